This design comes from an exercise in tuning for small area on the open sky130 flow, not from production work. At most, simulation tests tie the RTL to the original design; equivalence was not proved. Runs are listed by start time; runs that overlapped did not see each other's results, and the first one shown may already differ from the original design. The series may have gaps, and a smaller design here may also do less where the tests do not look. The RTL of run 1 was laid out without a check of its function. Power is estimated from default activity; no workload was simulated.

<file path="flow/design.v">
module fetch
#(
    parameter int unsigned NUM_HART = 4,
    parameter int unsigned REG_WIDTH = 32,
    parameter int unsigned MEM_ADDR_WIDTH = REG_WIDTH
)(
    input  logic [NUM_HART-1:0]         in_hart_sel,
    input  logic                        in_hart_valid,
    output logic [NUM_HART-1:0]         pc_rd_hart_sel,
    input  logic [REG_WIDTH-1:0]        pc,
    output logic                        imem_rd_en,
    output logic [MEM_ADDR_WIDTH-1:0]   imem_rd_addr,
    input  logic                        imem_rd_ack,
    input  logic [REG_WIDTH-1:0]        imem_rd_data,
    output logic [NUM_HART-1:0]         out_hart_sel,
    output logic                        out_instr_valid,
    output logic [31:0]                 out_instr,
    output logic [REG_WIDTH-1:0]        out_pc
);
    always_comb pc_rd_hart_sel = in_hart_sel;
    always_comb imem_rd_en = in_hart_valid;
    always_comb imem_rd_addr = pc[MEM_ADDR_WIDTH-1:0];
    always_comb out_hart_sel = in_hart_sel;
    always_comb out_instr_valid = imem_rd_ack;
    always_comb out_instr = imem_rd_data[31:0];
    always_comb out_pc = pc;
endmodule
module decode
#(
    parameter int unsigned NUM_HART = 4,
    parameter int unsigned REG_WIDTH = 32,
    localparam int unsigned BYTES_PER_REG = REG_WIDTH / 8
)(
    input  logic [NUM_HART-1:0]         in_hart_sel,
    input  logic                        in_instr_valid,
    input  logic [31:0]                 in_instr,
    input  logic [REG_WIDTH-1:0]        in_pc,
    output logic [NUM_HART-1:0]         reg_rd_hart_sel,
    output logic [4:0]                  reg1_rd_addr,
    output logic [4:0]                  reg2_rd_addr,
    input  logic [REG_WIDTH-1:0]        reg1,
    input  logic [REG_WIDTH-1:0]        reg2,
    output logic [NUM_HART-1:0]         out_hart_sel,
    output logic                        out_lane_j_add_pc,
    output logic                        out_tube_0c_sel,
    output logic                        out_op_sign,
    output logic                        out_op_inv2,
    output logic                        out_op_cin,
    output logic [1:0]                  out_op_rsel,
    output logic [1:0]                  out_op_fsel,
    output logic                        out_pc_wr_en,
    output logic                        out_branch,
    output logic                        out_pc_sel_j,
    output logic                        out_pc_sel_k,
    output logic                        out_lane_y_sel_j,
    output logic                        out_lane_y_sel_k,
    output logic                        out_mem_rd_en,
    output logic                        out_mem_wr_en,
    output logic [BYTES_PER_REG-1:0]    out_mem_wr_ben,
    output logic                        out_reg_wr_en,
    output logic [1:0]                  out_reg_wr_size,
    output logic                        out_reg_wr_sign_ext,
    output logic [4:0]                  out_reg_wr_addr,
    output logic [REG_WIDTH-1:0]        out_lane_a,
    output logic [REG_WIDTH-1:0]        out_lane_b,
    output logic [REG_WIDTH-1:0]        out_lane_c,
    output logic [REG_WIDTH-1:0]        out_lane_d
);
    logic [31:0] instr;
    logic [1:0] op0;
    logic [4:2] op1;
    logic [6:5] op2;
    logic [14:12] op3;
    logic [31:25] op7;
    logic rv_grp_load;
    logic rv_grp_loadfp;
    logic rv_grp_miscmem;
    logic rv_grp_opimm;
    logic rv_grp_auipc;
    logic rv_grp_store;
    logic rv_grp_storefp;
    logic rv_grp_amo;
    logic rv_grp_op;
    logic rv_grp_lui;
    logic rv_grp_branch;
    logic rv_grp_jalr;
    logic rv_grp_jal;
    logic rv_grp_system;
    logic rv_op_muldiv;
    logic [REG_WIDTH-1:0] imm_i;
    logic [REG_WIDTH-1:0] imm_s;
    logic [REG_WIDTH-1:0] imm_b;
    logic [REG_WIDTH-1:0] imm_u;
    logic [REG_WIDTH-1:0] imm_j;
    logic [REG_WIDTH-1:0] imm;
    logic [REG_WIDTH-1:0] lane_a;
    logic [REG_WIDTH-1:0] lane_b;
    logic [REG_WIDTH-1:0] lane_c;
    logic [REG_WIDTH-1:0] lane_d;
    logic lane_j_add_pc;
    logic tube_0c_sel;
    logic [6:0] tube_op;
    logic issue;     
    logic pc_wr_en;
    logic mem_rd_en;
    logic mem_wr_en;
    logic [BYTES_PER_REG-1:0] mem_wr_ben;
    logic mem_lane_y_sel_j;
    logic mem_lane_y_sel_k;
    logic       reg_wr_en;
    logic [4:0] reg_wr_addr;
    always_comb instr = in_instr;
    always_comb op0 = instr[1:0];
    always_comb op1 = instr[4:2];
    always_comb op2 = instr[6:5];
    always_comb op3 = instr[14:12];
    always_comb op7 = instr[31:25];
    always_comb reg_rd_hart_sel = in_hart_sel;
    always_comb reg1_rd_addr = instr[19:15];
    always_comb reg2_rd_addr = instr[24:20];
    always_comb rv_grp_load    = in_instr_valid & (op2 == 2'b00) & (op1 == 3'b000) & (op0 == 2'b11);
    always_comb rv_grp_loadfp  = in_instr_valid & (op2 == 2'b00) & (op1 == 3'b001) & (op0 == 2'b11);
    always_comb rv_grp_miscmem = in_instr_valid & (op2 == 2'b00) & (op1 == 3'b011) & (op0 == 2'b11);
    always_comb rv_grp_opimm   = in_instr_valid & (op2 == 2'b00) & (op1 == 3'b100) & (op0 == 2'b11);
    always_comb rv_grp_auipc   = in_instr_valid & (op2 == 2'b00) & (op1 == 3'b101) & (op0 == 2'b11);
    always_comb rv_grp_store   = in_instr_valid & (op2 == 2'b01) & (op1 == 3'b000) & (op0 == 2'b11);
    always_comb rv_grp_storefp = in_instr_valid & (op2 == 2'b01) & (op1 == 3'b001) & (op0 == 2'b11);
    always_comb rv_grp_amo     = in_instr_valid & (op2 == 2'b01) & (op1 == 3'b011) & (op0 == 2'b11);
    always_comb rv_grp_op      = in_instr_valid & (op2 == 2'b01) & (op1 == 3'b100) & (op0 == 2'b11);
    always_comb rv_grp_lui     = in_instr_valid & (op2 == 2'b01) & (op1 == 3'b101) & (op0 == 2'b11);
    always_comb rv_grp_branch  = in_instr_valid & (op2 == 2'b11) & (op1 == 3'b000) & (op0 == 2'b11);
    always_comb rv_grp_jalr    = in_instr_valid & (op2 == 2'b11) & (op1 == 3'b001) & (op0 == 2'b11);
    always_comb rv_grp_jal     = in_instr_valid & (op2 == 2'b11) & (op1 == 3'b011) & (op0 == 2'b11);
    always_comb rv_grp_system  = in_instr_valid & (op2 == 2'b11) & (op1 == 3'b100) & (op0 == 2'b11);
    always_comb rv_op_muldiv = (op7 == 7'b0000001);
    always_comb imm_i = { { REG_WIDTH-11 {instr[31]} }, instr[30:20] };
    always_comb imm_s = { { REG_WIDTH-11 {instr[31]} }, instr[30:25], instr[11:8], instr[7] };
    always_comb imm_b = { { REG_WIDTH-12 {instr[31]} }, instr[7], instr[30:25], instr[11:8], 1'b0 };
    always_comb imm_u = { { REG_WIDTH-31 {instr[31]} }, instr[30:12], 12'b0 };
    always_comb imm_j = { { REG_WIDTH-20 {instr[31]} }, instr[19:12], instr[20], instr[30:25], instr[24:21], 1'b0 };
    always_comb begin
        case (1'b1)
            rv_grp_load:        imm = imm_i;
            rv_grp_miscmem:     imm = imm_i;
            rv_grp_opimm:       imm = imm_i;
            rv_grp_auipc:       imm = imm_u;
            rv_grp_store:       imm = imm_s;
            rv_grp_lui:         imm = imm_u;
            rv_grp_branch:      imm = imm_b;
            rv_grp_jalr:        imm = imm_i;
            rv_grp_jal:         imm = imm_j;
            default:            imm = 'x;
        endcase
    end
    always_comb lane_a = in_pc;
    always_comb begin
        case (1'b1)
            rv_grp_load:        lane_b = imm;
            rv_grp_auipc:       lane_b = imm;
            rv_grp_store:       lane_b = reg2;
            rv_grp_lui:         lane_b = imm;
            rv_grp_branch:      lane_b = imm;
            rv_grp_jalr:        lane_b = imm;
            rv_grp_jal:         lane_b = imm;
            default:            lane_b = 'x;
        endcase
    end
    always_comb lane_c = reg1;
    always_comb begin
        case (1'b1)
            rv_grp_load:        lane_d = imm;
            rv_grp_opimm:       lane_d = imm;
            rv_grp_auipc:       lane_d = '0;
            rv_grp_store:       lane_d = imm;
            rv_grp_op:          lane_d = reg2;
            rv_grp_lui:         lane_d = '0;
            rv_grp_branch:      lane_d = reg2;
            rv_grp_jalr:        lane_d = imm;
            rv_grp_jal:         lane_d = '0;
            default:            lane_d = 'x;
        endcase
    end
    always_comb begin
        case (1'b1)
            rv_grp_load:        tube_0c_sel = 1'b1;
            rv_grp_opimm:       tube_0c_sel = 1'b1;
            rv_grp_store:       tube_0c_sel = 1'b1;
            rv_grp_storefp:     tube_0c_sel = 1'b1;
            rv_grp_op:          tube_0c_sel = ~rv_op_muldiv;
            rv_grp_branch:      tube_0c_sel = 1'b1;
            rv_grp_jalr:        tube_0c_sel = 1'b1;
            rv_grp_system:      tube_0c_sel = 1'b1;
            default:            tube_0c_sel = 1'b0;
        endcase
    end
    always_comb begin
        case (1'b1)
            rv_grp_load:        tube_op = { 1'b0,    1'b0, 1'b0, 2'b00, 2'b00 };
            rv_grp_opimm: begin
                case (op3)
                    3'b000:     tube_op = { 1'b1,    1'b0, 1'b0, 2'bxx, 2'b00 };  
                    3'b001:     tube_op = { 1'b0,    1'b0, 1'bx, 2'b00, 2'b11 };  
                    3'b010:     tube_op = { 1'b1,    1'b1, 1'b1, 2'b10, 2'b01 };  
                    3'b011:     tube_op = { 1'b0,    1'b1, 1'b1, 2'b10, 2'b01 };  
                    3'b100:     tube_op = { 1'b0,    1'b0, 1'bx, 2'b00, 2'b10 };  
                    3'b101:     tube_op = { op7[30], 1'b0, 1'bx, 2'b10, 2'b11 };  
                    3'b110:     tube_op = { 1'b0,    1'b0, 1'bx, 2'b10, 2'b10 };  
                    default:    tube_op = { 1'b0,    1'b0, 1'bx, 2'b11, 2'b10 };  
                endcase
            end
            rv_grp_store:       tube_op = { 1'b0,    1'b0, 1'b0, 2'bxx, 2'b00 };
            rv_grp_op: begin
                case (op3)
                    3'b000:     tube_op = { 1'b1,    op7[30], op7[30], 2'bxx, 2'b00 };  
                    3'b001:     tube_op = { 1'b0,    1'b0,    1'bx,    2'b00, 2'b11 };  
                    3'b010:     tube_op = { 1'b1,    1'b1,    1'b1,    2'b10, 2'b01 };  
                    3'b011:     tube_op = { 1'b0,    1'b1,    1'b1,    2'b10, 2'b01 };  
                    3'b100:     tube_op = { 1'b0,    1'b0,    1'bx,    2'b00, 2'b10 };  
                    3'b101:     tube_op = { op7[30], 1'b0,    1'bx,    2'b10, 2'b11 };  
                    3'b110:     tube_op = { 1'b0,    1'b0,    1'bx,    2'b10, 2'b10 };  
                    default:    tube_op = { 1'b0,    1'b0,    1'bx,    2'b11, 2'b10 };  
                endcase
            end
            rv_grp_branch: begin
                case (op3)
                    3'b000:     tube_op = { 1'bx, 1'b0, 1'bx, 2'b00, 2'b01 };  
                    3'b001:     tube_op = { 1'bx, 1'b0, 1'bx, 2'b01, 2'b01 };  
                    3'b100:     tube_op = { 1'b1, 1'b1, 1'b1, 2'b10, 2'b01 };  
                    3'b101:     tube_op = { 1'b1, 1'b1, 1'b1, 2'b11, 2'b01 };  
                    3'b110:     tube_op = { 1'b0, 1'b1, 1'b1, 2'b10, 2'b01 };  
                    3'b111:     tube_op = { 1'b0, 1'b1, 1'b1, 2'b11, 2'b01 };  
                    default:    tube_op = 'x;
                endcase
            end
            rv_grp_jalr:        tube_op = { 1'b0, 1'b0, 1'b0, 2'bxx, 2'b00 };
            default:            tube_op = 'x;
        endcase
    end
    always_comb issue = in_instr_valid & (op1 != 3'b111) & (op0 == 2'b11);
    always_comb pc_wr_en = issue;
    always_comb mem_rd_en = issue & rv_grp_load;
    always_comb mem_wr_en = issue & rv_grp_store;
    always_comb begin
        mem_wr_ben = 'x;
        if (rv_grp_store) begin
            mem_wr_ben = '0;
            case (op3)
                3'b000:     mem_wr_ben[0]   = 1'b1;
                3'b001:     mem_wr_ben[1:0] = 2'b11;
                3'b010:     mem_wr_ben[3:0] = 4'b1111;
                3'b011:     mem_wr_ben      = '1;
                default:    mem_wr_ben      = 'x;
            endcase
        end
    end
    always_comb lane_j_add_pc = rv_grp_auipc | rv_grp_branch | rv_grp_jal;
    always_comb mem_lane_y_sel_j = rv_grp_auipc | rv_grp_lui;
    always_comb mem_lane_y_sel_k = rv_grp_opimm | rv_grp_op;
    always_comb begin
        case (1'b1)
            rv_grp_load:        reg_wr_en = issue;
            rv_grp_opimm:       reg_wr_en = issue;
            rv_grp_auipc:       reg_wr_en = issue;
            rv_grp_op:          reg_wr_en = issue & ~rv_op_muldiv;
            rv_grp_lui:         reg_wr_en = issue;
            rv_grp_jalr:        reg_wr_en = issue;
            rv_grp_jal:         reg_wr_en = issue;
            rv_grp_system:      reg_wr_en = issue;
            default:            reg_wr_en = 1'b0;
        endcase
    end
    always_comb reg_wr_addr = instr[11:7];
    always_comb out_hart_sel        = in_hart_sel;
    always_comb out_tube_0c_sel     = issue ? tube_0c_sel : 1'b0;
    always_comb { out_op_sign, out_op_inv2, out_op_cin, out_op_rsel, out_op_fsel } = tube_op;
    always_comb out_pc_wr_en        = pc_wr_en;
    always_comb out_branch          = rv_grp_branch;
    always_comb out_pc_sel_j        = rv_grp_jal;
    always_comb out_pc_sel_k        = rv_grp_jalr;
    always_comb out_lane_y_sel_j    = mem_lane_y_sel_j;
    always_comb out_lane_y_sel_k    = mem_lane_y_sel_k;
    always_comb out_lane_j_add_pc   = lane_j_add_pc;
    always_comb out_mem_rd_en       = mem_rd_en;
    always_comb out_mem_wr_en       = mem_wr_en;
    always_comb out_mem_wr_ben      = mem_wr_ben;
    always_comb out_reg_wr_en       = reg_wr_en;
    always_comb out_reg_wr_size     = instr[13:12];
    always_comb out_reg_wr_sign_ext = ~instr[14];
    always_comb out_reg_wr_addr     = reg_wr_addr;
    always_comb out_lane_a          = lane_a;
    always_comb out_lane_b          = lane_b;
    always_comb out_lane_c          = lane_c;
    always_comb out_lane_d          = lane_d;
endmodule
module tube_0c
#(
    parameter int unsigned REG_WIDTH = 32
)(
    input  logic                    in_valid,
    input  logic [REG_WIDTH-1:0]    in_data1,
    input  logic [REG_WIDTH-1:0]    in_data2,
    input  logic                    op_sign,
    input  logic                    op_inv2,
    input  logic                    op_cin,
    input  logic [1:0]              op_rsel,
    input  logic [1:0]              op_fsel,
    output logic                    out_valid,
    output logic [REG_WIDTH-1:0]    out_data
);
    localparam int unsigned SHAMT_WIDTH = $clog2(REG_WIDTH);
    logic sign1;
    logic sign2;
    logic [REG_WIDTH-1:0] data1;
    logic [REG_WIDTH-1:0] data2;
    logic [SHAMT_WIDTH-1:0] shamt;
    logic [REG_WIDTH-1:0] res_sum;
    logic res_carry;
    logic res_eq;
    logic res_ne;
    logic res_lt;
    logic res_ge;
    logic [REG_WIDTH-1:0] res_xor;
    logic [REG_WIDTH-1:0] res_or;
    logic [REG_WIDTH-1:0] res_and;
    logic [REG_WIDTH-1:0] res_sll;
    logic [REG_WIDTH-1:0] res_srl;
    logic [REG_WIDTH-1:0] res_sra;
    logic [REG_WIDTH-1:0] res_sr;
    logic [REG_WIDTH-1:0] final_sum;
    logic [REG_WIDTH-1:0] final_bool;
    logic [REG_WIDTH-1:0] final_bitvec;
    logic [REG_WIDTH-1:0] final_shift;
    always_comb sign1 = in_data1[REG_WIDTH-1];
    always_comb sign2 = in_data2[REG_WIDTH-1];
    always_comb data1 = in_data1;
    always_comb data2 = op_inv2 ? ~in_data2 : in_data2;
    always_comb shamt = data2[SHAMT_WIDTH-1:0];
    always_comb { res_carry, res_sum } = {1'b0, data1} + {1'b0, data2} + {{REG_WIDTH{1'b0}}, op_cin};
    always_comb res_eq = (res_xor == '0);
    always_comb res_ne = ~res_eq;
    always_comb res_lt = (op_sign & (sign1 ^ sign2)) ? res_carry : ~res_carry;
    always_comb res_ge = ~res_lt;
    always_comb res_xor = data1 ^ data2;
    always_comb res_or = data1 | data2;
    always_comb res_and = data1 & data2;
    always_comb res_sll = data1 << shamt;
    always_comb res_srl = data1 >> shamt;
    always_comb res_sra = $signed(data1) >>> shamt;
    always_comb res_sr = op_sign ? res_sra : res_srl;
    always_comb final_sum = res_sum;
    always_comb begin
        case (op_rsel)
            2'b00:   final_bool = { { REG_WIDTH-1 {1'b0} }, res_eq };
            2'b01:   final_bool = { { REG_WIDTH-1 {1'b0} }, res_ne };
            2'b10:   final_bool = { { REG_WIDTH-1 {1'b0} }, res_lt };
            default: final_bool = { { REG_WIDTH-1 {1'b0} }, res_ge };
        endcase
    end
    always_comb begin
        case (op_rsel)
            2'b00:   final_bitvec = res_xor;
            2'b10:   final_bitvec = res_or;
            2'b11:   final_bitvec = res_and;
            default: final_bitvec = 'x;
        endcase
    end
    always_comb begin
        case (op_rsel)
            2'b00:   final_shift = res_sll;
            2'b10:   final_shift = res_sr;
            default: final_shift = 'x;
        endcase
    end
    always_comb out_valid = in_valid;
    always_comb begin
        case (op_fsel)
            2'b00:   out_data = final_sum;
            2'b01:   out_data = final_bool;
            2'b10:   out_data = final_bitvec;
            default: out_data = final_shift;
        endcase
    end
endmodule
module exec
#(
    parameter int unsigned REG_WIDTH = 32
)(
    input  logic                    in_tube_0c_sel,
    input  logic                    in_op_sign,
    input  logic                    in_op_inv2,
    input  logic                    in_op_cin,
    input  logic [1:0]              in_op_rsel,
    input  logic [1:0]              in_op_fsel,
    input  logic                    in_lane_j_add_pc,
    input  logic                    in_reg_wr_en,
    input  logic [REG_WIDTH-1:0]    in_lane_a,
    input  logic [REG_WIDTH-1:0]    in_lane_b,
    input  logic [REG_WIDTH-1:0]    in_lane_c,
    input  logic [REG_WIDTH-1:0]    in_lane_d,
    output logic                    out_reg_wr_en,
    output logic [REG_WIDTH-1:0]    out_lane_i,
    output logic [REG_WIDTH-1:0]    out_lane_j,
    output logic [REG_WIDTH-1:0]    out_lane_k
);
    logic [REG_WIDTH-1:0]   pc;
    logic [REG_WIDTH-1:0]   lane_i;
    logic [REG_WIDTH-1:0]   lane_j;
    logic                   tube_out_valid_0c;
    logic [REG_WIDTH-1:0]   tube_out_data_0c;
    logic                   tube_muxed_valid;
    logic [REG_WIDTH-1:0]   tube_muxed_data;
    always_comb pc = in_lane_a;
    always_comb lane_i = pc + 4;
    always_comb lane_j = in_lane_b + (in_lane_j_add_pc ? pc : '0);
    tube_0c #(
        .REG_WIDTH  (REG_WIDTH)
    ) i_tube_0c (
        .in_valid   (in_tube_0c_sel),
        .in_data1   (in_lane_c),
        .in_data2   (in_lane_d),
        .op_sign    (in_op_sign),
        .op_inv2    (in_op_inv2),
        .op_cin     (in_op_cin),
        .op_rsel    (in_op_rsel),
        .op_fsel    (in_op_fsel),
        .out_valid  (tube_out_valid_0c),
        .out_data   (tube_out_data_0c)
    );
    always_comb tube_muxed_valid = tube_out_valid_0c;
    always_comb tube_muxed_data = tube_out_valid_0c ? tube_out_data_0c : '0;
    always_comb out_reg_wr_en = in_reg_wr_en;
    always_comb out_lane_i = lane_i;
    always_comb out_lane_j = lane_j;
    always_comb out_lane_k = tube_muxed_data;
endmodule
module memrw
#(
    parameter int unsigned NUM_HART = 4,
    parameter int unsigned REG_WIDTH = 32,
    parameter int unsigned MEM_ADDR_WIDTH = 32,
    localparam int unsigned BYTES_PER_REG = REG_WIDTH / 8,
    localparam int unsigned MEM_LOW_WIDTH = $clog2(REG_WIDTH / 8)
)(
    input  logic [NUM_HART-1:0]         in_hart_sel,
    input  logic                        in_pc_wr_en,
    input  logic                        in_branch,
    input  logic                        in_pc_sel_j,
    input  logic                        in_pc_sel_k,
    input  logic                        in_lane_y_sel_j,
    input  logic                        in_lane_y_sel_k,
    input  logic                        in_mem_rd_en,
    input  logic                        in_mem_wr_en,
    input  logic [BYTES_PER_REG-1:0]    in_mem_wr_ben,
    input  logic                        in_reg_wr_en,
    input  logic [REG_WIDTH-1:0]        in_lane_i,
    input  logic [REG_WIDTH-1:0]        in_lane_j,
    input  logic [REG_WIDTH-1:0]        in_lane_k,
    output logic [MEM_ADDR_WIDTH-1:0]   dmem_addr,
    output logic                        dmem_rd_en,
    output logic                        dmem_wr_en,
    output logic [REG_WIDTH-1:0]        dmem_wr_data,
    output logic [BYTES_PER_REG-1:0]    dmem_wr_ben,
    input  logic                        dmem_rd_ack,
    input  logic [REG_WIDTH-1:0]        dmem_rd_data,
    input  logic                        dmem_wr_ack,
    output logic [NUM_HART-1:0]         pc_wr_hart_sel,
    output logic                        pc_wr_en,
    output logic [REG_WIDTH-1:0]        pc_wr_data,
    output logic                        out_reg_wr_en,
    output logic [MEM_LOW_WIDTH-1:0]    out_reg_wr_shift,
    output logic [REG_WIDTH-1:0]        out_lane_y,
    output logic [REG_WIDTH-1:0]        out_lane_z
);
    logic [MEM_LOW_WIDTH-1:0] mem_reg_byte_addr;
    logic pc_sel_j;
    logic [REG_WIDTH-1:0] lane_y;
    logic reg_wr_en;
    always_comb mem_reg_byte_addr = in_lane_k[MEM_LOW_WIDTH-1:0];
    always_comb dmem_addr = { in_lane_k[MEM_ADDR_WIDTH-1:MEM_LOW_WIDTH], { MEM_LOW_WIDTH { 1'b0 } } };
    always_comb dmem_rd_en = in_mem_rd_en;
    always_comb dmem_wr_en = in_mem_wr_en;
    always_comb dmem_wr_data = in_lane_j << { mem_reg_byte_addr, 3'b000 };
    always_comb dmem_wr_ben = in_mem_wr_ben << mem_reg_byte_addr;
    always_comb pc_sel_j = in_branch ? in_lane_k[0] : in_pc_sel_j;
    always_comb pc_wr_hart_sel = in_hart_sel;
    always_comb pc_wr_en = in_pc_wr_en &
        (in_mem_rd_en ? dmem_rd_ack : 1'b1) &
        (in_mem_wr_en ? dmem_wr_ack : 1'b1);
    always_comb pc_wr_data =
        in_pc_sel_k ? in_lane_k :
        pc_sel_j ? in_lane_j :
        in_lane_i;
    always_comb lane_y =
        in_lane_y_sel_k ? in_lane_k :
        in_lane_y_sel_j ? in_lane_j :
        in_lane_i;
    always_comb begin
        if (in_mem_rd_en) begin
            reg_wr_en = in_reg_wr_en & dmem_rd_ack;
        end else begin
            reg_wr_en = in_reg_wr_en;
        end
    end
    always_comb out_reg_wr_en = reg_wr_en;
    always_comb out_reg_wr_shift = in_lane_k[MEM_LOW_WIDTH-1:0];
    always_comb out_lane_y = lane_y;
    always_comb out_lane_z = dmem_rd_data;
endmodule
module regwr
#(
    parameter int unsigned NUM_HART = 4,
    parameter int unsigned REG_WIDTH = 32,
    localparam int unsigned MEM_LOW_WIDTH = $clog2(REG_WIDTH / 8)
)(
    input  logic [NUM_HART-1:0]         in_hart_sel,
    input  logic                        in_reg_wr_en,
    input  logic                        in_reg_wr_sel_z,
    input  logic [1:0]                  in_reg_wr_size,
    input  logic                        in_reg_wr_sign_ext,
    input  logic [MEM_LOW_WIDTH-1:0]    in_reg_wr_shift,
    input  logic [4:0]                  in_reg_wr_addr,
    input  logic [REG_WIDTH-1:0]        in_lane_y,
    input  logic [REG_WIDTH-1:0]        in_lane_z,
    output logic [NUM_HART-1:0]         reg_wr_hart_sel,
    output logic                        reg_wr_en,
    output logic [4:0]                  reg_wr_addr,
    output logic [REG_WIDTH-1:0]        reg_wr_data
);
    localparam int unsigned SHIFT_AMOUNT_WIDTH = $clog2(REG_WIDTH);
    logic [SHIFT_AMOUNT_WIDTH-1:0] shift_amount;
    logic [REG_WIDTH-1:0] data_shifted;
    logic [REG_WIDTH-1:0] data_sign_ext;
    always_comb shift_amount = { in_reg_wr_shift, 3'b000 };
    always_comb data_shifted = in_lane_z >> shift_amount;
    for (genvar gi = 0 ; gi < REG_WIDTH ; gi++) begin: gen_data_sign_ext
        if (gi < 8) begin: gen_7_0
            always_comb data_sign_ext[gi] = data_shifted[gi];
        end else if (gi < 16) begin: gen_15_8
            always_comb begin
                case (in_reg_wr_size)
                    2'b00:   data_sign_ext[gi] = in_reg_wr_sign_ext & data_shifted[7];
                    default: data_sign_ext[gi] = data_shifted[gi];
                endcase
            end
        end else begin: gen_31_16
            always_comb begin
                case (in_reg_wr_size)
                    2'b00:   data_sign_ext[gi] = in_reg_wr_sign_ext & data_shifted[7];
                    2'b01:   data_sign_ext[gi] = in_reg_wr_sign_ext & data_shifted[15];
                    default: data_sign_ext[gi] = data_shifted[gi];
                endcase
            end
        end
    end
    always_comb reg_wr_hart_sel = in_hart_sel;
    always_comb reg_wr_en = in_reg_wr_en;
    always_comb reg_wr_addr = in_reg_wr_addr;
    always_comb reg_wr_data = in_reg_wr_sel_z ? data_sign_ext : in_lane_y;
endmodule
module reg_file
#(
    parameter int unsigned REG_WIDTH = 32
)(
    input  logic                    clk,
    input  logic                    rst,
    input  logic                    pc_wr_en,
    input  logic [REG_WIDTH-1:0]    pc_wr_data,
    output logic [REG_WIDTH-1:0]    pc,
    input  logic                    reg_wr_en,
    input  logic [4:0]              reg_wr_addr,
    input  logic [REG_WIDTH-1:0]    reg_wr_data,
    input  logic [4:0]              reg1_rd_addr,
    input  logic [4:0]              reg2_rd_addr,
    output logic [REG_WIDTH-1:0]    reg1,
    output logic [REG_WIDTH-1:0]    reg2
);
    localparam int unsigned NUM_REG = 32;
    always_ff @(posedge clk) begin
        if (!rst) begin
            pc <= '0;
        end else if (pc_wr_en) begin
            pc <= pc_wr_data;
        end
    end
    logic [REG_WIDTH*NUM_REG-1:0]   reg_list;
    logic [NUM_REG-1:0]             reg_wren_1hot;
    always_comb reg_wren_1hot = { { NUM_REG-1 {1'b0} }, reg_wr_en } << reg_wr_addr;
    assign reg_list[REG_WIDTH-1:0] = '0;
    for (genvar gi = 1 ; gi < NUM_REG ; gi++) begin: gen_list
        logic [REG_WIDTH-1:0] r;
        always_ff @(posedge clk) begin
            if (!rst) begin
                r <= '0;
            end else if (reg_wren_1hot[gi]) begin
                r <= reg_wr_data;
            end
        end
        assign reg_list[gi*REG_WIDTH +: REG_WIDTH] = r;
    end
    always_comb reg1 = reg_list[reg1_rd_addr*REG_WIDTH +: REG_WIDTH];
    always_comb reg2 = reg_list[reg2_rd_addr*REG_WIDTH +: REG_WIDTH];
endmodule
module reg_group
#(
    parameter int unsigned NUM_HART = 4,
    parameter int unsigned REG_WIDTH = 32
)(
    input  logic                    clk,
    input  logic                    rst,
    input  logic [NUM_HART-1:0]     pc_wr_hart_sel,
    input  logic                    pc_wr_en,
    input  logic [REG_WIDTH-1:0]    pc_wr_data,
    input  logic [NUM_HART-1:0]     pc_rd_hart_sel,
    output logic [REG_WIDTH-1:0]    pc,
    input  logic [NUM_HART-1:0]     reg_wr_hart_sel,
    input  logic                    reg_wr_en,
    input  logic [4:0]              reg_wr_addr,
    input  logic [REG_WIDTH-1:0]    reg_wr_data,
    input  logic [NUM_HART-1:0]     reg_rd_hart_sel,
    input  logic [4:0]              reg1_rd_addr,
    input  logic [4:0]              reg2_rd_addr,
    output logic [REG_WIDTH-1:0]    reg1,
    output logic [REG_WIDTH-1:0]    reg2
);
    logic [REG_WIDTH*NUM_HART-1:0]  pc_list;
    logic [REG_WIDTH*NUM_HART-1:0]  reg1_list;
    logic [REG_WIDTH*NUM_HART-1:0]  reg2_list;
    for (genvar gi = 0 ; gi < NUM_HART ; gi++) begin: gen_reg_file
        logic regfile_pc_wren;
        logic regfile_reg_wren;
        always_comb regfile_pc_wren = pc_wr_en & pc_wr_hart_sel[gi];
        always_comb regfile_reg_wren = reg_wr_en & reg_wr_hart_sel[gi];
        reg_file #(
            .REG_WIDTH      (REG_WIDTH)
        ) i_reg_file (
            .clk            (clk),
            .rst            (rst),
            .pc_wr_en       (regfile_pc_wren),
            .pc_wr_data     (pc_wr_data),
            .pc             (pc_list[gi*REG_WIDTH +: REG_WIDTH]),
            .reg_wr_en      (regfile_reg_wren),
            .reg_wr_addr    (reg_wr_addr),
            .reg_wr_data    (reg_wr_data),
            .reg1_rd_addr   (reg1_rd_addr),
            .reg2_rd_addr   (reg2_rd_addr),
            .reg1           (reg1_list[gi*REG_WIDTH +: REG_WIDTH]),
            .reg2           (reg2_list[gi*REG_WIDTH +: REG_WIDTH])
        );
    end: gen_reg_file
    always_comb begin
        pc = '0;
        for (int i = 0 ; i < NUM_HART ; i++) begin
            pc = pc | (pc_rd_hart_sel[i] ? pc_list[i*REG_WIDTH +: REG_WIDTH] : '0);
        end
    end
    always_comb begin
        reg1 = '0;
        for (int i = 0 ; i < NUM_HART ; i++) begin
            reg1 = reg1 | (reg_rd_hart_sel[i] ? reg1_list[i*REG_WIDTH +: REG_WIDTH] : '0);
        end
    end
    always_comb begin
        reg2 = '0;
        for (int i = 0 ; i < NUM_HART ; i++) begin
            reg2 = reg2 | (reg_rd_hart_sel[i] ? reg2_list[i*REG_WIDTH +: REG_WIDTH] : '0);
        end
    end
endmodule
module pipeline
#(
    parameter int unsigned NUM_HART = 4,
    parameter int unsigned REG_WIDTH = 32,
    parameter int unsigned MEM_ADDR_WIDTH = 32,
    localparam int unsigned BYTES_PER_REG = REG_WIDTH / 8
)(
    input  logic                        clk,
    input  logic                        rst,
    output logic [NUM_HART-1:0]         pc_rd_hart_sel,
    input  logic [REG_WIDTH-1:0]        pc,
    output logic                        imem_rd_en,
    output logic [MEM_ADDR_WIDTH-1:0]   imem_rd_addr,
    input  logic                        imem_rd_ack,
    input  logic [REG_WIDTH-1:0]        imem_rd_data,
    output logic [NUM_HART-1:0]         reg_rd_hart_sel,
    output logic [4:0]                  reg1_rd_addr,
    output logic [4:0]                  reg2_rd_addr,
    input  logic [REG_WIDTH-1:0]        reg1,
    input  logic [REG_WIDTH-1:0]        reg2,
    output logic [MEM_ADDR_WIDTH-1:0]   dmem_addr,
    output logic                        dmem_rd_en,
    output logic                        dmem_wr_en,
    output logic [REG_WIDTH-1:0]        dmem_wr_data,
    output logic [BYTES_PER_REG-1:0]    dmem_wr_ben,
    input  logic                        dmem_rd_ack,
    input  logic [REG_WIDTH-1:0]        dmem_rd_data,
    input  logic                        dmem_wr_ack,
    output logic [NUM_HART-1:0]         pc_wr_hart_sel,
    output logic                        pc_wr_en,
    output logic [REG_WIDTH-1:0]        pc_wr_data,
    output logic [NUM_HART-1:0]         reg_wr_hart_sel,
    output logic                        reg_wr_en,
    output logic [4:0]                  reg_wr_addr,
    output logic [REG_WIDTH-1:0]        reg_wr_data
);
    localparam int unsigned MEM_LOW_WIDTH = $clog2(REG_WIDTH / 8);
    logic [NUM_HART-1:0]    hf_hart_sel;
    logic                   hf_hart_valid;
    if (1) begin: gen_hart_fetch_pipe
        logic init;
        logic [NUM_HART-1:0] hart_sel_shift;
        always_comb init = rst & ~hf_hart_valid;
        always_comb hart_sel_shift = {
            hf_hart_sel[NUM_HART-2:0], hf_hart_sel[NUM_HART-1]
        };
        always_ff @(posedge clk) begin
            if (!rst) begin
                hf_hart_sel <= '0;
                hf_hart_valid <= 1'b0;
            end else if (init) begin
                hf_hart_sel <= { { NUM_HART-1 { 1'b0 } }, 1'b1 };
                hf_hart_valid <= 1'b1;
            end else begin
                hf_hart_sel <= hart_sel_shift;
                hf_hart_valid <= rst;
            end
        end
    end: gen_hart_fetch_pipe
    logic [NUM_HART-1:0]    fd_d_hart_sel;
    logic                   fd_d_instr_valid;
    logic [31:0]            fd_d_instr;
    logic [REG_WIDTH-1:0]   fd_d_pc;
    logic [NUM_HART-1:0]    fd_hart_sel;
    logic                   fd_instr_valid;
    logic [31:0]            fd_instr;
    logic [REG_WIDTH-1:0]   fd_pc;
    fetch #(
        .NUM_HART           (NUM_HART),
        .REG_WIDTH          (REG_WIDTH),
        .MEM_ADDR_WIDTH     (MEM_ADDR_WIDTH)
    ) i_fetch (
        .in_hart_sel        (hf_hart_sel),
        .in_hart_valid      (hf_hart_valid),
        .pc_rd_hart_sel     (pc_rd_hart_sel),
        .pc                 (pc),
        .imem_rd_en         (imem_rd_en),
        .imem_rd_addr       (imem_rd_addr),
        .imem_rd_ack        (imem_rd_ack),
        .imem_rd_data       (imem_rd_data),
        .out_hart_sel       (fd_d_hart_sel),
        .out_instr_valid    (fd_d_instr_valid),
        .out_instr          (fd_d_instr),
        .out_pc             (fd_d_pc)
    );
    if (1) begin: gen_fetch_decode_pipe
        logic en;
        always_comb en = fd_d_instr_valid | fd_instr_valid;
        always_ff @(posedge clk) begin
            if (!rst) begin
                { fd_hart_sel, fd_instr_valid, fd_instr, fd_pc } <= '0;
            end else if (en) begin
                { fd_hart_sel, fd_instr_valid, fd_instr, fd_pc } <=
                    { fd_d_hart_sel, fd_d_instr_valid, fd_d_instr, fd_d_pc };
            end
        end
    end: gen_fetch_decode_pipe
    logic [NUM_HART-1:0]        de_d_hart_sel;
    logic                       de_d_lane_j_add_pc;
    logic                       de_d_tube_0c_sel;
    logic                       de_d_op_sign;
    logic                       de_d_op_inv2;
    logic                       de_d_op_cin;
    logic [1:0]                 de_d_op_rsel;
    logic [1:0]                 de_d_op_fsel;
    logic                       de_d_pc_wr_en;
    logic                       de_d_branch;
    logic                       de_d_pc_sel_j;
    logic                       de_d_pc_sel_k;
    logic                       de_d_lane_y_sel_j;
    logic                       de_d_lane_y_sel_k;
    logic                       de_d_mem_rd_en;
    logic                       de_d_mem_wr_en;
    logic [BYTES_PER_REG-1:0]   de_d_mem_wr_ben;
    logic                       de_d_reg_wr_en;
    logic [1:0]                 de_d_reg_wr_size;
    logic                       de_d_reg_wr_sign_ext;
    logic [4:0]                 de_d_reg_wr_addr;
    logic [REG_WIDTH-1:0]       de_d_lane_a;
    logic [REG_WIDTH-1:0]       de_d_lane_b;
    logic [REG_WIDTH-1:0]       de_d_lane_c;
    logic [REG_WIDTH-1:0]       de_d_lane_d;
    logic [NUM_HART-1:0]        de_hart_sel;
    logic                       de_lane_j_add_pc;
    logic                       de_tube_0c_sel;
    logic                       de_op_sign;
    logic                       de_op_inv2;
    logic                       de_op_cin;
    logic [1:0]                 de_op_rsel;
    logic [1:0]                 de_op_fsel;
    logic                       de_pc_wr_en;
    logic                       de_branch;
    logic                       de_pc_sel_j;
    logic                       de_pc_sel_k;
    logic                       de_lane_y_sel_j;
    logic                       de_lane_y_sel_k;
    logic                       de_mem_rd_en;
    logic                       de_mem_wr_en;
    logic [BYTES_PER_REG-1:0]   de_mem_wr_ben;
    logic                       de_reg_wr_en;
    logic [1:0]                 de_reg_wr_size;
    logic                       de_reg_wr_sign_ext;
    logic [4:0]                 de_reg_wr_addr;
    logic [REG_WIDTH-1:0]       de_lane_a;
    logic [REG_WIDTH-1:0]       de_lane_b;
    logic [REG_WIDTH-1:0]       de_lane_c;
    logic [REG_WIDTH-1:0]       de_lane_d;
    decode #(
        .NUM_HART               (NUM_HART),
        .REG_WIDTH              (REG_WIDTH)
    ) i_decode (
        .in_hart_sel            (fd_hart_sel),
        .in_instr_valid         (fd_instr_valid),
        .in_instr               (fd_instr),
        .in_pc                  (fd_pc),
        .reg_rd_hart_sel        (reg_rd_hart_sel),
        .reg1_rd_addr           (reg1_rd_addr),
        .reg2_rd_addr           (reg2_rd_addr),
        .reg1                   (reg1),
        .reg2                   (reg2),
        .out_hart_sel           (de_d_hart_sel),
        .out_lane_j_add_pc      (de_d_lane_j_add_pc),
        .out_tube_0c_sel        (de_d_tube_0c_sel),
        .out_op_sign            (de_d_op_sign),
        .out_op_inv2            (de_d_op_inv2),
        .out_op_cin             (de_d_op_cin),
        .out_op_rsel            (de_d_op_rsel),
        .out_op_fsel            (de_d_op_fsel),
        .out_pc_wr_en           (de_d_pc_wr_en),
        .out_branch             (de_d_branch),
        .out_pc_sel_j           (de_d_pc_sel_j),
        .out_pc_sel_k           (de_d_pc_sel_k),
        .out_lane_y_sel_j       (de_d_lane_y_sel_j),
        .out_lane_y_sel_k       (de_d_lane_y_sel_k),
        .out_mem_rd_en          (de_d_mem_rd_en),
        .out_mem_wr_en          (de_d_mem_wr_en),
        .out_mem_wr_ben         (de_d_mem_wr_ben),
        .out_reg_wr_en          (de_d_reg_wr_en),
        .out_reg_wr_size        (de_d_reg_wr_size),
        .out_reg_wr_sign_ext    (de_d_reg_wr_sign_ext),
        .out_reg_wr_addr        (de_d_reg_wr_addr),
        .out_lane_a             (de_d_lane_a),
        .out_lane_b             (de_d_lane_b),
        .out_lane_c             (de_d_lane_c),
        .out_lane_d             (de_d_lane_d)
    );
    if (1) begin: gen_decode_exec_pipe
        logic en;
        always_comb en =
            de_d_pc_wr_en |
            de_d_mem_rd_en | de_d_mem_wr_en |
            de_d_reg_wr_en |
            de_pc_wr_en |
            de_mem_rd_en | de_mem_wr_en |
            de_reg_wr_en;
        always_ff @(posedge clk) begin
            if (!rst) begin
                { de_hart_sel, de_lane_j_add_pc, de_tube_0c_sel,
                  de_op_sign, de_op_inv2, de_op_cin, de_op_rsel, de_op_fsel,
                  de_pc_wr_en, de_branch, de_pc_sel_j, de_pc_sel_k,
                  de_lane_y_sel_j, de_lane_y_sel_k,
                  de_mem_rd_en, de_mem_wr_en, de_mem_wr_ben,
                  de_reg_wr_en, de_reg_wr_size, de_reg_wr_sign_ext, de_reg_wr_addr,
                  de_lane_a, de_lane_b, de_lane_c, de_lane_d } <= '0;
            end else if (en) begin
                { de_hart_sel, de_lane_j_add_pc, de_tube_0c_sel,
                  de_op_sign, de_op_inv2, de_op_cin, de_op_rsel, de_op_fsel,
                  de_pc_wr_en, de_branch, de_pc_sel_j, de_pc_sel_k,
                  de_lane_y_sel_j, de_lane_y_sel_k,
                  de_mem_rd_en, de_mem_wr_en, de_mem_wr_ben,
                  de_reg_wr_en, de_reg_wr_size, de_reg_wr_sign_ext, de_reg_wr_addr,
                  de_lane_a, de_lane_b, de_lane_c, de_lane_d } <=
                { de_d_hart_sel, de_d_lane_j_add_pc, de_d_tube_0c_sel,
                  de_d_op_sign, de_d_op_inv2, de_d_op_cin, de_d_op_rsel, de_d_op_fsel,
                  de_d_pc_wr_en, de_d_branch, de_d_pc_sel_j, de_d_pc_sel_k,
                  de_d_lane_y_sel_j, de_d_lane_y_sel_k,
                  de_d_mem_rd_en, de_d_mem_wr_en, de_d_mem_wr_ben,
                  de_d_reg_wr_en, de_d_reg_wr_size, de_d_reg_wr_sign_ext, de_d_reg_wr_addr,
                  de_d_lane_a, de_d_lane_b, de_d_lane_c, de_d_lane_d };
            end
        end
    end: gen_decode_exec_pipe
    logic                       em_d_reg_wr_en;
    logic [REG_WIDTH-1:0]       em_d_lane_i;
    logic [REG_WIDTH-1:0]       em_d_lane_j;
    logic [REG_WIDTH-1:0]       em_d_lane_k;
    logic [NUM_HART-1:0]        em_hart_sel;
    logic                       em_pc_wr_en;
    logic                       em_branch;
    logic                       em_pc_sel_j;
    logic                       em_pc_sel_k;
    logic                       em_lane_y_sel_j;
    logic                       em_lane_y_sel_k;
    logic                       em_mem_rd_en;
    logic                       em_mem_wr_en;
    logic [BYTES_PER_REG-1:0]   em_mem_wr_ben;
    logic                       em_reg_wr_en;
    logic [1:0]                 em_reg_wr_size;
    logic                       em_reg_wr_sign_ext;
    logic [4:0]                 em_reg_wr_addr;
    logic [REG_WIDTH-1:0]       em_lane_i;
    logic [REG_WIDTH-1:0]       em_lane_j;
    logic [REG_WIDTH-1:0]       em_lane_k;
    exec #(
        .REG_WIDTH          (REG_WIDTH)
    ) i_exec (
        .in_tube_0c_sel     (de_tube_0c_sel),
        .in_op_sign         (de_op_sign),
        .in_op_inv2         (de_op_inv2),
        .in_op_cin          (de_op_cin),
        .in_op_rsel         (de_op_rsel),
        .in_op_fsel         (de_op_fsel),
        .in_lane_j_add_pc   (de_lane_j_add_pc),
        .in_reg_wr_en       (de_reg_wr_en),
        .in_lane_a          (de_lane_a),
        .in_lane_b          (de_lane_b),
        .in_lane_c          (de_lane_c),
        .in_lane_d          (de_lane_d),
        .out_reg_wr_en      (em_d_reg_wr_en),
        .out_lane_i         (em_d_lane_i),
        .out_lane_j         (em_d_lane_j),
        .out_lane_k         (em_d_lane_k)
    );
    if (1) begin: gen_exec_memrw_pipe
        logic en;
        always_comb en =
            de_pc_wr_en |
            de_mem_rd_en | de_mem_wr_en |
            em_d_reg_wr_en |
            em_pc_wr_en |
            em_mem_rd_en | em_mem_wr_en |
            em_reg_wr_en;
        always_ff @(posedge clk) begin
            if (!rst) begin
                { em_hart_sel, em_pc_wr_en, em_branch, em_pc_sel_j, em_pc_sel_k,
                  em_lane_y_sel_j, em_lane_y_sel_k,
                  em_mem_rd_en, em_mem_wr_en, em_mem_wr_ben,
                  em_reg_wr_en, em_reg_wr_size, em_reg_wr_sign_ext, em_reg_wr_addr,
                  em_lane_i, em_lane_j, em_lane_k } <= '0;
            end else if (en) begin
                { em_hart_sel, em_pc_wr_en, em_branch, em_pc_sel_j, em_pc_sel_k,
                  em_lane_y_sel_j, em_lane_y_sel_k,
                  em_mem_rd_en, em_mem_wr_en, em_mem_wr_ben,
                  em_reg_wr_en, em_reg_wr_size, em_reg_wr_sign_ext, em_reg_wr_addr,
                  em_lane_i, em_lane_j, em_lane_k } <=
                { de_hart_sel, de_pc_wr_en, de_branch, de_pc_sel_j, de_pc_sel_k,
                  de_lane_y_sel_j, de_lane_y_sel_k,
                  de_mem_rd_en, de_mem_wr_en, de_mem_wr_ben,
                  em_d_reg_wr_en, de_reg_wr_size, de_reg_wr_sign_ext, de_reg_wr_addr,
                  em_d_lane_i, em_d_lane_j, em_d_lane_k };
            end
        end
    end: gen_exec_memrw_pipe
    logic                       mr_d_reg_wr_en;
    logic [MEM_LOW_WIDTH-1:0]   mr_d_reg_wr_shift;
    logic [REG_WIDTH-1:0]       mr_d_lane_y;
    logic [REG_WIDTH-1:0]       mr_d_lane_z;
    logic [NUM_HART-1:0]        mr_hart_sel;
    logic                       mr_reg_wr_en;
    logic                       mr_reg_wr_sel_z;
    logic [1:0]                 mr_reg_wr_size;
    logic                       mr_reg_wr_sign_ext;
    logic [MEM_LOW_WIDTH-1:0]   mr_reg_wr_shift;
    logic [4:0]                 mr_reg_wr_addr;
    logic [REG_WIDTH-1:0]       mr_lane_y;
    logic [REG_WIDTH-1:0]       mr_lane_z;
    memrw #(
        .NUM_HART           (NUM_HART),
        .REG_WIDTH          (REG_WIDTH),
        .MEM_ADDR_WIDTH     (MEM_ADDR_WIDTH)
    ) i_memrw (
        .in_hart_sel        (em_hart_sel),
        .in_pc_wr_en        (em_pc_wr_en),
        .in_branch          (em_branch),
        .in_pc_sel_j        (em_pc_sel_j),
        .in_pc_sel_k        (em_pc_sel_k),
        .in_lane_y_sel_j    (em_lane_y_sel_j),
        .in_lane_y_sel_k    (em_lane_y_sel_k),
        .in_mem_rd_en       (em_mem_rd_en),
        .in_mem_wr_en       (em_mem_wr_en),
        .in_mem_wr_ben      (em_mem_wr_ben),
        .in_reg_wr_en       (em_reg_wr_en),
        .in_lane_i          (em_lane_i),
        .in_lane_j          (em_lane_j),
        .in_lane_k          (em_lane_k),
        .dmem_addr          (dmem_addr),
        .dmem_rd_en         (dmem_rd_en),
        .dmem_wr_en         (dmem_wr_en),
        .dmem_wr_data       (dmem_wr_data),
        .dmem_wr_ben        (dmem_wr_ben),
        .dmem_rd_ack        (dmem_rd_ack),
        .dmem_rd_data       (dmem_rd_data),
        .dmem_wr_ack        (dmem_wr_ack),
        .pc_wr_hart_sel     (pc_wr_hart_sel),
        .pc_wr_en           (pc_wr_en),
        .pc_wr_data         (pc_wr_data),
        .out_reg_wr_en      (mr_d_reg_wr_en),
        .out_reg_wr_shift   (mr_d_reg_wr_shift),
        .out_lane_y         (mr_d_lane_y),
        .out_lane_z         (mr_d_lane_z)
    );
    if (1) begin: gen_memrw_regwr_pipe
        logic en;
        always_comb en = mr_d_reg_wr_en | mr_reg_wr_en;
        always_ff @(posedge clk) begin
            if (!rst) begin
                { mr_hart_sel, mr_reg_wr_en, mr_reg_wr_sel_z, mr_reg_wr_size,
                  mr_reg_wr_sign_ext, mr_reg_wr_shift, mr_reg_wr_addr,
                  mr_lane_y, mr_lane_z } <= '0;
            end else if (en) begin
                { mr_hart_sel, mr_reg_wr_en, mr_reg_wr_sel_z, mr_reg_wr_size,
                  mr_reg_wr_sign_ext, mr_reg_wr_shift, mr_reg_wr_addr,
                  mr_lane_y, mr_lane_z } <=
                { em_hart_sel, mr_d_reg_wr_en, em_mem_rd_en, em_reg_wr_size,
                  em_reg_wr_sign_ext, mr_d_reg_wr_shift, em_reg_wr_addr,
                  mr_d_lane_y, mr_d_lane_z };
            end
        end
    end: gen_memrw_regwr_pipe
    regwr #(
        .NUM_HART           (NUM_HART),
        .REG_WIDTH          (REG_WIDTH)
    ) i_regwr (
        .in_hart_sel        (mr_hart_sel),
        .in_reg_wr_en       (mr_reg_wr_en),
        .in_reg_wr_sel_z    (mr_reg_wr_sel_z),
        .in_reg_wr_size     (mr_reg_wr_size),
        .in_reg_wr_sign_ext (mr_reg_wr_sign_ext),
        .in_reg_wr_shift    (mr_reg_wr_shift),
        .in_reg_wr_addr     (mr_reg_wr_addr),
        .in_lane_y          (mr_lane_y),
        .in_lane_z          (mr_lane_z),
        .reg_wr_hart_sel    (reg_wr_hart_sel),
        .reg_wr_en          (reg_wr_en),
        .reg_wr_addr        (reg_wr_addr),
        .reg_wr_data        (reg_wr_data)
    );
endmodule
module core
#(
    parameter int unsigned NUM_HART = 4,
    parameter int unsigned REG_WIDTH = 32,
    parameter int unsigned MEM_ADDR_WIDTH = 12,
    localparam int unsigned BYTES_PER_REG = REG_WIDTH / 8
)(
    input  logic                        clk,
    input  logic                        rst,
    output logic                        imem_rd_en,
    output logic [MEM_ADDR_WIDTH-1:0]   imem_rd_addr,
    input  logic                        imem_rd_ack,
    input  logic [REG_WIDTH-1:0]        imem_rd_data,
    output logic [MEM_ADDR_WIDTH-1:0]   dmem_addr,
    output logic                        dmem_rd_en,
    output logic                        dmem_wr_en,
    output logic [REG_WIDTH-1:0]        dmem_wr_data,
    output logic [BYTES_PER_REG-1:0]    dmem_wr_ben,
    input  logic                        dmem_rd_ack,
    input  logic [REG_WIDTH-1:0]        dmem_rd_data,
    input  logic                        dmem_wr_ack
);
    logic [NUM_HART-1:0]    pc_rd_hart_sel;
    logic [REG_WIDTH-1:0]   pc;
    logic [NUM_HART-1:0]    reg_rd_hart_sel;
    logic [4:0]             reg1_rd_addr;
    logic [4:0]             reg2_rd_addr;
    logic [REG_WIDTH-1:0]   reg1;
    logic [REG_WIDTH-1:0]   reg2;
    logic [NUM_HART-1:0]    pc_wr_hart_sel;
    logic                   pc_wr_en;
    logic [REG_WIDTH-1:0]   pc_wr_data;
    logic [NUM_HART-1:0]    reg_wr_hart_sel;
    logic                   reg_wr_en;
    logic [4:0]             reg_wr_addr;
    logic [REG_WIDTH-1:0]   reg_wr_data;
    pipeline #(
        .NUM_HART           (NUM_HART),
        .REG_WIDTH          (REG_WIDTH),
        .MEM_ADDR_WIDTH     (MEM_ADDR_WIDTH)
    ) i_pipeline (
        .clk                (clk),
        .rst                (rst),
        .pc_rd_hart_sel     (pc_rd_hart_sel),
        .pc                 (pc),
        .imem_rd_en         (imem_rd_en),
        .imem_rd_addr       (imem_rd_addr),
        .imem_rd_ack        (imem_rd_ack),
        .imem_rd_data       (imem_rd_data),
        .reg_rd_hart_sel    (reg_rd_hart_sel),
        .reg1_rd_addr       (reg1_rd_addr),
        .reg2_rd_addr       (reg2_rd_addr),
        .reg1               (reg1),
        .reg2               (reg2),
        .dmem_addr          (dmem_addr),
        .dmem_rd_en         (dmem_rd_en),
        .dmem_wr_en         (dmem_wr_en),
        .dmem_wr_data       (dmem_wr_data),
        .dmem_wr_ben        (dmem_wr_ben),
        .dmem_rd_ack        (dmem_rd_ack),
        .dmem_rd_data       (dmem_rd_data),
        .dmem_wr_ack        (dmem_wr_ack),
        .pc_wr_hart_sel     (pc_wr_hart_sel),
        .pc_wr_en           (pc_wr_en),
        .pc_wr_data         (pc_wr_data),
        .reg_wr_hart_sel    (reg_wr_hart_sel),
        .reg_wr_en          (reg_wr_en),
        .reg_wr_addr        (reg_wr_addr),
        .reg_wr_data        (reg_wr_data)
    );
    reg_group #(
        .NUM_HART           (NUM_HART),
        .REG_WIDTH          (REG_WIDTH)
    ) i_reg_group (
        .clk                (clk),
        .rst                (rst),
        .pc_wr_hart_sel     (pc_wr_hart_sel),
        .pc_wr_en           (pc_wr_en),
        .pc_wr_data         (pc_wr_data),
        .pc_rd_hart_sel     (pc_rd_hart_sel),
        .pc                 (pc),
        .reg_wr_hart_sel    (reg_wr_hart_sel),
        .reg_wr_en          (reg_wr_en),
        .reg_wr_addr        (reg_wr_addr),
        .reg_wr_data        (reg_wr_data),
        .reg_rd_hart_sel    (reg_rd_hart_sel),
        .reg1_rd_addr       (reg1_rd_addr),
        .reg2_rd_addr       (reg2_rd_addr),
        .reg1               (reg1),
        .reg2               (reg2)
    );
endmodule
</file>
<file path="flow/config.mk">
export PLATFORM = sky130hd
export DESIGN_NAME = core
export DESIGN_NICKNAME = core
export VERILOG_FILES = /design/flow/design.v
export SDC_FILE = /design/flow/constraint.sdc
export NUM_CORES = 8
export LEC_CHECK = 0
export CAP_MARGIN = 20
export CORE_MARGIN = 2
export CORE_UTILIZATION = 40
export SLEW_MARGIN = 20
</file>
<file path="flow/run.sh">
#!/bin/bash
# synth_recipe.tcl (not shown) runs the flow's synth.tcl, then flattens the netlist and writes it again
# the make line also repeats each setting of config.mk as NAME=value (left out here)
make -C /OpenROAD-flow-scripts/flow DESIGN_CONFIG=/design/flow/config.mk WORK_HOME=/design/flow/orfs CLKGATE_MAP_FILE= SYNTH_SCRIPT=/design/flow/synth_recipe.tcl finish
</file>
<file path="flow/constraint.sdc">
create_clock -name core_clock -period 5.0 [get_ports {clk}]
set_input_delay 1.0000 -clock core_clock [delete_from_list [all_inputs] [get_ports {clk}]]
set_output_delay 1.0000 -clock core_clock [all_outputs]
set_load 0.01 [all_outputs]
</file>
==> reports/qor.yml, run 1 <==
outcome: "no timing/DRC/antenna violations"
ys_types: 82
rsz0062_at_grt: "no"
hold_depth: 1
fin_ws_ns: 0.178
cap_viol_max_count: 0
grt_util_met2: 0.459
grt_pass1_vias: 184409
crit_top_cell: "buf_12"
drt-pass1-iter-count: 10
async_flop_share: 0
start_util: 0.401
area_growth_pct: 12.8
synth_edf_count: 0
placed_area_sq_mm: 0.246
routed_wl_um: 960000
synth_common_cells: "nand2_1 (4,624), dfxtp_1 (4,530), nor2_1 (2,699)"
vias_per_cell: 6.30
fin_util: 0.452
synth_most_common_cell: "nand2_1"
worstHoldStart: "rst"
ys_seq_elements: 4530
worstReg2RegStart: "i_pipeline.fd_instr[20]"
maxSlewViolCount: 0
hold_ws_ns: 0.206
holdPathEnd: "i_pipeline.hf_hart_valid"
ys_seq_area_frac: 0.387
htreeDepth: 6
core_sq_mm: 0.584
syn_inst: 23982
io_buffers: 129
clk-insertion-delay-late_ns: 1.14
ys_warn_count: 9
path_cells: "buf_12, buf_12, buf_12, mux4_2, mux4_2, o211ai_1, buf_4, nand4_1, a221o_1"
pre_cts_ws_ns: 0.373
place_congestion: 1.02
postCtsSetupBuffers: 0
fp.dieArea_sq_mm: 0.591
grt_pass1_wl_um: 1360000
worst_pin_slew_ns: 1.40
period_minus_slack_ns: 4.82
arrival_ns: 5.81
antenna_left: 0
synth_top_area_share: 0.387
grtUsageTotal: 0.312
ys.flop_type: "dfxtp_1"
path_class: "flip-flop to flip-flop"
crit_fanout: 24
cp_data_required_time_ns: 5.99
skew_ns: 0.121
wl_per_cell_um: 30.8
fp.dieH_um: 769
leakage_nw: 82.7
slowest_delay_ns: 1.01
crit_slowest_cell: "dfxtp_4"
r2r_cells: 9
synth_top_area_cell: "dfxtp_1"
drive_above_1_share: 0.198
final-setup-viol-count: 0
cts_buffers: 518
r2r-end: "i_pipeline.de_lane_d[15]"
drc: 0
cts.clk_slew.worst_paths_ns: 0.06
cts_resized: 0
gr-usage-met3: 0.0865
endpoint_kind: "flip-flop"
worstSetupStartpointType: "flip-flop"
drt-initial-drc-count: 27731
power.density_mw_per_mm2: 305
vias: 196657
root_buffer: "clkbuf_16"
setup_tns_ns: 0
grt_max_degree: 218
peakVddDrop_mv: 0.398
synth_area_leaders: "dfxtp_1 (39%), mux4_2 (23%), nand2_1 (7.4%), mux2i_1 (6.6%), a21oi_1 (4.7%)"
period_share: 0.964
antenna_found_initial: 84
grtUsageMet1: 0.407
hp-class: "input port to flip-flop"
slew_headroom: 0.0695
fin_nets: 23136
hold_viol: 0
tritoncts: "built"
r2r_slack_ns: 0.18
die_w_um: 769
grt_overflow: 0
syn_area_per_cell_sq_um: 9.76
synth_area_sq_mm: 0.234
place_hpwl_um: 616000
io_pins: 132
cts_hold_buffers: 0
clock.fmax_mhz: 207
postLayoutCellArea_sq_mm: 0.264
cts_sinks: 4530
clock_path_buffers: 4
row_count: 281
busiest_layer: "met2"
-- where the power goes --
group,leakage (nW),switching [mW],total (mW),internal (mW)
logic,37.5,2.80,4.22,1.42
registers,36.5,0.196,36.3,36.1
clock network,8.70,16.8,40.0,23.3
total,82.7,19.8,80.6,60.8
-- flip-flops by register name, indices dropped and copies added (netlist names), 32 cells and up --
signal and count:
i_pipeline.de_lane_c 32, i_pipeline.de_lane_d 32, i_pipeline.de_lane_b 32, i_pipeline.mr_lane_y 32
i_pipeline.de_lane_a 32, i_reg_group.gen_reg_file.i_reg_file.pc 128, i_pipeline.em_lane_j 32, i_pipeline.mr_lane_z 32
i_pipeline.fd_pc 32, i_reg_group.gen_reg_file.i_reg_file.gen_list.r 3968, i_pipeline.em_lane_i 32, i_pipeline.em_lane_k 32
i_pipeline.fd_instr 32
-- through the flow --
step	total power [mW]	std cells
4_1_cts	80.7	31156
6_report	80.6	31207
5_1_grt	82.4	31161
3_5_place_dp	41.2	30228
2_1_floorplan	39.6	23983
3_3_place_gp	41.2	30224
-- worst max path at each step --
| stage | start | endpoint | slack, ns | depth (start not counted) |
|---|---|---|---|---|
| after floorplan | i_pipeline.de_op_cin | i_pipeline.em_lane_k[23] | 1.20 | 16 |
| after global placement | i_pipeline.fd_instr[15] | i_pipeline.de_lane_c[27] | -0.07 | 9 |
| final | i_pipeline.fd_instr[20] | i_pipeline.de_lane_d[15] | 0.18 | 9 |
| after global routing | i_pipeline.fd_instr[20] | i_pipeline.de_lane_d[15] | 0.32 | 9 |
| after detailed placement | i_pipeline.fd_instr[20] | i_pipeline.de_lane_d[15] | 0.37 | 9 |
| after CTS | i_pipeline.fd_instr[20] | i_pipeline.de_lane_d[15] | 0.31 | 9 |
-- cell type report --
type                            instances  area, sq um
Fill cell                           54482       320000
Multi-Input combinational cell      16713       134000
Sequential cell                      4530        90800
Clock buffer                          759        15300
Timing Repair Buffer                 1076        11400
Tap cell                             7782         9740
Clock inverter                        169         2490
Inverter                              128          495
Antenna cell                           50          125
-- placed cells by master, fill, tap and decap left out, drive strengths merged, types with 15 or more instances in the layout --
cell type,count
xor2,61
clkinv,101
o21a,21
nor2,2699
nand2b,172
a31oi,80
a21oi,2179
mux4,2361
xnor2,36
ha,97
mux2i,1539
and3,28
o22a,17
a22o,259
a211oi,1071
mux2,264
o21ai,304
buf,948
bufinv,36
dfxtp,4530
clkbuf,759
nor3,50
inv,149
nor2b,45
clkdlybuf4s50,128
and2,89
nand4,46
a311oi,15
a222oi,42
nand2,4624
nand3,81
nor4,22
o211ai,170
a21o,30
a22oi,100
diode,50
or3,26
-- per-layer routing --
layer  routed length [um]  vias up
li1                     -    84274
met1               365000    98052
met2               409000    11767
met3               114000     2520
met4                71600       44
met5                  439        -
-- critical path, delay by kind of cell (launching register included) --
family | cells | cell delay [ns]
DFF | 1 | 1.01
buffers and inverters | 4 | 0.95
and+or+nand+nor | 1 | 0.19
muxes | 2 | 1.11
AOI/OAI and AO/OA | 2 | 1.28
-- cell families after synthesis --
| family | after synthesis | share of synthesized area |
|---|---|---|
| XOR/XNOR | 97 | 0.00387 |
| buffers and inverters | 2740 | 0.0470 |
| AO/OA/AOI/OAI | 4433 | 0.118 |
| flip-flops | 4530 | 0.387 |
| multiplexers | 4164 | 0.306 |
| adder cells (fa/ha/maj) | 100 | 0.00544 |
| AND/OR/NAND/NOR | 7917 | 0.133 |
| other | 1 | 0.0000160 |
==> inputs of run 2 (changes only) <==
==> flow/design.v (replaced) <==
module core
#(
    parameter int unsigned NUM_HART = 4,
    parameter int unsigned REG_WIDTH = 32,
    parameter int unsigned MEM_ADDR_WIDTH = 12,
    localparam int unsigned BYTES_PER_REG = REG_WIDTH / 8
)(
    input  logic                        clk,
    input  logic                        rst,
    output logic                        imem_rd_en,
    output logic [MEM_ADDR_WIDTH-1:0]   imem_rd_addr,
    input  logic                        imem_rd_ack,
    input  logic [REG_WIDTH-1:0]        imem_rd_data,
    output logic [MEM_ADDR_WIDTH-1:0]   dmem_addr,
    output logic                        dmem_rd_en,
    output logic                        dmem_wr_en,
    output logic [REG_WIDTH-1:0]        dmem_wr_data,
    output logic [BYTES_PER_REG-1:0]    dmem_wr_ben,
    input  logic                        dmem_rd_ack,
    input  logic [REG_WIDTH-1:0]        dmem_rd_data,
    input  logic                        dmem_wr_ack
);
    logic fe;        
    logic z2, z3;    
    logic clr;       
    always_ff @(posedge clk) begin
        fe <= rst;
        z2 <= ~fe;
        z3 <= z2;
    end
    always_comb clr = ~rst | ~fe | z2 | z3;
    logic [31:2] pc_f, pc_d, pc_e, pc_m;
    logic [31:2] pc_next;
    always_ff @(posedge clk) begin
        pc_f <= pc_next;
        pc_d <= pc_f;
        pc_e <= pc_d;
        pc_m <= pc_e;
    end
    logic [31:0] rf_d [1:31];
    logic [31:1] wr_sel;
    logic [31:0] wr_data;    
    logic [4:0]  wr_addr;
    logic        wr_en;
    logic        wr_clr;     
    for (genvar gi = 1; gi < 32; gi++) begin: gen_reg
        logic [31:0] f, d, e, m;
        always_ff @(posedge clk) begin
            f <= m;
            d <= wr_sel[gi] ? wr_data : f;
            e <= d;
            m <= e;
        end
        assign rf_d[gi] = d;
    end
    always_comb begin
        for (int i = 1; i < 32; i++) wr_sel[i] = wr_clr | (wr_en && wr_addr == 5'(i));
    end
    logic [31:2] i1, i2, i3;
    logic        v1, v2, v3;
    always_comb imem_rd_en = fe;
    always_comb imem_rd_addr = { pc_f[MEM_ADDR_WIDTH-1:2], 2'b00 };
    always_ff @(posedge clk) begin
        v1 <= rst & imem_rd_ack;
        v2 <= rst & v1;
        v3 <= rst & v2;
        i1 <= imem_rd_data[31:2];
        i2 <= i1;
        i3 <= i2;
    end
    logic d_b6, d_b5, d_b3, d_b2;
    logic [4:0] d_rs1, d_rs2;
    always_comb { d_b6, d_b5, d_b3, d_b2 } = { i1[6:5], i1[3:2] };
    always_comb d_rs1 = i1[19:15];
    always_comb d_rs2 = i1[24:20];
    logic d_use_pc, d_use_rs1;
    always_comb d_use_pc  = (~d_b6 & ~d_b5 & d_b2) | (d_b6 & d_b3);
    always_comb d_use_rs1 = ~(~d_b6 & d_b2) & ~(d_b6 & d_b3);
    logic [31:0] rv1, rv2;
    always_comb begin
        rv1 = d_use_pc ? { pc_d, 2'b00 } : '0;
        rv2 = '0;
        for (int i = 1; i < 32; i++) begin
            rv1 = rv1 | ({32{d_use_rs1 && d_rs1 == 5'(i)}} & rf_d[i]);
            rv2 = rv2 | ({32{d_rs2 == 5'(i)}} & rf_d[i]);
        end
    end
    logic [31:0] a, rs2v;
    always_ff @(posedge clk) begin
        a    <= rv1;
        rs2v <= rv2;
    end
    logic e_b6, e_b5, e_b4, e_b3, e_b2;
    logic [2:0] e_f3;
    always_comb { e_b6, e_b5, e_b4, e_b3, e_b2 } = i2[6:2];
    always_comb e_f3  = i2[14:12];
    logic e_store, e_branch, e_jal, e_lui, e_auipc, e_alu, e_op;
    always_comb e_store  = ~e_b6 &  e_b5 & ~e_b4;
    always_comb e_branch =  e_b6 & ~e_b2;
    always_comb e_jal    =  e_b6 &  e_b3;
    always_comb e_lui    = ~e_b6 &  e_b5 &  e_b2;
    always_comb e_auipc  = ~e_b6 & ~e_b5 &  e_b2;
    always_comb e_alu    = ~e_b6 &  e_b4 & ~e_b2;        
    always_comb e_op     = ~e_b6 &  e_b5 &  e_b4 & ~e_b2;
    logic use_rs2;
    always_comb use_rs2 = e_op | e_branch;
    logic [31:0] imm;
    always_comb begin
        if (e_store)
            imm = { {20{i2[31]}}, i2[31:25], i2[11:7] };
        else if (e_lui | e_auipc)
            imm = { i2[31:12], 12'b0 };
        else if (e_jal)
            imm = { {11{i2[31]}}, i2[31], i2[19:12], i2[20], i2[30:21], 1'b0 };
        else
            imm = { {20{i2[31]}}, i2[31:20] };
    end
    logic [31:0] b, bx;
    logic        sub;
    logic [32:0] sum;
    always_comb b = use_rs2 ? rs2v : imm;
    always_comb sub = e_branch | (e_alu & ((e_f3 == 3'b000 & e_op & i2[30]) | (e_f3[2:1] == 2'b01)));
    always_comb bx = b ^ {32{sub}};
    always_comb sum = { 1'b0, a } + { 1'b0, bx } + { 32'b0, sub };
    logic uns, lt, eq, taken;
    always_comb uns = e_branch ? e_f3[1] : e_f3[0];
    always_comb lt = (a[31] ^ b[31]) ? (uns ? b[31] : a[31]) : ~sum[32];
    always_comb eq = (a == b);
    always_comb taken = (e_f3[2] ? lt : eq) ^ e_f3[0];
    logic [31:0] sh_in, sh_out, sh_rev;
    logic        sh_left, sh_fill;
    logic [4:0]  shamt;
    always_comb shamt = b[4:0];
    always_comb sh_left = ~e_f3[2];
    always_comb sh_fill = i2[30] & a[31] & ~sh_left;
    always_comb begin
        for (int i = 0; i < 32; i++) sh_in[i] = sh_left ? a[31-i] : a[i];
    end
    always_comb sh_out = 32'($signed({ sh_fill, sh_in }) >>> shamt);
    always_comb begin
        for (int i = 0; i < 32; i++) sh_rev[i] = sh_out[31-i];
    end
    logic [31:0] alu;
    always_comb begin
        if (!e_alu) begin
            alu = sum[31:0];
        end else begin
            case (e_f3)
                3'b000:  alu = sum[31:0];
                3'b001:  alu = sh_rev;
                3'b010:  alu = { 31'b0, lt };
                3'b011:  alu = { 31'b0, lt };
                3'b100:  alu = a ^ b;
                3'b101:  alu = sh_out;
                3'b110:  alu = a | b;
                default: alu = a & b;
            endcase
        end
    end
    logic [31:0] st_data;
    always_comb st_data = {
        e_f3[1] ? rs2v[31:24] : e_f3[0] ? rs2v[15:8] : rs2v[7:0],
        e_f3[1] ? rs2v[23:16] : rs2v[7:0],
        e_f3[1] | e_f3[0] ? rs2v[15:8] : rs2v[7:0],
        rs2v[7:0]
    };
    logic [31:0] r3;
    logic [11:0] a3;
    logic        t3;
    always_ff @(posedge clk) begin
        r3 <= e_store ? st_data : alu;
        a3 <= sum[11:0];
        t3 <= taken;
    end
    logic b6, b5, b4, b3, b2;
    logic [2:0] f3;
    logic [4:0] rd;
    always_comb { b6, b5, b4, b3, b2 } = i3[6:2];
    always_comb f3  = i3[14:12];
    always_comb rd  = i3[11:7];
    logic is_load, is_store, is_branch, is_jump;
    always_comb is_load   = ~b6 & ~b5 & ~b4;
    always_comb is_store  = ~b6 &  b5 & ~b4;
    always_comb is_branch =  b6 & ~b2;
    always_comb is_jump   =  b6 &  b2;
    logic [1:0]  la;
    logic [31:0] ld;
    logic [7:0]  ld_b;
    logic [15:0] ld_h;
    always_comb la = a3[1:0];
    always_comb begin
        case (la)
            2'd0:    ld_b = dmem_rd_data[7:0];
            2'd1:    ld_b = dmem_rd_data[15:8];
            2'd2:    ld_b = dmem_rd_data[23:16];
            default: ld_b = dmem_rd_data[31:24];
        endcase
    end
    always_comb ld_h = la[1] ? dmem_rd_data[31:16] : dmem_rd_data[15:0];
    always_comb begin
        case (f3[1:0])
            2'b00:   ld = { {24{ld_b[7] & ~f3[2]}}, ld_b };
            2'b01:   ld = { {16{ld_h[15] & ~f3[2]}}, ld_h };
            default: ld = dmem_rd_data;
        endcase
    end
    always_comb dmem_addr = { a3[MEM_ADDR_WIDTH-1:2], 2'b00 };
    always_comb dmem_rd_en = v3 & is_load;
    always_comb dmem_wr_en = v3 & is_store;
    always_comb dmem_wr_data = r3;
    always_comb begin
        case (f3[1:0])
            2'b00:   dmem_wr_ben = 4'b0001 << la;
            2'b01:   dmem_wr_ben = la[1] ? 4'b1100 : 4'b0011;
            default: dmem_wr_ben = 4'b1111;
        endcase
    end
    logic retire, we;
    always_comb retire = v3 & ~(is_load & ~dmem_rd_ack) & ~(is_store & ~dmem_wr_ack);
    always_comb we = retire & ~is_store & ~is_branch;
    logic [31:2] pc_inc, pc_br;
    always_comb pc_inc = pc_m + 30'd1;
    always_comb pc_br = pc_m + { {20{i3[31]}}, i3[7], i3[30:25], i3[11:9] };
    logic [31:0] res;
    always_comb begin
        if (is_load)
            res = ld;
        else if (is_jump)
            res = { pc_inc, 2'b00 };
        else
            res = r3;
    end
    always_ff @(posedge clk) begin
        wr_clr  <= clr;
        wr_en   <= ~clr & we;
        wr_addr <= rd;
        wr_data <= clr ? '0 : res;
    end
    always_comb begin
        if (clr)
            pc_next = '0;
        else if (!retire)
            pc_next = pc_m;
        else if (is_jump)
            pc_next = r3[31:2];
        else if (is_branch & t3)
            pc_next = pc_br;
        else
            pc_next = pc_inc;
    end
endmodule
--- a/flow/config.mk
+++ b/flow/config.mk
@@ -8,4 +8,7 @@
 export CAP_MARGIN = 20
 export CORE_MARGIN = 2
-export CORE_UTILIZATION = 40
+export CORE_UTILIZATION = 65
+export CTS_BUF_LIST = sky130_fd_sc_hd__clkbuf_8
+export CTS_CLUSTER_DIAMETER = 50
+export CTS_CLUSTER_SIZE = 16
 export SLEW_MARGIN = 20
==> run 2 against run 1 <==
Largest power group is now registers. Sequential share of layout area up 31 points. Critical path depth up 10. Sequential power about the same. Critical endpoint is now r3[30]. Critical path type unchanged.
==> reports/qor.yml, run 2 <==
outcome: "no timing/DRC/antenna violations"
drc: 0
clock_path_buffers: 4
slowest_delay_ns: 0.46
row_count: 158
synth_area_leaders: "dfxtp_1 (71%), mux2_2 (9.3%), a22oi_1 (4.4%), clkbuf_1 (1.5%), ha_1 (1.3%)"
drt-initial-drc-count: 13783
arrival_ns: 5.71
crit_buf_inv: 4
leakage_nw: 52.9
antenna_found_initial: 49
ys_seq_area_frac: 0.710
grt_max_degree: 83
maxSlewViolCount: 0
vias_per_cell: 6.87
period_minus_slack_ns: 4.76
skew_ns: 0.125
drt-pass1-iter-count: 12
io_pins: 132
switchingPower_mw: 13.4
internal_power_mw: 42.8
postCtsSetupBuffers: 0
path_class: "flip-flop to flip-flop"
hold_viol: 0
drive_above_1_share: 0.198
placed_area_sq_mm: 0.128
syn_area_per_cell_sq_um: 13.4
clockPowerShare: 0.310
worstSetupStartpointType: "flip-flop"
cap_viol_max_count: 0
ys_seq_elements: 4321
syn_inst: 9101
pre_cts_ws_ns: 0.190
final_common_cell: "dfxtp_1"
slew_headroom: 0.144
crit_family: "compound AO/OA/AOI/OAI gates"
hp-class: "flip-flop to flip-flop"
clk-insertion-delay-late_ns: 1.17
fin_nets: 9490
postLayoutCellArea_sq_mm: 0.133
io_buffers: 125
final_cell_mix: "dfxtp_1 (4,295), mux2_2 (1,007), a22oi_1 (709), clkbuf_8 (351), nand2_1 (252)"
root_buffer: "clkbuf_8"
ys_types: 96
crit_slowest_cell: "fa_1"
ys.flop_type: "dfxtp_1"
fill_cells: 12264
synth_common_cells: "dfxtp_1 (4,321), mux2_2 (1,007), a22oi_1 (709)"
async_flop_share: 0
cts_buffers: 340
grt_overflow: 0
htreeDepth: 5
area_growth_pct: 9.23
peakVddDrop_mv: 0.397
grtUsageTotal: 0.458
start_util: 0.656
combPwrFrac: 0.051
antenna_left: 0
setup_tns_ns: 0
worst_pin_slew_ns: 1.28
synth_top_area_cell: "dfxtp_1"
synth_most_common_cell: "dfxtp_1"
fp.dieArea_sq_mm: 0.191
fin_ws_ns: 0.239
place_congestion: 1.03
place_hpwl_um: 278000
final-setup-viol-count: 0
synth_edf_count: 0
synth_top_area_share: 0.710
clock.fmax_mhz: 210
grt_pass1_vias: 76986
path_cells: "buf_4, a21oi_2, buf_4, or3_1, nand2_2, xnor2_1, inv_1, fa_1, nand2b_1, a21oi_1, o31ai_1, buf_4, a21oi_1, o41ai_2, a21oi_2, a31oi_1, xnor2_1, a221oi_2, o21ai_1"
period_share: 0.952
crit_fanout: 18
wl_per_cell_um: 37.6
cp_data_required_time_ns: 5.95
crit_top_cell: "buf_4"
fp.dieH_um: 437
rsz0062_at_grt: "no"
vias: 81816
switching_share: 0.238
core_sq_mm: 0.186
power.density_mw_per_mm2: 422
cts.clk_slew.worst_paths_ns: 0.09
synth_area_sq_mm: 0.122
cts_sinks: 4321
routed_wl_um: 448000
tritoncts: "built"
die_w_um: 437
grt_pass1_wl_um: 609000
ys_warn_count: 2
endpoint_kind: "flip-flop"
seqPwrFrac: 0.640
==> run 2: cell types whose count changed after synthesis, moves of 609 or more <==
cell / previous run / this run
a21oi_1: 2179 / 206
nor2_1: 2699 / 238
a211oi_1: 1071 / 45
mux2i_1: 1539 / 80
clkbuf_1: 1859 / 472
nand2_1: 4624 / 253
mux4_2: 2361 / 6
mux2_2: 264 / 1007
a22oi_1: 100 / 709
==> run 2: metal layers <==
metal | global-route usage | vias up | routed length (um)
li1 | - | 32795 | -
met1 | 0.593 | 39654 | 167000
met2 | 0.621 | 7084 | 176000
met3 | 0.194 | 2252 | 66200
met4 | 0.307 | 31 | 38500
met5 | 0.00252 | - | 298
==> run 2: power groups by stage <==
| stage | Clock [mW] | Sequential [mW] | Combinational (mW) |
|---|---|---|---|
| 3_5_place_dp | 0 | 36.7 | 2.70 |
| 5_1_grt | 18.6 | 36.0 | 2.88 |
| 2_1_floorplan | 0 | 36.4 | 1.44 |
| 3_3_place_gp | 0 | 36.7 | 2.68 |
| 6_report | 17.4 | 36.0 | 2.86 |
| 4_1_cts | 17.3 | 35.9 | 2.71 |
==> run 2: worst register-to-register path, cell delays in order (launching register included) <==
cell and delay [ns]:
dfxtp_1 0.33, buf_4 0.21, a21oi_2 0.26, buf_4 0.20, or3_1 0.29, nand2_2 0.12, xnor2_1 0.36, inv_1 0.11
fa_1 0.46, nand2b_1 0.20, a21oi_1 0.25, o31ai_1 0.12, buf_4 0.15, a21oi_1 0.21, o41ai_2 0.14, a21oi_2 0.34
a31oi_1 0.16, xnor2_1 0.23, a221oi_2 0.37, o21ai_1 0.11
==> run 2: layout make-up <==
class	instances	area, sq um	area share
antenna	82	205	0.00154
clock buffer	351	4830	0.0363
clock inverter	45	494	0.00371
inverter	102	385	0.00289
multi-input combinational	4124	33700	0.253
sequential	4321	86500	0.650
tap	2480	3100	0.0233
timing repair buffer	405	3900	0.0293
==> run 2: worst paths after layout <==
kind,cells past startpoint,end,from,slack (ns)
worst max-delay path,19,r3[30],i2[6],0.24
worst min-delay path,0,gen_reg[22].m[31],gen_reg[22].e[31],0.27
worst max register to register,19,r3[30],i2[6],0.24
worst min register to register,0,gen_reg[22].m[31],gen_reg[22].e[31],0.27
==> run 2: cells by family after synthesis <==
| group | count (synthesis) | synth area share |
|---|---|---|
| flip-flops | 4321 | 0.710 |
| AO/OA/AOI/OAI | 1754 | 0.105 |
| multiplexers | 1095 | 0.101 |
| AND/OR/NAND/NOR | 1038 | 0.0420 |
| buffers and inverters | 659 | 0.0215 |
| adder cells (fa/ha/maj) | 127 | 0.0132 |
| XOR/XNOR | 106 | 0.00761 |
| other | 1 | 0.0000308 |
==> run 2: metrics by stage <==
stage                     utilization  power (mW)  hold WS, ns  cells
after floorplan                     -        37.8        0.310   9104
after global placement          0.686        39.4        0.310  11428
after detailed placement        0.686        39.4        0.312  11430
after CTS                       0.715        56.0        0.285  11826
after global routing            0.716        57.5        0.289  11862
final                           0.717        56.3        0.267  11910
==> run 2: what timing repair did <==
action | CTS | global route
resized for setup | 0 | 8
hold buffers | 0 | 0
endpoints found under the setup margin | 0 | 4
==> inputs of run 3 (changes only) <==
--- a/flow/design.v
+++ b/flow/design.v
@@ -38,15 +38,34 @@
         pc_m <= pc_e;
     end
-    logic [31:0] rf_d [1:31];
+    logic [31:0] rf_d [1:31];    
     logic [31:1] wr_sel;
-    logic [31:0] wr_data;    
-    logic [4:0]  wr_addr;
-    logic        wr_en;
-    logic        wr_clr;     
+    logic [31:0] wr_data;
+    logic [31:0] wr_word;        
+    logic        wr_clr;         
+    logic        q_f, q_d, q_e, q_m;
+    always_ff @(posedge clk) begin
+        wr_clr <= clr;
+        q_f <= ~wr_clr & ~q_m;
+        q_d <= q_f;
+        q_e <= q_d;
+        q_m <= q_e;
+    end
+    always_comb wr_word = wr_data ^ {32{wr_clr | q_m}};
+    logic [31:1] wr_sel_n;
+    always_comb wr_sel_n = ~wr_sel;
     for (genvar gi = 1; gi < 32; gi++) begin: gen_reg
-        logic [31:0] f, d, e, m;
+        logic [31:0] f, d, e, m, fy;
+        for (genvar gj = 0; gj < 32; gj++) begin: gen_bit
+            wbit i_wbit (
+                .s  (wr_sel[gi]),
+                .sn (wr_sel_n[gi]),
+                .w  (wr_word[gj]),
+                .m  (m[gj]),
+                .y  (fy[gj])
+            );
+        end
         always_ff @(posedge clk) begin
-            f <= m;
-            d <= wr_sel[gi] ? wr_data : f;
+            f <= fy;
+            d <= f;
             e <= d;
             m <= e;
@@ -54,7 +73,4 @@
         assign rf_d[gi] = d;
     end
-    always_comb begin
-        for (int i = 1; i < 32; i++) wr_sel[i] = wr_clr | (wr_en && wr_addr == 5'(i));
-    end
     logic [31:2] i1, i2, i3;
     logic        v1, v2, v3;
@@ -78,16 +94,33 @@
     always_comb d_use_rs1 = ~(~d_b6 & d_b2) & ~(d_b6 & d_b3);
     logic [31:0] rv1, rv2;
+    logic [31:1] sel1, sel2;
+    logic [31:0] rm1_n, rm2_n;       
     always_comb begin
-        rv1 = d_use_pc ? { pc_d, 2'b00 } : '0;
-        rv2 = '0;
         for (int i = 1; i < 32; i++) begin
-            rv1 = rv1 | ({32{d_use_rs1 && d_rs1 == 5'(i)}} & rf_d[i]);
-            rv2 = rv2 | ({32{d_rs2 == 5'(i)}} & rf_d[i]);
+            sel1[i] = d_use_rs1 && d_rs1 == 5'(i);
+            sel2[i] = d_rs2 == 5'(i);
         end
     end
+    for (genvar gj = 0; gj < 32; gj++) begin: gen_rd
+        logic [31:1] col;
+        for (genvar gi = 1; gi < 32; gi++) begin: gen_col
+            assign col[gi] = rf_d[gi][gj];
+        end
+        rdbit i_rd1 (.s(sel1), .d(col), .yn(rm1_n[gj]));
+        rdbit i_rd2 (.s(sel2), .d(col), .yn(rm2_n[gj]));
+    end
+    always_comb begin
+        rv1 = (d_use_pc ? { pc_d, 2'b00 } : '0) |
+              (~rm1_n ^ {32{q_d & d_use_rs1 & (d_rs1 != 5'd0)}});
+        rv2 = ~rm2_n ^ {32{q_d & (d_rs2 != 5'd0)}};
+    end
     logic [31:0] a, rs2v;
+    logic        use_rs2, sub;
     always_ff @(posedge clk) begin
-        a    <= rv1;
-        rs2v <= rv2;
+        a       <= rv1;
+        rs2v    <= rv2;
+        use_rs2 <= i1[4] ? (i1[5] & ~i1[2]) : i1[6] & ~i1[2];
+        sub     <= (i1[6] & ~i1[2]) |
+                   (~i1[6] & i1[4] & ~i1[2] & ((i1[14:12] == 3'b000 & i1[5] & i1[30]) | (i1[14:13] == 2'b01)));
     end
     logic e_b6, e_b5, e_b4, e_b3, e_b2;
@@ -103,6 +136,4 @@
     always_comb e_alu    = ~e_b6 &  e_b4 & ~e_b2;        
     always_comb e_op     = ~e_b6 &  e_b5 &  e_b4 & ~e_b2;
-    logic use_rs2;
-    always_comb use_rs2 = e_op | e_branch;
     logic [31:0] imm;
     always_comb begin
@@ -117,42 +148,39 @@
     end
     logic [31:0] b, bx;
-    logic        sub;
-    logic [32:0] sum;
+    logic [31:0] g, p, sum;
+    logic        cout, pall;
     always_comb b = use_rs2 ? rs2v : imm;
-    always_comb sub = e_branch | (e_alu & ((e_f3 == 3'b000 & e_op & i2[30]) | (e_f3[2:1] == 2'b01)));
     always_comb bx = b ^ {32{sub}};
-    always_comb sum = { 1'b0, a } + { 1'b0, bx } + { 32'b0, sub };
+    always_comb g = a & bx;
+    always_comb p = a ^ bx;
+    adder #(.N(32)) i_adder (
+        .g      (g),
+        .p      (p),
+        .cin    (sub),
+        .sum    (sum),
+        .cout   (cout),
+        .pall   (pall)
+    );
     logic uns, lt, eq, taken;
     always_comb uns = e_branch ? e_f3[1] : e_f3[0];
-    always_comb lt = (a[31] ^ b[31]) ? (uns ? b[31] : a[31]) : ~sum[32];
-    always_comb eq = (a == b);
+    always_comb lt = (a[31] ^ b[31]) ? (uns ? b[31] : a[31]) : ~cout;
+    always_comb eq = pall;
     always_comb taken = (e_f3[2] ? lt : eq) ^ e_f3[0];
-    logic [31:0] sh_in, sh_out, sh_rev;
-    logic        sh_left, sh_fill;
-    logic [4:0]  shamt;
+    logic [4:0] shamt, rot;
     always_comb shamt = b[4:0];
-    always_comb sh_left = ~e_f3[2];
-    always_comb sh_fill = i2[30] & a[31] & ~sh_left;
-    always_comb begin
-        for (int i = 0; i < 32; i++) sh_in[i] = sh_left ? a[31-i] : a[i];
-    end
-    always_comb sh_out = 32'($signed({ sh_fill, sh_in }) >>> shamt);
-    always_comb begin
-        for (int i = 0; i < 32; i++) sh_rev[i] = sh_out[31-i];
-    end
+    always_comb rot = e_f3[2] ? shamt : 5'(0 - shamt);
     logic [31:0] alu;
     always_comb begin
         if (!e_alu) begin
-            alu = sum[31:0];
+            alu = sum;
         end else begin
             case (e_f3)
-                3'b000:  alu = sum[31:0];
-                3'b001:  alu = sh_rev;
+                3'b000:  alu = sum;
                 3'b010:  alu = { 31'b0, lt };
                 3'b011:  alu = { 31'b0, lt };
-                3'b100:  alu = a ^ b;
-                3'b101:  alu = sh_out;
-                3'b110:  alu = a | b;
-                default: alu = a & b;
+                3'b100:  alu = p;            
+                3'b110:  alu = g | p;        
+                3'b111:  alu = g;            
+                default: alu = a;            
             endcase
         end
@@ -168,8 +196,12 @@
     logic [11:0] a3;
     logic        t3;
+    logic [4:0]  k3;
+    logic        sf3;
     always_ff @(posedge clk) begin
-        r3 <= e_store ? st_data : alu;
+        r3 <= clr ? '0 : e_store ? st_data : alu;
         a3 <= sum[11:0];
         t3 <= taken;
+        k3 <= rot;
+        sf3 <= ~clr & i2[30] & a[31];
     end
     logic b6, b5, b4, b3, b2;
@@ -184,25 +216,35 @@
     always_comb is_branch =  b6 & ~b2;
     always_comb is_jump   =  b6 &  b2;
+    logic is_shift;
+    always_comb is_shift = ~b6 & b4 & ~b2 & (f3[1:0] == 2'b01);
+    logic        ld_sel;
     logic [1:0]  la;
-    logic [31:0] ld;
-    logic [7:0]  ld_b;
-    logic [15:0] ld_h;
+    logic [31:0] rot_a, rot_b, rot_c, rot_x, rot_y, rot_z, rot_res;
+    logic [1:0]  k_hi;
+    always_comb ld_sel = v3 & is_load;
     always_comb la = a3[1:0];
-    always_comb begin
-        case (la)
-            2'd0:    ld_b = dmem_rd_data[7:0];
-            2'd1:    ld_b = dmem_rd_data[15:8];
-            2'd2:    ld_b = dmem_rd_data[23:16];
-            default: ld_b = dmem_rd_data[31:24];
-        endcase
-    end
-    always_comb ld_h = la[1] ? dmem_rd_data[31:16] : dmem_rd_data[15:0];
-    always_comb begin
-        case (f3[1:0])
-            2'b00:   ld = { {24{ld_b[7] & ~f3[2]}}, ld_b };
-            2'b01:   ld = { {16{ld_h[15] & ~f3[2]}}, ld_h };
-            default: ld = dmem_rd_data;
-        endcase
+    always_comb rot_a = k3[0] ? { r3[0],   r3[31:1] }    : r3;
+    always_comb rot_b = k3[1] ? { rot_a[1:0], rot_a[31:2] } : rot_a;
+    always_comb rot_c = k3[2] ? { rot_b[3:0], rot_b[31:4] } : rot_b;
+    always_comb rot_x = ld_sel ? dmem_rd_data : rot_c;
+    always_comb k_hi = ld_sel ? la : k3[4:3];
+    always_comb rot_y = k_hi[0] ? { rot_x[7:0],  rot_x[31:8] }  : rot_x;
+    always_comb rot_z = k_hi[1] ? { rot_y[15:0], rot_y[31:16] } : rot_y;
+    logic [31:0] keep, keep_r;
+    logic        kz, fill;
+    always_comb kz = (k3 == 5'd0);
+    always_comb begin
+        for (int i = 0; i < 32; i++) keep_r[i] = (5'(i) <= ~k3);
+    end
+    always_comb begin
+        if (ld_sel)
+            keep = f3[1] ? 32'hffffffff : f3[0] ? 32'h0000ffff : 32'h000000ff;
+        else if (f3[2])
+            keep = keep_r;                   
+        else
+            keep = ~keep_r | {32{kz}};       
     end
+    always_comb fill = ld_sel ? ~f3[2] & (f3[0] ? rot_z[15] : rot_z[7]) : sf3;
+    always_comb rot_res = (rot_z & keep) | ({32{fill}} & ~keep);
     always_comb dmem_addr = { a3[MEM_ADDR_WIDTH-1:2], 2'b00 };
     always_comb dmem_rd_en = v3 & is_load;
@@ -219,21 +261,25 @@
     always_comb retire = v3 & ~(is_load & ~dmem_rd_ack) & ~(is_store & ~dmem_wr_ack);
     always_comb we = retire & ~is_store & ~is_branch;
-    logic [31:2] pc_inc, pc_br;
-    always_comb pc_inc = pc_m + 30'd1;
-    always_comb pc_br = pc_m + { {20{i3[31]}}, i3[7], i3[30:25], i3[11:9] };
-    logic [31:0] res;
-    always_comb begin
-        if (is_load)
-            res = ld;
-        else if (is_jump)
-            res = { pc_inc, 2'b00 };
+    logic [31:2] pc_add, pc_seq;
+    logic        pc_cout, pc_pall;
+    always_comb pc_add = (is_branch & t3) ? { {20{i3[31]}}, i3[7], i3[30:25], i3[11:9] } : 30'd1;
+    adder #(.N(30)) i_pc_adder (
+        .g      (pc_m & pc_add),
+        .p      (pc_m ^ pc_add),
+        .cin    (1'b0),
+        .sum    (pc_seq),
+        .cout   (pc_cout),
+        .pall   (pc_pall)
+    );
+    always_comb begin
+        if (ld_sel | is_shift)
+            wr_data = rot_res;
+        else if (v3 & is_jump)
+            wr_data = { pc_seq, 2'b00 };
         else
-            res = r3;
+            wr_data = r3;
     end
-    always_ff @(posedge clk) begin
-        wr_clr  <= clr;
-        wr_en   <= ~clr & we;
-        wr_addr <= rd;
-        wr_data <= clr ? '0 : res;
+    always_comb begin
+        for (int i = 1; i < 32; i++) wr_sel[i] = wr_clr | (we && rd == 5'(i));
     end
     always_comb begin
@@ -244,8 +290,75 @@
         else if (is_jump)
             pc_next = r3[31:2];
-        else if (is_branch & t3)
-            pc_next = pc_br;
         else
-            pc_next = pc_inc;
+            pc_next = pc_seq;
     end
 endmodule
+module adder
+#(
+    parameter int unsigned N = 32
+)(
+    input  logic [N-1:0]    g,
+    input  logic [N-1:0]    p,
+    input  logic            cin,
+    output logic [N-1:0]    sum,
+    output logic            cout,
+    output logic            pall
+);
+    logic [N-1:0] gg, pp;
+    always_comb begin
+        gg = g;
+        pp = p;
+        gg[0] = g[0] | (p[0] & cin);
+        for (int l = 1; l < N; l = l * 2) begin
+            for (int i = 2 * l - 1; i < N; i = i + 2 * l) begin
+                gg[i] = gg[i] | (pp[i] & gg[i - l]);
+                pp[i] = pp[i] & pp[i - l];
+            end
+        end
+        for (int l = 1 << ($clog2(N) - 2); l >= 1; l = l / 2) begin
+            for (int i = 3 * l - 1; i < N; i = i + 2 * l) begin
+                gg[i] = gg[i] | (pp[i] & gg[i - l]);
+                pp[i] = pp[i] & pp[i - l];
+            end
+        end
+    end
+    always_comb sum = p ^ { gg[N-2:0], cin };
+    always_comb cout = gg[N-1];
+    always_comb pall = pp[N-1];
+endmodule
+module wbit (
+    input  logic s,
+    input  logic sn,
+    input  logic w,
+    input  logic m,
+    output logic y
+);
+    always_comb y = ~((sn | w) & (s | m));
+endmodule
+module rdbit (
+    input  logic [31:1] s,
+    input  logic [31:1] d,
+    output logic        yn
+);
+    logic [9:0] g;
+    for (genvar gk = 0; gk < 10; gk++) begin: gen_grp
+        ao222n i_ao (
+            .a0 (s[3*gk+1]), .b0 (d[3*gk+1]),
+            .a1 (s[3*gk+2]), .b1 (d[3*gk+2]),
+            .a2 (s[3*gk+3]), .b2 (d[3*gk+3]),
+            .y  (g[gk])
+        );
+    end
+    always_comb yn = ~(~&g[3:0] | ~&g[7:4] | ~&{ g[9:8], ~(s[31] & d[31]) });
+endmodule
+module ao222n (
+    input  logic a0,
+    input  logic b0,
+    input  logic a1,
+    input  logic b1,
+    input  logic a2,
+    input  logic b2,
+    output logic y
+);
+    always_comb y = ~(a0 & b0 | a1 & b1 | a2 & b2);
+endmodule
--- a/flow/config.mk
+++ b/flow/config.mk
@@ -13,2 +13,3 @@
 export CTS_CLUSTER_SIZE = 16
 export SLEW_MARGIN = 20
+export SYNTH_HIERARCHICAL = 1
==> run 3 against run 2 <==
Largest cell class unchanged. Fmax decreased by 1.6%. Critical path depth decreased by 10. Sequential share of layout area increased by 2.7 points. Sequential cell count decreased by 26. Register-to-register slack got worse by 0.08 ns. Synthesized cell count decreased by 8.5%. Global-route usage decreased by 4.6 points. Combinational power increased by 63%. Still clean.
==> reports/qor.yml, run 3 <==
wl_met3_um: 48400
leakage_nw: 50.0
die_w_um: 424
fp.dieH_um: 424
power.density_mw_per_mm2: 479
synth_area_sq_mm: 0.114
worstHoldStart: "gen_reg[15].f[7]"
r2r_cells: 9
fill_cells: 11607
tritoncts: "built"
start_util: 0.656
clock.fmax_mhz: 207
clk-insertion-delay-late_ns: 1.12
cts_sinks: 4295
vias_per_cell: 6.81
hold_viol: 0
cts_buffers: 325
routed_wl_um: 379000
slowest_delay_ns: 1.03
period_minus_slack_ns: 4.84
multiInputGateArea_sq_mm: 0.0282
final_cell_mix: "dfxtp_1 (4,287), o22ai_1 (1,013), a222oi_1 (643), nand2_1 (363), clkbuf_8 (334)"
internal_power_mw: 45.8
grtUsageTotal: 0.412
dp.cells: 10942
grt_max_degree: 75
outcome: "no timing/DRC/antenna violations"
final-setup-viol-count: 0
drt-met1-wl_um: 148000
grt_pass1_wl_um: 532000
clock_path_buffers: 4
r2r-end: "a[11]"
core_sq_mm: 0.174
drt-initial-drc-count: 12336
drive_above_1_share: 0.114
switching_share: 0.246
area_growth_pct: 11.0
peakVddDrop_mv: 0.388
io_pins: 132
highest_layer: "met5"
worst_pin_slew_ns: 1.30
path_cells: "and3_1, nand3_1, nor2_4, buf_4, a222oi_1, nand4_1, a2111oi_2, xnor2_1, nand2_1"
endpoint_kind: "flip-flop"
antenna_left: 0
wl_met2_um: 157000
io_buffers: 125
r2r_slack_ns: 0.16
period_share: 0.968
fin_nets: 9144
hp-class: "flip-flop to flip-flop"
holdPathEnd: "gen_reg[15].d[7]"
syn_inst: 8328
htreeDepth: 5
drt-pass1-iter-count: 14
hold_depth: 0
root_buffer: "clkbuf_8"
maxSlewViolCount: 0
cts.clk_slew.worst_paths_ns: 0.10
ys_warn_count: 13
crit_fanout: 22
row_count: 153
switchingPower_mw: 15.0
seqCellArea_sq_mm: 0.0860
combPwrFrac: 0.077
cts_hold_buffers: 0
total_power_mw: 60.8
seqPwrFrac: 0.651
crit_slowest_cell: "nor2_4"
antenna_found_initial: 15
arrival_ns: 5.80
wl_per_cell_um: 33.5
cp_data_required_time_ns: 5.96
fin_cells: 11314
place_congestion: 1.01
path_class: "flip-flop to flip-flop"
skew_ns: 0.118
slew_headroom: 0.130
worstSetupStartpointType: "flip-flop"
cap_viol_max_count: 0
place_hpwl_um: 243000
final_common_cell: "dfxtp_1"
clockPowerShare: 0.273
syn_area_per_cell_sq_um: 13.7
fp.dieArea_sq_mm: 0.179
grt_pass1_vias: 74205
drc: 0
grt_overflow: 0
vias: 77041
worstReg2RegStart: "i1[19]"
run 3: power by group through the flow:
| stage | clock (mW) | sequential, mW | combinational (mW) |
|---|---|---|---|
| after global routing | 17.9 | 39.9 | 4.85 |
| after detailed placement | 0 | 40.2 | 4.48 |
| after global placement | 0 | 40.1 | 4.39 |
| after floorplan | 0 | 39.5 | 2.74 |
| final | 16.6 | 39.6 | 4.67 |
| after CTS | 16.6 | 39.5 | 4.50 |
run 3: stage by stage:
| stage | setup slack, ns | hold slack, ns | TNS (ns) | area [sq um] | util |
|---|---|---|---|---|---|
| 2_1_floorplan | 0.0338 | 0.310 | 0 | 114000 | - |
| 3_3_place_gp | 0.154 | 0.309 | 0 | 122000 | 0.700 |
| 3_5_place_dp | 0.0945 | 0.312 | 0 | 122000 | 0.700 |
| 4_1_cts | 0.0734 | 0.270 | 0 | 127000 | 0.728 |
| 5_1_grt | -0.0324 | 0.296 | -0.0324 | 127000 | 0.728 |
| 6_report | 0.162 | 0.285 | 0 | 127000 | 0.729 |
run 3: what timing repair did:
item,CTS,global route
resized for setup,0,7
endpoints found under the hold margin,0,0
endpoints found under the setup margin,0,4
buffers inserted,0,1
run 3: final cells by class:
type | instances | share of cell area
well taps | 2325 | 0.0229
diodes | 7 | 0.000138
flip-flops and latches | 4295 | 0.677
multi-input cells | 3725 | 0.222
clock inverters | 28 | 0.00229
inverters | 111 | 0.00328
clock buffers | 334 | 0.0362
repair buffers | 489 | 0.0363
run 3: worst max-delay path by stage:
stage	from	to	slack [ns]	depth (start not counted)
2_1_floorplan	i3[6]	gen_reg[10].f[17]	0.03	18
3_3_place_gp	i2[5]	r3[0]	0.15	22
3_5_place_dp	i2[6]	r3[0]	0.09	22
4_1_cts	i2[6]	r3[0]	0.07	22
5_1_grt	i2[5]	r3[0]	-0.03	23
6_report	i1[19]	a[11]	0.16	9
run 3: critical path: cells and delay by family, from the launching register on:
kind                   cells  cell delay, ns
AO/OA/AOI/OAI              2            0.29
XOR/XNOR                   1            0.41
buffers and inverters      1            0.48
flip-flops                 1            0.85
AND/OR/NAND/NOR            5            2.63
run 3: routing by layer:
layer | track usage | vias up
li1 | - | 32647
met1 | 0.557 | 37812
met2 | 0.585 | 5416
met3 | 0.123 | 1158
met4 | 0.246 | 8
met5 | 0 | -
==> inputs of run 4 (changes only) <==
==> flow/flow/run.sh (new file) <==
#!/bin/bash
# Layout flow: the standard flow (standard.sh), with two changes to how the layout is
# made: the clock tree is built from clkbuf_8 buffers without dummy loads, and the port
# buffers are the smallest buffer. Each tool's output goes to the ORFS logs under orfs/logs;
# the make output goes to flow.log here.
set -euo pipefail
export CTS_ARGS="-sink_clustering_enable -repair_clock_nets -dont_use_dummy_load -buf_list sky130_fd_sc_hd__clkbuf_8 -sink_clustering_size 16 -sink_clustering_max_diameter 50"
export BUFFER_PORTS_ARGS="-buffer_cell sky130_fd_sc_hd__buf_1"
bash standard.sh > flow.log 2>&1
==> flow/standard.sh (new file) <==
#!/bin/bash
# synth_recipe.tcl (not shown) runs the flow's synth.tcl, then flattens the netlist and writes it again
# the make line also repeats each setting of config.mk as NAME=value (left out here)
make -C /OpenROAD-flow-scripts/flow DESIGN_CONFIG=/design/flow/config.mk WORK_HOME=/design/flow/orfs CLKGATE_MAP_FILE= SYNTH_SCRIPT=/design/flow/synth_recipe.tcl "${@:-finish}"
--- a/flow/config.mk
+++ b/flow/config.mk
@@ -9,7 +9,4 @@
 export CORE_MARGIN = 2
 export CORE_UTILIZATION = 65
-export CTS_BUF_LIST = sky130_fd_sc_hd__clkbuf_8
-export CTS_CLUSTER_DIAMETER = 50
-export CTS_CLUSTER_SIZE = 16
 export SLEW_MARGIN = 20
 export SYNTH_HIERARCHICAL = 1
removed: flow/run.sh
==> run 4 against run 3 <==
Still clean. Worst hold slack lost 0.21 ns. Fmax grew 4.4%. Sequential share of layout area grew 0.60 points. Setup slack gained 0.21 ns. Via count shrank 0.24%. Total power shrank 0.99%. Combinational power shrank 2%. Critical path type unchanged. Sequential power is essentially flat. Die area is the same. Wire length grew 0.27%. Utilization shrank 0.64 points. Sequential cell count is the same.
==> reports/qor.yml, run 4 <==
worst_pin_slew_ns: 1.22
vias_per_cell: 6.82
htreeDepth: 5
fin_nets: 9130
grt_util_met2: 0.588
cp_data_required_time_ns: 5.96
place_congestion: 1.02
path_class: "flip-flop to flip-flop"
total_power_mw: 60.2
core_sq_mm: 0.174
gr-usage-met3: 0.124
leakage_nw: 49.4
fp.dieArea_sq_mm: 0.179
slew_headroom: 0.173
final_common_cell: "dfxtp_1"
area_growth_pct: 10.1
io_pins: 132
drt-pass1-iter-count: 15
slowest_delay_ns: 0.49
peakVddDrop_mv: 0.385
grt_pass1_vias: 74572
worstSetupStartpointType: "flip-flop"
critPathCapture: "r3[0]"
grt_overflow: 0
clock.fmax_mhz: 216
cts_sinks: 4295
clock_path_buffers: 4
drive_above_1_share: 0.107
antenna_found_initial: 22
start_util: 0.656
cap_viol_max_count: 0
busiest_layer: "met2"
r2r_slack_ns: 0.37
routed_wl_um: 380000
place_hpwl_um: 239000
period_minus_slack_ns: 4.63
drt-initial-drc-count: 11875
path_cells: "nor2b_2, nor2b_4, buf_4, buf_4, a22oi_1, nor2_1, a21oi_1, xnor2_1, inv_1, ha_1, nand2_1, nor2_1, a21o_1, a21o_1, a21oi_2, o21ai_2, maj3_1, mux2i_2, mux2i_1, o211ai_1, o211ai_1, a211oi_1"
crit_slowest_cell: "buf_4"
tritoncts: "built"
io_buffers: 125
die_w_um: 424
antenna_left: 0
ys_warn_count: 13
drc: 0
hp-class: "input port to flip-flop"
synth_area_sq_mm: 0.114
grtUsageMet1: 0.562
grtUsageTotal: 0.413
cts_buffers: 330
crit_fanout: 39
fill_cells: 11777
clk-insertion-delay-late_ns: 1.11
arrival_ns: 5.59
grt_pass1_wl_um: 533000
wl_per_cell_um: 33.8
vias: 76854
hold_viol: 0
fp.dieH_um: 424
row_count: 153
worstReg2RegStart: "i2[5]"
fin_cells: 11264
skew_ns: 0.175
grt_max_degree: 75
final-setup-viol-count: 0
syn_area_per_cell_sq_um: 13.7
root_buffer: "clkbuf_8"
endpoint_kind: "flip-flop"
outcome: "no timing/DRC/antenna violations"
crit_path_start: "i2[5]"
r2r-end: "r3[0]"
r2r_cells: 22
final_cell_mix: "dfxtp_1 (4,286), o22ai_1 (1,013), a222oi_1 (643), nand2_1 (363), clkbuf_8 (330)"
period_share: 0.927
maxSlewViolCount: 0
power.density_mw_per_mm2: 478
dp.cells: 10896
cts.clk_slew.worst_paths_ns: 0.09
syn_inst: 8328
==> run 4: routing by layer <==
metal | vias to the layer above | share of wire
li1 | 32539 | -
met1 | 37823 | 0.39
met2 | 5394 | 0.41
met3 | 1082 | 0.13
met4 | 16 | 0.064
met5 | - | 0.00029
==> run 4: layout make-up <==
class | count | area, sq um | area share
Timing Repair Buffer | 470 | 3810 | 0.0303
Antenna cell | 8 | 20.0 | 0.000159
Clock buffer | 330 | 4540 | 0.0361
Multi-Input combinational cell | 3725 | 28200 | 0.224
Inverter | 111 | 417 | 0.00331
Sequential cell | 4295 | 86000 | 0.683
Tap cell | 2325 | 2910 | 0.0231
==> run 4: through the flow <==
step	utilization	TNS (ns)	worst slack, ns	hold slack [ns]	instance area (sq um)
after detailed placement	0.694	0	0.263	0.312	121000
after floorplan	-	0	0.0338	0.310	114000
after global placement	0.694	0	0.246	0.309	121000
after global routing	0.722	-0.0131	-0.0131	0.0389	126000
final	0.722	0	0.367	0.0799	126000
after CTS	0.721	0	0.212	0.000187	126000
==> run 4: power by group <==
group          leakage, nW  total [mW]  internal (mW)  switching, mW
combinational         11.7        4.59           1.69           2.90
sequential            35.4        39.6           37.8           1.78
clock                 2.37        16.1           5.94           10.1
==> run 4: critical path, delay by kind of cell, from the launching register on <==
family	cells	cell delay, ns
AO/OA/AOI/OAI	9	1.51
XOR/XNOR	1	0.25
adder cells (fa/ha/maj)	2	0.68
buffers and inverters	3	0.89
flip-flops	1	0.34
multiplexers	2	0.30
AND/OR/NAND/NOR	5	0.59
==> run 4: worst min path at each step <==
| stage | startpoint | end | cells after the start |
|---|---|---|---|
| 2_1_floorplan | gen_reg[10].f[0] | gen_reg[10].d[0] | 0 |
| 3_3_place_gp | gen_reg[25].f[13] | gen_reg[25].d[13] | 0 |
| 3_5_place_dp | gen_reg[22].f[29] | gen_reg[22].d[29] | 0 |
| 4_1_cts | imem_rd_data[4] | i1[4] | 1 |
| 5_1_grt | imem_rd_data[2] | i1[2] | 1 |
| 6_report | imem_rd_data[4] | i1[4] | 1 |
==> run 4: what timing repair did <==
action / CTS / global route
setup endpoints to repair: 0 / 3
endpoints found under the hold margin: 26 / 0
hold buffers: 26 / 0
buffers inserted: 0 / 2
gates resized for setup: 0 / 10
==> inputs of run 5 (changes only) <==
--- a/flow/design.v
+++ b/flow/design.v
@@ -93,13 +93,28 @@
     always_comb d_use_pc  = (~d_b6 & ~d_b5 & d_b2) | (d_b6 & d_b3);
     always_comb d_use_rs1 = ~(~d_b6 & d_b2) & ~(d_b6 & d_b3);
+    logic d_use_rs2;
+    logic [31:0] d_imm;
+    always_comb d_use_rs2 = ~d_b2 & (d_b6 | d_b5);
+    always_comb begin
+        if (~d_b6 & d_b2)
+            d_imm = { i1[31:12], 12'b0 };
+        else if (d_b6 & d_b3)
+            d_imm = { {11{i1[31]}}, i1[31], i1[19:12], i1[20], i1[30:21], 1'b0 };
+        else
+            d_imm = { {20{i1[31]}}, i1[31:20] };
+    end
     logic [31:0] rv1, rv2;
-    logic [31:1] sel1, sel2;
+    logic [32:1] sel1, sel2;
     logic [31:0] rm1_n, rm2_n;       
     always_comb begin
         for (int i = 1; i < 32; i++) begin
             sel1[i] = d_use_rs1 && d_rs1 == 5'(i);
-            sel2[i] = d_rs2 == 5'(i);
+            sel2[i] = d_use_rs2 && d_rs2 == 5'(i);
         end
+        sel1[32] = d_use_pc;
+        sel2[32] = ~d_use_rs2;
     end
+    logic [31:0] pc_dw;
+    always_comb pc_dw = { pc_d, 2'b00 };
     for (genvar gj = 0; gj < 32; gj++) begin: gen_rd
         logic [31:1] col;
@@ -107,20 +122,19 @@
             assign col[gi] = rf_d[gi][gj];
         end
-        rdbit i_rd1 (.s(sel1), .d(col), .yn(rm1_n[gj]));
-        rdbit i_rd2 (.s(sel2), .d(col), .yn(rm2_n[gj]));
+        rdbit i_rd1 (.s(sel1), .d({ pc_dw[gj], col }), .yn(rm1_n[gj]));
+        rdbit i_rd2 (.s(sel2), .d({ d_imm[gj], col }), .yn(rm2_n[gj]));
     end
     always_comb begin
-        rv1 = (d_use_pc ? { pc_d, 2'b00 } : '0) |
-              (~rm1_n ^ {32{q_d & d_use_rs1 & (d_rs1 != 5'd0)}});
-        rv2 = ~rm2_n ^ {32{q_d & (d_rs2 != 5'd0)}};
+        rv1 = ~rm1_n ^ {32{q_d & d_use_rs1 & (d_rs1 != 5'd0)}};
+        rv2 = ~rm2_n ^ {32{q_d & d_use_rs2 & (d_rs2 != 5'd0)}};
     end
     logic [31:0] a, rs2v;
-    logic        use_rs2, sub;
+    logic        bst, sub;
     always_ff @(posedge clk) begin
-        a       <= rv1;
-        rs2v    <= rv2;
-        use_rs2 <= i1[4] ? (i1[5] & ~i1[2]) : i1[6] & ~i1[2];
-        sub     <= (i1[6] & ~i1[2]) |
-                   (~i1[6] & i1[4] & ~i1[2] & ((i1[14:12] == 3'b000 & i1[5] & i1[30]) | (i1[14:13] == 2'b01)));
+        a    <= rv1;
+        rs2v <= rv2;
+        bst  <= ~d_b6 & d_b5 & ~i1[4];
+        sub  <= (i1[6] & ~i1[2]) |
+                (~i1[6] & i1[4] & ~i1[2] & ((i1[14:12] == 3'b000 & i1[5] & i1[30]) | (i1[14:13] == 2'b01)));
     end
     logic e_b6, e_b5, e_b4, e_b3, e_b2;
@@ -128,27 +142,13 @@
     always_comb { e_b6, e_b5, e_b4, e_b3, e_b2 } = i2[6:2];
     always_comb e_f3  = i2[14:12];
-    logic e_store, e_branch, e_jal, e_lui, e_auipc, e_alu, e_op;
+    logic e_store, e_branch, e_alu, e_shift;
     always_comb e_store  = ~e_b6 &  e_b5 & ~e_b4;
     always_comb e_branch =  e_b6 & ~e_b2;
-    always_comb e_jal    =  e_b6 &  e_b3;
-    always_comb e_lui    = ~e_b6 &  e_b5 &  e_b2;
-    always_comb e_auipc  = ~e_b6 & ~e_b5 &  e_b2;
     always_comb e_alu    = ~e_b6 &  e_b4 & ~e_b2;        
-    always_comb e_op     = ~e_b6 &  e_b5 &  e_b4 & ~e_b2;
-    logic [31:0] imm;
-    always_comb begin
-        if (e_store)
-            imm = { {20{i2[31]}}, i2[31:25], i2[11:7] };
-        else if (e_lui | e_auipc)
-            imm = { i2[31:12], 12'b0 };
-        else if (e_jal)
-            imm = { {11{i2[31]}}, i2[31], i2[19:12], i2[20], i2[30:21], 1'b0 };
-        else
-            imm = { {20{i2[31]}}, i2[31:20] };
-    end
+    always_comb e_shift  = e_alu & (e_f3[1:0] == 2'b01);
     logic [31:0] b, bx;
     logic [31:0] g, p, sum;
     logic        cout, pall;
-    always_comb b = use_rs2 ? rs2v : imm;
+    always_comb b = bst ? { {20{i2[31]}}, i2[31:25], i2[11:7] } : rs2v;
     always_comb bx = b ^ {32{sub}};
     always_comb g = a & bx;
@@ -195,13 +195,19 @@
     logic [31:0] r3;
     logic [11:0] a3;
-    logic        t3;
     logic [4:0]  k3;
-    logic        sf3;
+    logic        t3, sf3;
+    always_comb k3 = a3[4:0];
+    always_comb sf3 = a3[5];
+    always_comb t3 = a3[11];
     always_ff @(posedge clk) begin
         r3 <= clr ? '0 : e_store ? st_data : alu;
-        a3 <= sum[11:0];
-        t3 <= taken;
-        k3 <= rot;
-        sf3 <= ~clr & i2[30] & a[31];
+        if (clr)
+            a3 <= '0;
+        else if (e_branch)
+            a3 <= { taken, i2[31], i2[7], i2[30:25], i2[11:9] };
+        else if (e_shift)
+            a3 <= { 6'b0, i2[30] & a[31], rot };
+        else
+            a3 <= sum[11:0];
     end
     logic b6, b5, b4, b3, b2;
@@ -263,5 +269,5 @@
     logic [31:2] pc_add, pc_seq;
     logic        pc_cout, pc_pall;
-    always_comb pc_add = (is_branch & t3) ? { {20{i3[31]}}, i3[7], i3[30:25], i3[11:9] } : 30'd1;
+    always_comb pc_add = (is_branch & t3) ? { {20{a3[10]}}, a3[9:0] } : 30'd1;
     adder #(.N(30)) i_pc_adder (
         .g      (pc_m & pc_add),
@@ -337,6 +343,6 @@
 endmodule
 module rdbit (
-    input  logic [31:1] s,
-    input  logic [31:1] d,
+    input  logic [32:1] s,
+    input  logic [32:1] d,
     output logic        yn
 );
@@ -350,5 +356,5 @@
         );
     end
-    always_comb yn = ~(~&g[3:0] | ~&g[7:4] | ~&{ g[9:8], ~(s[31] & d[31]) });
+    always_comb yn = ~(~&g[3:0] | ~&g[7:4] | ~&{ g[9:8], ~(s[31] & d[31] | s[32] & d[32]) });
 endmodule
 module ao222n (
==> flow/run.sh (new file) <==
#!/bin/bash
# synth_recipe.tcl (not shown) runs the flow's synth.tcl, then flattens the netlist and writes it again
# the make line also repeats each setting of config.mk as NAME=value (left out here)
make -C /OpenROAD-flow-scripts/flow DESIGN_CONFIG=/design/flow/config.mk WORK_HOME=/design/flow/orfs CLKGATE_MAP_FILE= SYNTH_SCRIPT=/design/flow/synth_recipe.tcl finish
--- a/flow/config.mk
+++ b/flow/config.mk
@@ -9,4 +9,7 @@
 export CORE_MARGIN = 2
 export CORE_UTILIZATION = 65
+export CTS_BUF_LIST = sky130_fd_sc_hd__clkbuf_8
+export CTS_CLUSTER_DIAMETER = 50
+export CTS_CLUSTER_SIZE = 16
 export SLEW_MARGIN = 20
 export SYNTH_HIERARCHICAL = 1
removed: flow/flow/run.sh
removed: flow/standard.sh
==> run 5 against run 4 <==
Clock power increased by 4%. Cell area increased by 0.70%. Utilization increased by 0.59 points. Fmax decreased by 1.7%. Register-to-register slack got worse by 0.08 ns. Final cell count increased by 0.71%. Combinational power decreased by about 20%. Critical path type unchanged. Largest power group unchanged. Highest routed layer unchanged.
==> reports/qor.yml, run 5 <==
grtUsageMet1: 0.558
combPwrFrac: 0.061
cts_sinks: 4270
fp.dieH_um: 423
crit_buf_inv: 2
drt-initial-drc-count: 12930
cts_buffers: 328
grt_max_degree: 68
io_buffers: 125
path_class: "flip-flop to flip-flop"
switchingPower_mw: 14.2
fin_cells: 11344
clk-insertion-delay-late_ns: 1.13
period_minus_slack_ns: 4.72
final-setup-viol-count: 0
hp-class: "flip-flop to flip-flop"
place_hpwl_um: 246000
arrival_ns: 5.65
gr-usage-met3: 0.134
crit_slowest_cell: "or3_1"
fp.dieArea_sq_mm: 0.179
peakVddDrop_mv: 0.392
total_power_mw: 59.4
routed_wl_um: 386000
outcome: "no timing/DRC/antenna violations"
crit_family: "simple AND/OR/NAND/NOR gates"
slowest_delay_ns: 0.48
slew_headroom: 0.123
io_pins: 132
antenna_found_initial: 26
internal_power_mw: 45.2
tritoncts: "built"
worst_pin_slew_ns: 1.31
fin_util: 0.728
placed_area_sq_mm: 0.122
grt_pass1_wl_um: 539000
syn_inst: 8380
power.density_mw_per_mm2: 468
row_count: 153
hold_viol: 0
cts_hold_buffers: 0
drive_above_1_share: 0.113
start_util: 0.655
place_congestion: 1.02
vias_per_cell: 6.80
hold_ws_ns: 0.288
seqPwrFrac: 0.658
cts.clk_slew.worst_paths_ns: 0.10
syn_area_per_cell_sq_um: 13.6
grt_overflow: 0
die_w_um: 423
core_sq_mm: 0.174
ys_warn_count: 13
fin_ws_ns: 0.285
grtUsageTotal: 0.420
root_buffer: "clkbuf_8"
fill_cells: 11623
pre_cts_ws_ns: 0.185
dp.cells: 10959
busiest_layer: "met2"
cp_data_required_time_ns: 5.94
wl_per_cell_um: 34.0
crit_fanout: 19
antenna_left: 0
clock.fmax_mhz: 212
maxSlewViolCount: 0
rsz0062_at_grt: "no"
synth_area_sq_mm: 0.114
fin_nets: 9162
drc: 0
leakage_nw: 49.9
endpoint_kind: "flip-flop"
clockPowerShare: 0.281
skew_ns: 0.0975
crit_top_cell: "ha_1"
drt-pass1-iter-count: 8
final_common_cell: "dfxtp_1"
cap_viol_max_count: 0
clock_path_buffers: 4
htreeDepth: 5
period_share: 0.943
setup_tns_ns: 0
postLayoutCellArea_sq_mm: 0.127
grt_pass1_vias: 74479
area_growth_pct: 11.1
worstSetupStartpointType: "flip-flop"
grt_util_met2: 0.592
vias: 77171
path_cells: "nand2b_1, or3_1, ha_1, or2_2, ha_1, o211ai_1, a21boi_2, o211ai_1, and2_1, a31oi_1, ha_1, nor2_1, xnor2_1, nand2_1, and3_1, a311oi_2, buf_4, xnor2_4, buf_12, o22ai_1"
final_cell_mix: "dfxtp_1 (4,264), o22ai_1 (1,007), a222oi_1 (640), nand2_1 (347), clkbuf_8 (337)"
switching_share: 0.239
## run 5: cell types whose count changed in the layout (fill, tap and decap cells not counted), moves of 55 or more
cell,change
buf_1,-125
clkdlybuf4s50_1,+125
a2111oi_2,-64
nor4_2,+64
o21ai_0,+80
a22o_1,+55
## run 5: per-layer routing
layer  wire length, um  vias to the layer above
met5               105                        -
met4             28100                       14
met3             52100                     1229
met2            159000                     5272
met1            147000                    37906
li1                  -                    32750
## run 5: final cells by class
| cell class | instances | area, sq um | share of cell area |
|---|---|---|---|
| inverters | 112 | 420 | 0.00331 |
| multi-input cells | 3800 | 28500 | 0.225 |
| diodes | 10 | 25.0 | 0.000197 |
| repair buffers | 453 | 4440 | 0.0350 |
| clock inverters | 37 | 370 | 0.00292 |
| flip-flops and latches | 4270 | 85500 | 0.674 |
| well taps | 2325 | 2910 | 0.0229 |
| clock buffers | 337 | 4640 | 0.0366 |
## run 5: path summary, 6_finish.rpt
check	startpoint	endpoint	slack, ns	cells after the start
max	i3[0]	gen_reg[3].f[29]	0.28	20
min	gen_reg[26].e[19]	gen_reg[26].m[19]	0.29	0
max reg2reg	i3[0]	gen_reg[3].f[29]	0.28	20
min reg2reg	gen_reg[26].e[19]	gen_reg[26].m[19]	0.29	0
## run 5: timing repair
action,4_1_cts,5_1_grt
setup endpoints to repair,0,25
resized for setup,0,1
setup buffers,0,0
## run 5: power groups by stage
stage | sequential, mW | combinational [mW] | clock, mW
3_5_place_dp | 39.7 | 3.50 | 0
2_1_floorplan | 39.1 | 2.09 | 0
5_1_grt | 39.3 | 3.80 | 17.9
6_report | 39.0 | 3.65 | 16.7
4_1_cts | 39.0 | 3.52 | 16.7
3_3_place_gp | 39.6 | 3.41 | 0
==> inputs of run 6 (changes only) <==
==> flow/flow/run.sh (new file) <==
#!/bin/bash
# Layout flow: the standard flow (standard.sh), with two changes to how the layout is
# made: the clock tree is built from clkbuf_8 buffers without dummy loads, and the port
# buffers are the smallest buffer. Each tool's output goes to the ORFS logs under orfs/logs;
# the make output goes to flow.log here.
set -euo pipefail
export CTS_ARGS="-sink_clustering_enable -repair_clock_nets -dont_use_dummy_load -buf_list sky130_fd_sc_hd__clkbuf_8 -sink_clustering_size 16 -sink_clustering_max_diameter 50"
export BUFFER_PORTS_ARGS="-buffer_cell sky130_fd_sc_hd__buf_1"
bash standard.sh > flow.log 2>&1
==> flow/standard.sh (new file) <==
#!/bin/bash
# synth_recipe.tcl (not shown) runs the flow's synth.tcl, then flattens the netlist and writes it again
# the make line also repeats each setting of config.mk as NAME=value (left out here)
make -C /OpenROAD-flow-scripts/flow DESIGN_CONFIG=/design/flow/config.mk WORK_HOME=/design/flow/orfs CLKGATE_MAP_FILE= SYNTH_SCRIPT=/design/flow/synth_recipe.tcl "${@:-finish}"
--- a/flow/config.mk
+++ b/flow/config.mk
@@ -8,8 +8,6 @@
 export CAP_MARGIN = 20
 export CORE_MARGIN = 2
-export CORE_UTILIZATION = 65
-export CTS_BUF_LIST = sky130_fd_sc_hd__clkbuf_8
-export CTS_CLUSTER_DIAMETER = 50
-export CTS_CLUSTER_SIZE = 16
+export CORE_UTILIZATION = 75
+export GPL_ROUTABILITY_DRIVEN = 0
 export SLEW_MARGIN = 20
 export SYNTH_HIERARCHICAL = 1
removed: flow/run.sh
==> run 6 against run 5 <==
Still clean. Wire length decreased by 1.8%. Synthesized cell count unchanged. Die area is 13% lower. Count of clock-buffer cells in the layout fell by 14. Global-route usage grew 5.4 points. Synthesized area is the same. Sequential cell count unchanged. Fmax shrank 3.9%. Utilization increased by 9.4 points. Final cell count shrank 3.5%. Sequential power about the same. Critical path depth did not move. Critical path type unchanged.
==> reports/qor.yml, run 6 <==
period_share: 0.982
cts_buffers: 323
crit_path_start: "i3[0]"
worstSetupStartpointType: "flip-flop"
postLayoutCellArea_sq_mm: 0.125
cts.clk_slew.worst_paths_ns: 0.10
fp.dieArea_sq_mm: 0.155
clock.fmax_mhz: 204
syn_inst: 8380
worstReg2RegStart: "i3[0]"
vias: 78864
postCtsSetupBuffers: 0
cts_sinks: 4270
worstHoldStart: "imem_rd_data[10]"
drc: 0
gr-usage-met3: 0.188
power.density_mw_per_mm2: 469
ys_warn_count: 13
endpoint_kind: "flip-flop"
path_cells: "nand2b_1, or3_1, ha_1, or2_2, ha_1, o211ai_1, a21boi_2, o211ai_1, and2_1, a31oi_1, ha_1, nor2_1, xnor2_1, nand2_1, and3_1, a311oi_1, buf_4, xnor2_4, buf_12, o22ai_1"
grtUsageMet1: 0.601
row_count: 143
io_buffers: 125
final-setup-viol-count: 0
grtUsageTotal: 0.474
final_common_cell: "dfxtp_1"
worst_pin_slew_ns: 1.21
placed_area_sq_mm: 0.120
routed_wl_um: 379000
hp-class: "input port to flip-flop"
hold_viol: 0
core_sq_mm: 0.152
die_w_um: 394
cp_num_cells: 20
slowest_delay_ns: 0.46
clock_path_buffers: 4
crit_family: "simple AND/OR/NAND/NOR gates"
path_class: "flip-flop to flip-flop"
area_growth_pct: 9.14
cap_viol_max_count: 0
grt_overflow: 0
hold_ws_ns: 0.0450
setup_tns_ns: 0
outcome: "no timing/DRC/antenna violations"
crit_slowest_cell: "or3_1"
arrival_ns: 5.75
drt-pass1-iter-count: 14
clk-insertion-delay-late_ns: 1.08
peakVddDrop_mv: 0.472
fin_util: 0.822
grt_max_degree: 72
grt_pass1_vias: 76799
vias_per_cell: 7.20
cp_data_required_time_ns: 5.84
final_cell_mix: "dfxtp_1 (4,264), o22ai_1 (1,007), a222oi_1 (640), nand2_1 (346), clkbuf_8 (323)"
fin_nets: 9108
rsz0062_at_grt: "no"
io_pins: 132
drive_above_1_share: 0.102
crit_buf_inv: 2
r2r_cells: 20
syn_area_per_cell_sq_um: 13.6
maxSlewViolCount: 0
skew_ns: 0.131
root_buffer: "clkbuf_8"
synth_area_sq_mm: 0.114
wl_per_cell_um: 34.6
htreeDepth: 5
fill_cells: 8163
antenna_left: 0
tritoncts: "built"
busiest_layer: "met2"
place_hpwl_um: 235000
crit_fanout: 31
grt_util_met2: 0.665
drt-initial-drc-count: 14666
leakage_nw: 48.9
start_util: 0.753
crit_top_cell: "ha_1"
antenna_found_initial: 26
hold_depth: 1
slew_headroom: 0.188
fp.dieH_um: 394
grt_pass1_wl_um: 533000
period_minus_slack_ns: 4.91
[run 6: final timing paths]
kind                                           to  slack (ns)
worst min register to register  gen_reg[20].m[30]        0.26
worst max-delay path            gen_reg[25].f[29]        0.09
worst min-delay path                       i1[10]        0.04
worst max register to register  gen_reg[25].f[29]        0.09
[run 6: metal layers]
layer,part of all wire,up-vias
li1,-,32575
met1,0.35,38108
met2,0.40,6460
met3,0.16,1701
met4,0.088,20
met5,0.00090,-
[run 6: cell type report]
cell class | instances | area (sq um) | area share
tap | 2030 | 2540 | 0.0204
antenna | 9 | 22.5 | 0.000181
timing repair buffer | 404 | 3140 | 0.0252
clock buffer | 323 | 4450 | 0.0357
inverter | 112 | 420 | 0.00337
multi-input combinational | 3800 | 28500 | 0.229
sequential | 4270 | 85500 | 0.686
[run 6: metrics by stage]
| stage | power, mW | std cells | setup WS, ns |
|---|---|---|---|
| after CTS | 58.1 | 10938 | 0.152 |
| after global placement | 42.8 | 10614 | 0.360 |
| after detailed placement | 43.1 | 10615 | 0.246 |
| final | 58.5 | 10948 | 0.0915 |
| after floorplan | 41.2 | 8386 | 0.0155 |
| after global routing | 59.9 | 10943 | 0.0219 |
[run 6: power breakdown]
| group | switching, mW | internal [mW] |
|---|---|---|
| logic | 2.25 | 1.32 |
| clock network | 9.97 | 5.81 |
| registers | 1.64 | 37.5 |
| total | 13.9 | 44.6 |
[run 6: repair_timing]
item                       in CTS  in global routing
resized for setup               0                  1
setup endpoints to repair       0                 31
hold buffers                    0                  0
==> inputs of run 7 (changes only) <==
--- a/flow/design.v
+++ b/flow/design.v
@@ -40,20 +40,28 @@
     logic [31:0] rf_d [1:31];    
     logic [31:1] wr_sel;
-    logic [31:0] wr_data;
+    logic [31:0] wr_data;        
+    logic [31:0] wr_data_r;      
+    logic [4:0]  wr_addr_r;
+    logic        wr_en_r;
     logic [31:0] wr_word;        
     logic        wr_clr;         
+    logic        wr_clr1;
     logic        q_f, q_d, q_e, q_m;
     always_ff @(posedge clk) begin
-        wr_clr <= clr;
-        q_f <= ~wr_clr & ~q_m;
-        q_d <= q_f;
+        wr_clr1 <= clr;
+        wr_clr <= wr_clr1;
+        q_f <= q_m;
+        q_d <= ~wr_clr & ~q_f;
         q_e <= q_d;
         q_m <= q_e;
     end
-    always_comb wr_word = wr_data ^ {32{wr_clr | q_m}};
+    always_comb wr_word = wr_data_r ^ {32{wr_clr | q_f}};
     logic [31:1] wr_sel_n;
+    always_comb begin
+        for (int i = 1; i < 32; i++) wr_sel[i] = wr_clr | (wr_en_r && wr_addr_r == 5'(i));
+    end
     always_comb wr_sel_n = ~wr_sel;
     for (genvar gi = 1; gi < 32; gi++) begin: gen_reg
-        logic [31:0] f, d, e, m, fy;
+        logic [31:0] f, d, e, m, dy;
         for (genvar gj = 0; gj < 32; gj++) begin: gen_bit
             wbit i_wbit (
@@ -61,11 +69,11 @@
                 .sn (wr_sel_n[gi]),
                 .w  (wr_word[gj]),
-                .m  (m[gj]),
-                .y  (fy[gj])
+                .m  (f[gj]),
+                .y  (dy[gj])
             );
         end
         always_ff @(posedge clk) begin
-            f <= fy;
-            d <= f;
+            f <= m;
+            d <= dy;
             e <= d;
             m <= e;
@@ -201,8 +209,6 @@
     always_comb t3 = a3[11];
     always_ff @(posedge clk) begin
-        r3 <= clr ? '0 : e_store ? st_data : alu;
-        if (clr)
-            a3 <= '0;
-        else if (e_branch)
+        r3 <= e_store ? st_data : alu;
+        if (e_branch)
             a3 <= { taken, i2[31], i2[7], i2[30:25], i2[11:9] };
         else if (e_shift)
@@ -286,6 +292,8 @@
             wr_data = r3;
     end
-    always_comb begin
-        for (int i = 1; i < 32; i++) wr_sel[i] = wr_clr | (we && rd == 5'(i));
+    always_ff @(posedge clk) begin
+        wr_data_r <= wr_clr1 ? '0 : wr_data;
+        wr_addr_r <= rd;
+        wr_en_r   <= we;
     end
     always_comb begin
==> flow/flow/run.sh (replaced) <==
#!/bin/bash
# Layout flow: the standard flow (standard.sh), with three changes to how the layout
# is made: after synthesis every combinational cell gets the smallest drive strength of
# its function (flow/downsize.tcl; repair sizes up where needed), the clock tree is
# built from clkbuf_8 buffers without dummy loads, and the port buffers are the smallest
# buffer. Each tool's output goes to the ORFS logs under orfs/logs; the make output goes
# to flow.log here.
set -euo pipefail
here=$(pwd)
export POST_SYNTH_TCL="$here/flow/downsize.tcl"
export CTS_ARGS="-sink_clustering_enable -repair_clock_nets -dont_use_dummy_load -buf_list sky130_fd_sc_hd__clkbuf_8 -sink_clustering_size 16 -sink_clustering_max_diameter 50"
export BUFFER_PORTS_ARGS="-buffer_cell sky130_fd_sc_hd__buf_1"
bash standard.sh > flow.log 2>&1
==> flow/flow/downsize.tcl (new file) <==
# After synthesis: give every combinational cell the smallest drive strength of its
# function (same cell name but for the _N suffix). The flow's own repair sizes cells up
# again where the layout needs it. Flip-flops keep the cell synthesis gave them.
set block [ord::get_db_block]
set db [ord::get_db]
set smallest [dict create]
foreach lib [$db getLibs] {
  foreach master [$lib getMasters] {
    set name [$master getName]
    if {![regexp {^(sky130_fd_sc_hd__[a-z0-9]+)_([0-9]+)$} $name -> base drive]} continue
    set area [expr {[$master getWidth] * [$master getHeight]}]
    if {![dict exists $smallest $base] || $area < [lindex [dict get $smallest $base] 1]} {
      dict set smallest $base [list $name $area]
    }
  }
}
set n 0
foreach inst [$block getInsts] {
  set master [$inst getMaster]
  set name [$master getName]
  if {![regexp {^(sky130_fd_sc_hd__[a-z0-9]+)_([0-9]+)$} $name -> base drive]} continue
  if {[regexp {^sky130_fd_sc_hd__(df|edf|sdf|dl|conb|tap|fill|decap|diode|clkbuf|buf|clkdly|dlygate)} $name]} continue
  set best [lindex [dict get $smallest $base] 0]
  if {$best ne $name} {
    replace_cell [$inst getName] $best
    incr n
  }
}
puts "downsize: replaced $n cells"
==> run 7 against run 6 <==
Count of clock-buffer cells in the layout is 4 higher. Worst hold slack got worse by 0.0072 ns. Global-route usage rose by 0.32 points. Sequential power is essentially flat. First-iteration DRC count up 1.6%. Utilization down 0.56 points. Synthesized cell count is 0.19% lower. Sequential share of layout area up 1.1 points. Critical path type unchanged. Critical endpoint is now r3[0].
==> reports/qor.yml, run 7 <==
outcome: "no timing/DRC/antenna violations"
cts_sinks: 4309
worstSetupStartpointType: "flip-flop"
area_growth_pct: 8.51
hp-class: "input port to flip-flop"
seqCellArea_sq_mm: 0.0863
hold_depth: 1
r2r_cells: 18
period_share: 0.916
grtUsageTotal: 0.478
period_minus_slack_ns: 4.58
place_hpwl_um: 233000
worstReg2RegStart: "bst"
setup_tns_ns: 0
cts_buffers: 327
syn_area_per_cell_sq_um: 13.6
slowest_delay_ns: 0.40
peakVddDrop_mv: 0.493
drt-pass1-iter-count: 14
arrival_ns: 5.52
r2r-end: "r3[0]"
clock.fmax_mhz: 218
crit_slowest_cell: "mux2i_1"
postCtsSetupBuffers: 0
fp.dieH_um: 394
cap_viol_max_count: 0
multiInputGateArea_sq_mm: 0.0272
rsz0062_at_grt: "no"
row_count: 143
root_buffer: "clkbuf_8"
endpoint_kind: "flip-flop"
tritoncts: "built"
clk-insertion-delay-late_ns: 1.09
wl_per_cell_um: 34.8
cp_data_required_time_ns: 5.94
power.density_mw_per_mm2: 489
io_buffers: 125
vias_per_cell: 7.24
fin_util: 0.816
core_sq_mm: 0.152
holdPathEnd: "i1[11]"
crit_path_start: "bst"
slew_headroom: 0.180
final-setup-viol-count: 0
antenna_left: 0
final_common_cell: "dfxtp_1"
hold_viol: 0
htreeDepth: 5
synth_area_sq_mm: 0.114
path_cells: "mux2i_1, xnor2_1, inv_1, ha_1, ha_1, or2_0, ha_1, o211ai_1, nand2_1, a21o_1, a21o_1, a21oi_1, o21ai_0, maj3_1, mux2_1, nor3b_1, o221ai_1, a31oi_1"
worst_pin_slew_ns: 1.22
fp.dieArea_sq_mm: 0.155
syn_inst: 8364
vias: 79160
skew_ns: 0.130
cts.clk_slew.worst_paths_ns: 0.11
drt-initial-drc-count: 14903
grt_pass1_wl_um: 535000
die_w_um: 394
grt_max_degree: 77
crit_family: "compound AO/OA/AOI/OAI gates"
maxSlewViolCount: 0
fill_cells: 8527
crit_buf_inv: 1
drc: 0
io_pins: 132
start_util: 0.752
total_power_mw: 60.5
drive_above_1_share: 0.0858
grt_overflow: 0
grt_pass1_vias: 76985
fin_nets: 9088
r2r_slack_ns: 0.42
antenna_found_initial: 37
clock_path_buffers: 4
worstHoldStart: "imem_rd_data[11]"
leakage_nw: 48.5
routed_wl_um: 380000
crit_fanout: 5
crit_top_cell: "ha_1"
path_class: "flip-flop to flip-flop"
ys_warn_count: 13
final_cell_mix: "dfxtp_1 (4,302), o22ai_1 (1,026), a222oi_1 (640), nand2_1 (342), clkbuf_8 (327)"
run 7: worst max path at each step:
stage                    endpoint  cells past startpoint
floorplan           wr_data_r[23]                     20
global placement            r3[0]                     18
detailed placement          r3[0]                     18
CTS                         r3[0]                     18
global route        wr_data_r[24]                     16
finish                      r3[0]                     18
run 7: repair_timing:
action	in CTS	in global routing
gates resized for setup	0	1
hold endpoints to repair	1	0
endpoints found under the setup margin	0	1
hold buffers	1	0
run 7: metrics by stage:
| stage | area, sq um | hold WS [ns] | cells | setup WS, ns |
|---|---|---|---|---|
| after CTS | 124000 | 0.000869 | 10917 | 0.508 |
| after global placement | 119000 | 0.310 | 10587 | 0.650 |
| after detailed placement | 119000 | 0.312 | 10589 | 0.574 |
| after floorplan | 114000 | 0.310 | 8370 | 0.950 |
| after global routing | 124000 | 0.0112 | 10921 | 0.101 |
| final | 124000 | 0.0378 | 10940 | 0.418 |
run 7: where the power goes:
group / total, mW / internal [mW] / switching (mW)
Clock: 16.0 / 5.89 / 10.1
Combinational: 5.34 / 1.91 / 3.42
Sequential: 39.2 / 37.3 / 1.87
run 7: final cells by class:
type	instances	share of cell area
Sequential cell	4309	0.697
Timing Repair Buffer	389	0.0218
Inverter	121	0.00367
Tap cell	2030	0.0205
Multi-Input combinational cell	3743	0.220
Antenna cell	21	0.000425
Clock buffer	327	0.0364
run 7: metal layers:
layer,global-route usage,part of all wire,vias up
met5,0.00800,0.0013,-
met4,0.337,0.087,42
met3,0.209,0.16,1914
met2,0.663,0.40,6763
met1,0.596,0.35,37908
li1,-,-,32533
==> inputs of run 8 (changes only) <==
--- a/flow/config.mk
+++ b/flow/config.mk
@@ -8,5 +8,5 @@
 export CAP_MARGIN = 20
 export CORE_MARGIN = 2
-export CORE_UTILIZATION = 75
+export CORE_UTILIZATION = 80
 export GPL_ROUTABILITY_DRIVEN = 0
 export SLEW_MARGIN = 20
==> run 8 against run 7 <==
Still clean. Critical path depth stayed put. Wire length is 6.2% higher. Utilization is 5.5 points higher. Fmax is 3.5% lower. Via count grew 4.9%. Global-route usage grew 6.4 points. Setup slack got worse by 0.17 ns. Count of clock-buffer cells in the layout shrank 1. Largest power group unchanged. Highest routed layer unchanged.
==> reports/qor.yml, run 8 <==
die_w_um: 382
arrival_ns: 5.65
syn_area_per_cell_sq_um: 13.6
final-setup-viol-count: 0
seqPwrFrac: 0.644
clockPowerShare: 0.266
grtUsageTotal: 0.542
placed_area_sq_mm: 0.119
crit_buf_inv: 1
final_common_cell: "dfxtp_1"
grt_overflow: 0
antenna_found_initial: 43
cts_sinks: 4309
fill_cells: 6265
slew_headroom: 0.133
power.density_mw_per_mm2: 496
total_power_mw: 61.1
outcome: "no timing/DRC/antenna violations"
io_buffers: 125
endpoint_kind: "flip-flop"
setup_tns_ns: 0
postLayoutCellArea_sq_mm: 0.123
fin_nets: 9062
hold_ws_ns: 0.0620
switching_share: 0.262
drt-pass1-iter-count: 13
area_growth_pct: 8.15
drive_above_1_share: 0.0826
cts_hold_buffers: 0
leakage_nw: 48.5
syn_inst: 8364
final_cell_mix: "dfxtp_1 (4,302), o22ai_1 (1,026), a222oi_1 (640), nand2_1 (342), clkbuf_8 (326)"
antenna_left: 0
clock_path_buffers: 4
fin_util: 0.871
peakVddDrop_mv: 0.495
drt-initial-drc-count: 17383
clk-insertion-delay-late_ns: 1.08
cap_viol_max_count: 0
crit_family: "compound AO/OA/AOI/OAI gates"
cts.clk_slew.worst_paths_ns: 0.09
grt_pass1_vias: 82427
period_minus_slack_ns: 4.75
tritoncts: "built"
fp.dieArea_sq_mm: 0.146
grt_pass1_wl_um: 568000
htreeDepth: 5
switchingPower_mw: 16.0
combPwrFrac: 0.089
slowest_delay_ns: 0.67
place_hpwl_um: 237000
crit_fanout: 6
worstSetupStartpointType: "flip-flop"
routed_wl_um: 404000
worst_pin_slew_ns: 1.30
period_share: 0.949
row_count: 138
synth_area_sq_mm: 0.114
path_class: "flip-flop to flip-flop"
path_cells: "nand2b_1, or3_1, ha_1, or2_0, ha_1, o211ai_1, a21boi_0, nor2_1, inv_1, a221oi_2, o31ai_1, ha_1, nor2_1, xnor2_1, nand2_1, a31oi_1, o21ai_0, a211oi_1"
root_buffer: "clkbuf_8"
vias_per_cell: 7.71
crit_slowest_cell: "a31oi_1"
hp-class: "input port to flip-flop"
vias: 83011
skew_ns: 0.116
cts_buffers: 326
wl_per_cell_um: 37.5
drc: 0
fp.dieH_um: 382
crit_top_cell: "ha_1"
grt_max_degree: 56
hold_viol: 0
ys_warn_count: 13
core_sq_mm: 0.142
start_util: 0.805
internal_power_mw: 45.1
cp_data_required_time_ns: 5.90
rsz0062_at_grt: "no"
io_pins: 132
clock.fmax_mhz: 211
maxSlewViolCount: 0
==> run 8: final timing paths <==
kind	start	cells past startpoint	end	slack, ns
setup / recovery	i3[0]	18	wr_data_r[25]	0.25
hold / removal	imem_rd_data[10]	1	i1[10]	0.06
setup reg to reg	i3[0]	18	wr_data_r[25]	0.25
hold reg to reg	gen_reg[3].e[10]	0	gen_reg[3].m[10]	0.28
==> run 8: per-stage QoR <==
stage	worst slack, ns	cells
CTS	0.442	10750
global route	0.0673	10757
global placement	0.598	10424
detailed placement	0.518	10424
finish	0.253	10769
floorplan	0.950	8370
==> run 8: power by group through the flow <==
stage / logic (mW) / registers (mW) / clock network [mW]
after floorplan: 3.30 / 39.0 / 0
after global placement: 4.80 / 39.6 / 0
after detailed placement: 4.97 / 39.8 / 0
after CTS: 5.05 / 39.2 / 16.0
after global routing: 5.55 / 39.5 / 17.2
final: 5.46 / 39.4 / 16.3
==> run 8: routing by layer <==
| metal | GRT usage | share of wire |
|---|---|---|
| met1 | 0.654 | 0.32 |
| met2 | 0.743 | 0.40 |
| met3 | 0.249 | 0.18 |
| met4 | 0.437 | 0.11 |
| met5 | 0.0106 | 0.0013 |
==> run 8: final cells by class <==
cell class | instances | area, sq um | area share
Inverter | 121 | 454 | 0.00368
Multi-Input combinational cell | 3743 | 27200 | 0.221
Tap cell | 1890 | 2360 | 0.0192
Timing Repair Buffer | 364 | 2510 | 0.0204
Clock buffer | 326 | 4490 | 0.0364
Antenna cell | 16 | 40.0 | 0.000325
Sequential cell | 4309 | 86300 | 0.700
==> run 8: repair_timing <==
action / 4_1_cts / 5_1_grt
setup buffers: 0 / 0
setup endpoints to repair: 0 / 1
resized for setup: 0 / 1

## port drivers added, routing unchanged
In the flow no input, the clock included, has a driving cell. The finished layouts below were timed again as built, in two steps.
Step 1, drivers: a clkbuf_16 drives clk and a buf_2 each remaining input, both assumed.
Step 2 times the ports against the registers' clock, not the clock port: input delays grow and output delays shrink by t, the midpoint of the rising clock arrivals with the driver on.
a / b / c = ideal / step 1 / step 2; a / b = the first two.
run | shift t [ns] | slack for setup (ns) | hold WS [ns] | clock arrival spread, ns | worst slew at a driven data input, ns
run 1 | 1.217 | 0.178 / 0.178 / 0.178 | 0.206 / 0.102 / 0.427 | 0.143 / 0.143 | 0.18
run 2 | 1.190 | 0.239 / 0.239 / 0.239 | 0.267 / 0.264 / 0.267 | 0.134 / 0.135 | 0.10
run 3 | 1.162 | 0.162 / 0.162 / 0.162 | 0.285 / 0.285 / 0.285 | 0.118 / 0.118 | 0.11
run 4 | 1.099 | 0.367 / 0.367 / 0.367 | 0.080 / 0.022 / 0.254 | 0.185 / 0.185 | 0.06
run 5 | 1.154 | 0.285 / 0.285 / 0.285 | 0.288 / 0.268 / 0.288 | 0.098 / 0.098 | 0.05
run 6 | 1.107 | 0.092 / 0.092 / 0.092 | 0.045 / -0.021 / 0.263 | 0.130 / 0.131 | 0.04
run 7 | 1.115 | 0.418 / 0.418 / 0.418 | 0.038 / -0.032 / 0.263 | 0.131 / 0.131 | 0.05
run 8 | 1.101 | 0.253 / 0.253 / 0.253 | 0.062 / 0.015 / 0.283 | 0.117 / 0.117 | 0.05
After both steps setup and hold are still met in every run listed.
